This design comes from an exercise in tuning for small area, a short achievable clock period and few clock cycles per item on the open sky130 flow, not from production work. The RTL was checked by simulation tests, not by an equivalence proof against the original design. Order is by start time. A run may have started before the one above it ended, and the first run may already hold edits. The series may have gaps, and a smaller design here may also do less where the tests do not look.

File: run.sh
#!/bin/bash
# synth_recipe.tcl (not shown) runs the flow's synth.tcl, then flattens the netlist and writes it again
# the make line also repeats each setting of config.mk as NAME=value (left out here)
make -C /OpenROAD-flow-scripts/flow DESIGN_CONFIG=/design/flow/config.mk WORK_HOME=/design/flow/orfs CLKGATE_MAP_FILE= SYNTH_SCRIPT=/design/flow/synth_recipe.tcl finish
File: config.mk
export PLATFORM = sky130hd
export DESIGN_NAME = mult_top
export DESIGN_NICKNAME = mult_top
export VERILOG_FILES = /design/flow/design.v
export SDC_FILE = /design/flow/constraint.sdc
export NUM_CORES = 4
export LEC_CHECK = 0
export CAP_MARGIN = 20
export CORE_MARGIN = 2
export CORE_UTILIZATION = 30
export PLACE_DENSITY = 0.45
export SLEW_MARGIN = 20
File: constraint.sdc
create_clock -name core_clock -period 55.0 [get_ports {clk}]
set_input_delay 11.0000 -clock core_clock [delete_from_list [all_inputs] [get_ports {clk}]]
set_output_delay 11.0000 -clock core_clock [all_outputs]
set_load 0.01 [all_outputs]
File: design.v
module booth_1bit #(parameter WIDTH=32) (
  input   [WIDTH-1:0] x,
  input   [      2:0] s,
  output  [  WIDTH:0] psum,  
  output              clow   
);
  wire y_add,y,y_sub;  
  wire sel_negative,sel_double_negative,sel_positive,sel_double_positive;
  assign {y_add,y,y_sub} = s;
  assign sel_negative =  y_add & (y & ~y_sub | ~y & y_sub);
  assign sel_positive = ~y_add & (y & ~y_sub | ~y & y_sub);
  assign sel_double_negative =  y_add & ~y & ~y_sub;
  assign sel_double_positive = ~y_add &  y &  y_sub;
  assign psum = sel_double_negative ? ~{x, 1'b0} : 
            (sel_double_positive ?  {x, 1'b0} :
            (sel_negative ? ~{x[WIDTH-1],x} :
            (sel_positive ?  {x[WIDTH-1],x} : {(WIDTH+1){1'b0}})));
  assign clow = sel_double_negative | sel_negative;
endmodule
module booth #(
  parameter INXY_W = 66 ,
  parameter PSUM_W = INXY_W*2,
  parameter PSUM_N = INXY_W/2
)(
  input  [INXY_W-1:0] x,
  input  [INXY_W-1:0] y,
  output [PSUM_N-1:0][PSUM_W-1:0] psum  
);
  logic [PSUM_N-1:0][INXY_W:0] psum_raw;
  logic [PSUM_N-1:0]          clow_raw;
  booth_1bit #(.WIDTH (INXY_W)) B_0(.x (x),.s ({y[1:0], 1'b0}),.psum (psum_raw[0]), .clow(clow_raw[0]));
  assign psum[0] = {{(INXY_W-1){psum_raw[0][INXY_W]}}, psum_raw[0]};   
  for(genvar i=1; i<PSUM_N; i=i+1) begin: gen_shift_partial_sum
    booth_1bit #(.WIDTH (INXY_W)) B_(.x (x),.s (y[2*i+1 : 2*i-1]),.psum (psum_raw[i]), .clow(clow_raw[i]));
    assign psum[i] = {{(INXY_W-1-2*i){psum_raw[i][INXY_W]}}, psum_raw[i], 1'b0, clow_raw[i-1], {(2*i-2){1'b0}}};
  end
endmodule
module csa_nbit#(
  parameter N = 64
)(
  input  [N-1:0] i_a, 
  input  [N-1:0] i_b, 
  input  [N-1:0] i_c, 
  output [N-1:0] o_s, 
  output [N-1:0] o_c
);
  wire [N-1:0] p;
  wire [N-1:0] g;
  genvar i;
  generate
    for(i=0; i<N; i=i+1)begin:csa
      assign g[i] = i_a[i] & i_b[i];
      assign p[i] = i_a[i] ^ i_b[i];
      assign o_s[i] = p[i] ^ i_c[i];
      assign o_c[i] = i_c[i] & p[i] | g[i] ;
    end
  endgenerate
endmodule
module rca_nbit#(
  parameter N = 64
)(
  input  [N-1:0] i_a, 
  input  [N-1:0] i_b, 
  input          i_c, 
  output [N-1:0] o_s, 
  output         o_c
);
  wire [N-1:0] p;
  wire [N-1:0] g;
  /*verilator lint_off UNOPTFLAT*/
  wire [N:0] c;
  /*verilator lint_on UNOPTFLAT*/
  for(genvar i=0; i<N; i=i+1)begin:csa
    assign g[i]   = i_a[i] & i_b[i];
    assign p[i]   = i_a[i] ^ i_b[i];
    assign c[i+1] = c[i] & p[i] | g[i];
    assign o_s[i] = p[i] ^ c[i];
  end
  assign c[0] = i_c;
  assign o_c = c[N];
endmodule
module wallace_tree_33 #(
  parameter WIDTH=132
) (
  input  [32:0][WIDTH-1:0] in,
  output [1:0][WIDTH-1:0] out
);
  wire  [WIDTH-1:0] s_row1[11:0];
  wire  [WIDTH-1:0] c_row1[11:0];
  wire  [WIDTH-1:0] c_row1_shift[11:0];
  wire  [WIDTH-1:0] s_row2[6:0];
  wire  [WIDTH-1:0] c_row2[6:0];
  wire  [WIDTH-1:0] c_row2_shift[6:0];
  wire  [WIDTH-1:0] s_row3[4:0];
  wire  [WIDTH-1:0] c_row3[4:0];
  wire  [WIDTH-1:0] c_row3_shift[4:0];
  wire  [WIDTH-1:0] s_row4[2:0];
  wire  [WIDTH-1:0] c_row4[2:0];
  wire  [WIDTH-1:0] c_row4_shift[2:0];
  wire  [WIDTH-1:0] s_row5[1:0];
  wire  [WIDTH-1:0] c_row5[1:0];
  wire  [WIDTH-1:0] c_row5_shift[1:0];
  wire  [WIDTH-1:0] s_row6, c_row6, c_row6_shift;
  wire  [WIDTH-1:0] s_row7, c_row7, c_row7_shift;
  wire  [WIDTH-1:0] s_row8, c_row8, c_row8_shift;
  for(genvar i=0; i<11; i=i+1)begin: csa_row1
    csa_nbit #(.N(WIDTH)) csa_row1  (in[3*i] , in[3*i+1] , in[3*i+2] , s_row1[i], c_row1[i]);
    assign c_row1_shift[i] = {c_row1[i][WIDTH-2:0], 1'b0};
  end
  csa_nbit #(.N(WIDTH)) csa_row2_0  (s_row1[0]      , c_row1_shift[0],  s_row1[1]      ,  s_row2[0], c_row2[0]);
  csa_nbit #(.N(WIDTH)) csa_row2_1  (c_row1_shift[1], s_row1[2]      ,  c_row1_shift[2],  s_row2[1], c_row2[1]);
  csa_nbit #(.N(WIDTH)) csa_row2_2  (s_row1[3]      , c_row1_shift[3],  s_row1[4]      ,  s_row2[2], c_row2[2]);
  csa_nbit #(.N(WIDTH)) csa_row2_3  (c_row1_shift[4], s_row1[5]      ,  c_row1_shift[5],  s_row2[3], c_row2[3]);
  csa_nbit #(.N(WIDTH)) csa_row2_4  (s_row1[6]      , c_row1_shift[6],  s_row1[7]      ,  s_row2[4], c_row2[4]);
  csa_nbit #(.N(WIDTH)) csa_row2_5  (c_row1_shift[7], s_row1[8]      ,  c_row1_shift[8],  s_row2[5], c_row2[5]);
  csa_nbit #(.N(WIDTH)) csa_row2_6  (s_row1[9]      , c_row1_shift[9],  s_row1[10]     ,  s_row2[6], c_row2[6]);
  for(genvar i=0; i<7; i=i+1)begin: csa_row2_shift
    assign c_row2_shift[i] = {c_row2[i][WIDTH-2:0], 1'b0};
  end
  csa_nbit #(.N(WIDTH)) csa_row3_0  (c_row1_shift[10], s_row2[0]      , c_row2_shift[0], s_row3[0], c_row3[0]);
  csa_nbit #(.N(WIDTH)) csa_row3_1  (s_row2[1]       , c_row2_shift[1], s_row2[2]      , s_row3[1], c_row3[1]);
  csa_nbit #(.N(WIDTH)) csa_row3_2  (c_row2_shift[2] , s_row2[3]      , c_row2_shift[3], s_row3[2], c_row3[2]);
  csa_nbit #(.N(WIDTH)) csa_row3_3  (s_row2[4]       , c_row2_shift[4], s_row2[5]      , s_row3[3], c_row3[3]);
  csa_nbit #(.N(WIDTH)) csa_row3_4  (c_row2_shift[5] , s_row2[6]      , c_row2_shift[6], s_row3[4], c_row3[4]);
  for(genvar i=0; i<5; i=i+1)begin: csa_row3_shift
    assign c_row3_shift[i] = {c_row3[i][WIDTH-2:0], 1'b0};
  end
  csa_nbit #(.N(WIDTH)) csa_row4_0  (s_row3[0]       , c_row3_shift[0], s_row3[1]      , s_row4[0], c_row4[0]);
  csa_nbit #(.N(WIDTH)) csa_row4_1  (c_row3_shift[1] , s_row3[2]      , c_row3_shift[2], s_row4[1], c_row4[1]);
  csa_nbit #(.N(WIDTH)) csa_row4_2  (s_row3[3]       , c_row3_shift[3], s_row3[4]      , s_row4[2], c_row4[2]);
  for(genvar i=0; i<3; i=i+1)begin: csa_row4_shift
    assign c_row4_shift[i] = {c_row4[i][WIDTH-2:0], 1'b0};
  end
  csa_nbit #(.N(WIDTH)) csa_row5_0  (c_row3_shift[4], s_row4[0]      , c_row4_shift[0], s_row5[0], c_row5[0]);
  csa_nbit #(.N(WIDTH)) csa_row5_1  (s_row4[1]      , c_row4_shift[1], s_row4[2]      , s_row5[1], c_row5[1]);
  for(genvar i=0; i<2; i=i+1)begin: csa_row5_shift
    assign c_row5_shift[i] = {c_row5[i][WIDTH-2:0], 1'b0};
  end
  csa_nbit #(.N(WIDTH)) csa_row6    (c_row4_shift[2], s_row5[0], c_row5_shift[0], s_row6, c_row6);
  assign c_row6_shift = {c_row6[WIDTH-2:0], 1'b0};
  csa_nbit #(.N(WIDTH)) csa_row7    (s_row5[1], c_row5_shift[1], s_row6, s_row7, c_row7);
  assign c_row7_shift = {c_row7[WIDTH-2:0], 1'b0};
  csa_nbit #(.N(WIDTH)) csa_row8    (c_row6_shift, s_row7, c_row7_shift, s_row8, c_row8);
  assign c_row8_shift = {c_row8[WIDTH-2:0], 1'b0};
  assign out[1] = c_row8_shift;
  assign out[0] = s_row8;
endmodule
module mult #(
  parameter W = 64           
)(
  input             i_mulw  ,
  input             i_x_sign,
  input             i_y_sign,
  input 	[W-1:0]   i_x     ,
  input 	[W-1:0]   i_y     ,
  output 	[W-1:0]   o_hi_res,
  output 	[W-1:0]   o_lw_res
);
  localparam EXTEN_W = W + 2 ;  
  localparam PSUM_W = EXTEN_W*2;
  localparam PSUM_N = EXTEN_W/2;
  logic	[EXTEN_W-1:0] x, y;
  assign x = i_mulw ? {{(2+W/2){i_x[W/2-1]}}, i_x[W/2-1:0]} : {i_x_sign ? {2{i_x[W-1]}} : 2'b0, i_x[W-1:0]};
  assign y = i_mulw ? {{(2+W/2){i_y[W/2-1]}}, i_y[W/2-1:0]} : {i_y_sign ? {2{i_y[W-1]}} : 2'b0, i_y[W-1:0]};
  logic  [PSUM_N-1:0][PSUM_W-1:0] psum;
  booth #(
    .INXY_W(EXTEN_W),
    .PSUM_W(PSUM_W),
    .PSUM_N(PSUM_N)
  ) u_booth (
    .x   (x   ),
    .y   (y   ),
    .psum(psum)
  );
  wire [1:0][PSUM_W-1:0] tree_out;
  wallace_tree_33 #(PSUM_W) wallace_tree (.in(psum),.out(tree_out));
  logic [PSUM_W-1:0] res;
  logic carry;
  rca_nbit #(
    .N (PSUM_W)
  ) u_rca_nbit(
    .i_a (tree_out[1]),
    .i_b (tree_out[0]),
    .i_c (1'b0       ),
    .o_s (res        ),
    .o_c (carry      ));
  assign {o_hi_res, o_lw_res} = res[2*W-1:0];
endmodule
module mult_top (
  input               clk     ,
  input               rst_n   ,
  input               i_valid ,
  input               i_mulw  ,
  input               i_x_sign,
  input               i_y_sign,
  input      [63:0]   i_x     ,
  input      [63:0]   i_y     ,
  output reg          o_valid ,
  output reg [63:0]   o_hi_res,
  output reg [63:0]   o_lw_res
);
  reg        s1_valid;
  reg        s1_mulw, s1_x_sign, s1_y_sign;
  reg [63:0] s1_x, s1_y;
  always @(posedge clk or negedge rst_n) begin
    if (!rst_n) begin
      s1_valid <= 1'b0;
      o_valid  <= 1'b0;
    end else begin
      s1_valid <= i_valid;
      o_valid  <= s1_valid;
    end
  end
  always @(posedge clk) begin
    if (i_valid) begin
      s1_mulw   <= i_mulw;
      s1_x_sign <= i_x_sign;
      s1_y_sign <= i_y_sign;
      s1_x      <= i_x;
      s1_y      <= i_y;
    end
  end
  wire [63:0] hi, lw;
  mult #(.W(64)) u_mult (
    .i_mulw  (s1_mulw  ),
    .i_x_sign(s1_x_sign),
    .i_y_sign(s1_y_sign),
    .i_x     (s1_x     ),
    .i_y     (s1_y     ),
    .o_hi_res(hi       ),
    .o_lw_res(lw       )
  );
  always @(posedge clk) begin
    if (s1_valid) begin
      o_hi_res <= hi;
      o_lw_res <= lw;
    end
  end
endmodule
==> run summary, run 1 <==
status=no timing/DRC/antenna violations; vias in the first global route=108300; top-count cell post-synth=fa_1; Num CTS Buffers=45; worst reg2reg setup slack=1.65 ns; minimum clock period after layout=53.35 ns; die outline width=654.7 um; overall routing resource usage=0.2939; die footprint=~0.43 mm^2; Fillers=44350; Rows=238; Slew Viols, Final=0; fin area=0.1368 mm^2; die height=654.7 um; setup violators final=0; Syn Area/Cell=8.572 um^2; initial antenna violation count=47; sequential area share after synthesis=0.06163; distinct cell type count after synthesis=60; Hold EP=o_valid; Post-synth ARST share=0.007663; Root Buffer=clkbuf_16; placed cell areas=0.1349 mm^2; Pre-antenna DRT Iters=7; Min-Delay Path Class=reg -> reg; RSZ-0062 raised after global routing=false; worst hold stages=0; First DRT Iteration DRCs=between 10000 and 15000; top cells by instance count after synthesis=fa_1 (2441), inv_1 (2411), nor2_1 (2171), xnor2_1 (1187), clkbuf_1 (1132); Synth-to-Final Area Change=7.674%; GPL Wtd Cong=between 0.9 and 1; cell area after synthesis=about 0.13 mm^2; Skew-Pair Late Insertion Delay=0.79 ns; FF+latch count, synth=about 260; Critical R2R Launch=s1_y[1]; fmax=18.74 MHz; nets@finish=16830; Worst path max stage delay=0.56 ns; worst reg2reg endpoint=o_hi_res[63]; Ports=263; Setup CP Type=reg -> reg; maxcap violations=0; hold_buf cts=0; Initial Util=0.3018; Max clock buf depth=3; share of the synthesized area in the top cell type=0.3848; crit path capture type=register; post-route setup TNS=0 ns; DRT Wirelength=634400 um; post-layout util=0.3250; core area=roughly 0.42 mm^2; Post-synth top flop=edfxtp_1; vias=roughly 110k; fraction of layout cells with a size suffix above 1=0.06042; crit path DAT=53.82 ns; area leader, netlist=fa_1; CTS clk-pin slew, worst paths=0.07 ns; gr ovfl total=0; CTS tree=built; FF-to-FF path depth=approximately 140; worst-margin pin slew=1.181 ns; post-route ant nets=0; CP startpoint kind=register; Residual DRC=0; clk_skew=0.06793 ns; H-tree depth=2; Area contributors post-synth=fa_1 (38%), xnor2_1 (8.2%), a221oi_1 (7.4%), inv_1 (7.1%), nor2_1 (6.4%); Mapped Cells=around 15000; largest net degree at the start of global routing=113; cell mode on critical path=fa_1; PortBufs=262; Worst slew margin=0.2106; CP Data Required Time=55.47 ns; Tcrit/Tclk final=0.9700; CP max stage cell=fa_1; clock sink total=261; Hold WS=0.7123 ns; synth warn=2; Hold Startpoint=s1_valid; crit path max fanout=16; vias per inst=5.609; Post-DP HPWL=485100 um; first-pass GRT wire length=894500 um; Routed wire per std cell=32.23 um; EDFF count, synth=259; hold violation count in the final report=0
## layer usage
metal | share of wire | wire length, um | global-route usage | up-vias
li1 | - | - | - | 45830
met1 | 0.41 | 258400 | 0.3988 | 57140
met2 | 0.42 | 268100 | 0.4321 | 6293
met3 | 0.11 | 70030 | 0.07813 | 1098
met4 | 0.059 | 37520 | 0.1403 | 48
met5 | 0.00052 | 331 | 0 | -
## worst max-delay path by stage
stage | from | endpoint | slack [ns] | cells after the start
CTS | s1_y[3] | o_hi_res[63] | 0.76 | 136
finish | s1_y[1] | o_hi_res[63] | 1.65 | 138
detailed placement | s1_y[3] | o_hi_res[63] | 0.79 | 136
floorplan | s1_y[3] | o_hi_res[63] | 4.53 | 139
global placement | s1_y[3] | o_hi_res[63] | 0.91 | 136
global route | s1_y[1] | o_hi_res[63] | 0.04 | 138
## repair_timing
item / CTS / global route
resized for setup: 0 / 25
setup endpoints to repair: 0 / 1
buffers inserted: 0 / 25
## worst max-delay path, delay by kind of cell (launching register included)
| kind | cells | cell delay [ns] |
|---|---|---|
| fa+ha+maj | 125 | 50.44 |
| xor+xnor | 5 | 1.07 |
| simple gates | 1 | 0.26 |
| buf+inv | 6 | 0.61 |
| compound gates | 1 | 0.13 |
| flops | 1 | 0.48 |
## flip-flops by register name, indices dropped and copies added (netlist names)
name	count
o_hi_res	64
o_lw_res	64
o_valid	1
s1_mulw	1
s1_valid	1
s1_x	64
s1_x_sign	1
s1_y	64
s1_y_sign	1
## layout make-up
class | count | area [um^2] | area share
multi-input cells | 10430 | 104100 | 0.7610
inverters | 2414 | 9070 | 0.06633
flip-flops and latches | 261 | 7831 | 0.05727
repair buffers | 841 | 7166 | 0.05240
well taps | 5640 | 7057 | 0.05160
clock buffers | 53 | 1156 | 0.008454
clock inverters | 31 | 372.9 | 0.002727
diodes | 12 | 30.03 | 0.0002196
## cell usage in the layout (no fill, tap or decap), types with 12 or more instances in the layout
master / synthesis / final
a21o_1: 32 / 30
a21oi_1: 170 / 159
a21oi_4: 9 / 32
a221o_1: 171 / 171
a221oi_1: 1072 / 1070
a221oi_2: 11 / 13
a22o_1: 26 / 26
a22oi_1: 120 / 120
a31oi_1: 20 / 20
and2_1: 55 / 51
and3_1: 14 / 13
buf_12: 0 / 12
buf_4: 83 / 559
clkbuf_16: 0 / 45
clkdlybuf4s50_1: 0 / 261
diode_2: 0 / 12
edfxtp_1: 259 / 259
fa_1: 2441 / 2435
ha_1: 257 / 257
inv_1: 2411 / 2409
mux2i_1: 39 / 39
nand2_1: 846 / 835
nor2_1: 2171 / 2145
nor2_2: 0 / 12
nor2_4: 1 / 15
nor2b_1: 24 / 23
nor3_1: 24 / 21
o21ai_0: 129 / 129
o221ai_1: 537 / 537
o22ai_1: 117 / 117
or2_2: 31 / 31
xnor2_1: 1187 / 1175
xor2_1: 841 / 817
xor2_4: 0 / 20
## cells by family (layout without fill, tap and decap cells)
family / Yosys count / after routing / synth area share
compound gates: 2451 / 2451 / 0.1586
xor+xnor: 2029 / 2029 / 0.1400
fa+ha+maj: 2698 / 2698 / 0.4101
buf+inv: 4121 / 3339 / 0.1274
flops: 261 / 261 / 0.06163
mux: 40 / 40 / 0.003162
other cells: 0 / 12 / 0
simple gates: 3216 / 3216 / 0.09914
## stage by stage
step                      std cells  setup WS [ns]
after floorplan               14820          4.528
after global placement        19560         0.9101
after detailed placement      19560         0.7945
after CTS                     19650         0.7593
after global routing          19680        0.03997
final                         19690          1.652
Testbench counts, summed over its fixed seeds: cycles 15,012, items 15,000.
Power of run 1 is left out: the tool's default activity adds up to more than one toggle a clock period on the data nets, which glitch-free logic cannot reach.
## Run 2: large edit since run 1, in outline
design.v: 239 -> 11095 lines; modules unchanged: 0
  mult_top: edited, 51 -> 11086 lines, shown in part
  mul_fa: new, 5 lines
  mul_ha: new, 4 lines
  removed: booth_1bit, booth, csa_nbit, rca_nbit, wallace_tree_33, mult
==> module mult_top, changes in run 2, first 94 of 11098 lines <==
@@ -11,9 +11,11 @@
   output reg [63:0]   o_hi_res,
   output reg [63:0]   o_lw_res
 );
-  reg        s1_valid;
-  reg        s1_mulw, s1_x_sign, s1_y_sign;
-  reg [63:0] s1_x, s1_y;
+  reg         s1_valid;
+  reg  [64:0] xr, yr;    
+  wire [64:0] xe, ye;
+  assign xe = i_mulw ? {{33{i_x[31]}}, i_x[31:0]} : {i_x_sign & i_x[63], i_x};
+  assign ye = i_mulw ? {{33{i_y[31]}}, i_y[31:0]} : {i_y_sign & i_y[63], i_y};
   always @(posedge clk or negedge rst_n) begin
     if (!rst_n) begin
       s1_valid <= 1'b0;
@@ -24,28 +26,11061 @@
     end
   end
   always @(posedge clk) begin
-    if (i_valid) begin
-      s1_mulw   <= i_mulw;
-      s1_x_sign <= i_x_sign;
-      s1_y_sign <= i_y_sign;
-      s1_x      <= i_x;
-      s1_y      <= i_y;
-    end
+    xr <= xe;
+    yr <= ye;
   end
-  wire [63:0] hi, lw;
-  mult #(.W(64)) u_mult (
-    .i_mulw  (s1_mulw  ),
-    .i_x_sign(s1_x_sign),
-    .i_y_sign(s1_y_sign),
-    .i_x     (s1_x     ),
-    .i_y     (s1_y     ),
-    .o_hi_res(hi       ),
-    .o_lw_res(lw       )
-  );
+  wire tg1;
+  wire tg2;
+  wire tg3;
+  wire tg4;
+  wire tg5;
+  wire tg6;
+  wire tg7;
+  wire tg8;
+  wire tg9;
+  wire tg10;
+  wire tg11;
+  wire tg12;
+  wire tg13;
+  wire tg14;
+  wire tg15;
+  wire tg16;
+  wire tg17;
+  wire tg18;
+  wire tg19;
+  wire tg20;
+  wire tg21;
+  wire tg22;
+  wire tg23;
+  wire tg24;
+  wire tg25;
+  wire tg26;
+  wire tg27;
+  wire tg28;
+  wire tg29;
+  wire tg30;
+  wire tg31;
+  wire tg32;
+  wire tg33;
+  wire tg34;
+  wire tg35;
+  wire tg36;
+  wire tg37;
+  wire tg38;
+  wire tg39;
+  wire tg40;
+  wire tg41;
+  wire tg42;
+  wire tg43;
+  wire tg44;
+  wire tg45;
+  wire tg46;
+  wire tg47;
+  wire tg48;
+  wire tg49;
+  wire tg50;
+  wire tg51;
+  wire tg52;
+  wire tg53;
+  wire tg54;
+  wire tg55;
==> module mul_fa as of run 2 <==
module mul_fa (input a, input b, input c, output s, output co);
  wire p = a ^ b;
  assign s  = p ^ c;
  assign co = (a & b) | (p & c);
endmodule
==> module mul_ha as of run 2 <==
module mul_ha (input a, input b, output s, output co);
  assign s  = a ^ b;
  assign co = a & b;
endmodule
removed: run.sh
==> flow/run.sh (new file) <==
#!/bin/bash
# Layout flow: the standard ORFS layout (standard.sh, standard synthesis and
# every standard step), except that the port buffers that global placement
# inserts on every input and output are sky130_fd_sc_hd__buf_2 cells instead of
# the default delay-buffer choice. The whole make output goes to run_standard.log.
set -euo pipefail
bash standard.sh BUFFER_PORTS_ARGS="-buffer_cell sky130_fd_sc_hd__buf_2" finish > run_standard.log 2>&1
==> standard.sh (new file) <==
#!/bin/bash
# synth_recipe.tcl (not shown) runs the flow's synth.tcl, then flattens the netlist and writes it again
# the make line also repeats each setting of config.mk as NAME=value (left out here)
make -C /OpenROAD-flow-scripts/flow DESIGN_CONFIG=/design/flow/config.mk WORK_HOME=/design/flow/orfs CLKGATE_MAP_FILE= SYNTH_SCRIPT=/design/flow/synth_recipe.tcl "${@:-finish}"
==> config.mk (replaced) <==
export PLATFORM = sky130hd
export DESIGN_NAME = mult_top
export DESIGN_NICKNAME = mult_top
export VERILOG_FILES = /design/flow/design.v
export SDC_FILE = /design/flow/constraint.sdc
export NUM_CORES = 4
export LEC_CHECK = 0
export ABC_AREA = 1
export CAP_MARGIN = 40
export CELL_PAD_IN_SITES_DETAIL_PLACEMENT = 1
export CELL_PAD_IN_SITES_GLOBAL_PLACEMENT = 2
export CORE_MARGIN = 2
export CORE_UTILIZATION = 35
export PLACE_DENSITY = 0.5
export SLEW_MARGIN = 50
export SYNTH_HIERARCHICAL = 1
==> run 2 against run 1 <==
Against the previous run: via count down 9.7%; first-iteration DRC count up 3.8%; count of clock-buffer cells in the layout down 10.
==> run summary, run 2 <==
CP Data Required Time=44.00 ns; Worst slew margin=0.4157; top cells by instance count after synthesis=xor2_1 (1522), a21oi_1 (1385), fa_1 (1344), o22ai_1 (1333), clkbuf_1 (1017); commonest cells after routing, fill and taps aside=xor2_1 (1476), a21oi_1 (1383), fa_1 (1343); Levels on crit path=1; critical path capture point=o_hi_res[58]; share of the synthesized area in the top cell type=0.3139; setup violators final=0; Root Buffer=clkbuf_16; crit path DAT=1.24 ns; Max clock buf depth=3; Residual DRC=0; Tcrit/Tclk final=0.2226; number of setup buffers added after CTS=0; clock sink total=260; Rows=around 180; synth warn=7; post-route ant nets=0; critical-path cell list=buf_2; sequential area share after synthesis=0.06085; hold violation count in the final report=0; DRT Wirelength=~670000 um; die outline width=between 400 and 500 um; CP startpoint kind=register; top-count cell post-synth=xor2_1; Slew Viols, Final=0; Buf/Inv on CP=1; Synth-to-Final Area Change=9.279%; vias in the first global route=99810; vias per inst=7.340; dpl cells=13440; First DRT Iteration DRCs=15350; die footprint=0.2488 mm^2; crit path launch=o_hi_res[58]; Min-Delay Path Class=reg -> reg; crit path max fanout=1; Initial Util=0.3520; fmax=81.67 MHz; Num CTS Buffers=37; Pre-antenna DRT Iters=9; Post-synth ARST share=0.007692; CTS clk-pin slew, worst paths=about 0.06 ns; CP max stage cell=dfxtp_1; Routed wire per std cell=just under 50 um; CTS resizes=0; cell area after synthesis=about 0.086 mm^2; PortBufs=262; worst reg2reg endpoint=o_hi_res[62]; Ports=263; RSZ-0062 raised after global routing=false; Post-DP HPWL=467300 um; Finished Layout Cells=around 14000; fraction of layout cells with a size suffix above 1=0.1207; overall routing resource usage=0.5198; Worst path max stage delay=0.38 ns; GPL Wtd Cong=between 1 and 1.5; Largest regs=xr (65), yr (65); status=no timing/DRC/antenna violations; CTS tree=built; core area=about 0.24 mm^2; Post-synth top flop=dfxtp_1; worst reg2reg setup slack=approximately 43 ns; Setup CP Type=reg -> out; Mapped Cells=10650; H-tree depth=2; most common cell after layout, fill and taps aside=xor2_1; maxcap violations=0; Area contributors post-synth=fa_1 (31%), xor2_1 (16%), o22ai_1 (9.7%), a21oi_1 (8.1%), dfxtp_1 (6.0%); die height=about 500 um; nets@finish=12050; Critical R2R Launch=xr[4]; gr ovfl total=0; Syn Area/Cell=8.046 um^2; minimum clock period after layout=12.24 ns; EDFF count, synth=0; FF+latch count, synth=260; first-pass GRT wire length=890300 um; hold_buf cts=0; vias=approximately 100000; post-route setup TNS=0 ns; area leader, netlist=fa_1; Worst path top cell family by delay=flip-flops; Skew-Pair Late Insertion Delay=0.72 ns; distinct cell type count after synthesis=65; Fillers=28700; FF-to-FF path depth=42; largest net degree at the start of global routing=69; worst-margin pin slew=0.8764 ns; crit path capture type=output port; initial antenna violation count=63; clk_skew=0.04479 ns
run 2: routing by layer:
| metal | up-vias | track usage | wire length [um] |
|---|---|---|---|
| met2 | 9566 | 0.7177 | 263800 |
| met1 | 50670 | 0.5954 | 231100 |
| li1 | 36270 | - | - |
| met5 | - | 0.01563 | 867 |
| met4 | 34 | 0.4505 | 71860 |
| met3 | 3128 | 0.2491 | 97860 |
run 2: kinds of logic (layout without fill, tap and decap cells):
group / Yosys count / after routing / synth area share
adders and majority gates: 1638 / 1638 / 0.3569
buffers and inverters: 1706 / 1321 / 0.07767
DFF: 260 / 260 / 0.06085
AOI/OAI and AO/OA: 4209 / 4209 / 0.2756
and+or+nand+nor: 1194 / 1194 / 0.06082
xor gates and xnor gates: 1644 / 1644 / 0.1682
other: 1 / 109 / 0.00004375
run 2: layout make-up:
class                      instances  area, um^2  share of cell area
sequential                       260        5313             0.05672
clock buffer                      43       978.4             0.01045
timing repair buffer             819        5977             0.06382
multi-input combinational       8727       75170              0.8026
inverter                         434        1679             0.01793
clock inverter                    25       364.1            0.003888
tap                             3202        4006             0.04278
antenna                           67       167.7            0.001790
run 2: how the worst min path moves through the flow:
stage,cells past startpoint,to,from,slack (ns)
CTS,0,o_valid,s1_valid,0.35
detailed placement,0,o_valid,s1_valid,0.34
floorplan,0,o_valid,s1_valid,0.33
global placement,0,o_valid,s1_valid,0.34
finish,0,o_valid,s1_valid,0.35
global route,0,o_valid,s1_valid,0.37
run 2: metrics by stage:
step	worst slack, ns	hold slack, ns	instance area (um^2)	util
floorplan	43.26	0.3312	85860	-
global placement	42.12	0.3373	91140	0.3744
detailed placement	42.51	0.3410	91960	0.3777
CTS	42.73	0.3537	93310	0.3833
global route	42.52	0.3682	93500	0.3841
finish	42.76	0.3511	93660	0.3847
run 2: modules after synthesis, one instance, submodules excluded:
module    copies in the design  cells  area (um^2)  flip-flops and latches
mul_fa                    1281      1        20.02                       0
mul_ha                     104      1        12.51                       0
mult_top                     1   9267        58760                     260
Testbench counts for the RTL of run 2, summed over its fixed seeds: cycles 15,012, items 15,000.
Power of run 2 is left out for the same reason.
## Run 3: large edit since run 2, in outline
design.v: 11095 -> 12777 lines; modules unchanged: 2
  mult_top: edited, 11086 -> 12768 lines, shown in part
==> module mult_top as of run 3, first 102 of 12768 lines <==
module mult_top (
  input               clk     ,
  input               rst_n   ,
  input               i_valid ,
  input               i_mulw  ,
  input               i_x_sign,
  input               i_y_sign,
  input      [63:0]   i_x     ,
  input      [63:0]   i_y     ,
  output reg          o_valid ,
  output reg [63:0]   o_hi_res,
  output reg [63:0]   o_lw_res
);
  reg         s1_valid;
  reg  [64:0] xr, yr;    
  wire [64:0] xe, ye;
  assign xe = i_mulw ? {{33{i_x[31]}}, i_x[31:0]} : {i_x_sign & i_x[63], i_x};
  assign ye = i_mulw ? {{33{i_y[31]}}, i_y[31:0]} : {i_y_sign & i_y[63], i_y};
  always @(posedge clk or negedge rst_n) begin
    if (!rst_n) begin
      s1_valid <= 1'b0;
      o_valid  <= 1'b0;
    end else begin
      s1_valid <= i_valid;
      o_valid  <= s1_valid;
    end
  end
  always @(posedge clk) begin
    xr <= xe;
    yr <= ye;
  end
  wire eb1;
  wire ec2;
  wire one3;
  wire two4;
  wire pp5;
  wire pp6;
  wire pp7;
  wire pp8;
  wire pp9;
  wire pp10;
  wire pp11;
  wire pp12;
  wire pp13;
  wire pp14;
  wire pp15;
  wire pp16;
  wire pp17;
  wire pp18;
  wire pp19;
  wire pp20;
  wire pp21;
  wire pp22;
  wire pp23;
  wire pp24;
  wire pp25;
  wire pp26;
  wire pp27;
  wire pp28;
  wire pp29;
  wire pp30;
  wire pp31;
  wire pp32;
  wire pp33;
  wire pp34;
  wire pp35;
  wire pp36;
  wire pp37;
  wire pp38;
  wire pp39;
  wire pp40;
  wire pp41;
  wire pp42;
  wire pp43;
  wire pp44;
  wire pp45;
  wire pp46;
  wire pp47;
  wire pp48;
  wire pp49;
  wire pp50;
  wire pp51;
  wire pp52;
  wire pp53;
  wire pp54;
  wire pp55;
  wire pp56;
  wire pp57;
  wire pp58;
  wire pp59;
  wire pp60;
  wire pp61;
  wire pp62;
  wire pp63;
  wire pp64;
  wire pp65;
  wire pp66;
  wire pp67;
  wire pp68;
  wire pp69;
  wire pp70;
  wire eb71;
==> run 3 against run 2 <==
Against the previous run: global-route usage fell by 13 points; worst setup slack improved by 0.11 ns; non-clock buffer count fell by 216; register-to-register slack improved by 1.1 ns; flip-flop and latch count did not move; cell count fell by 13%; first-iteration DRC count fell by 44%; largest cell class unchanged; highest routed layer unchanged.
==> run summary, run 3 <==
crit path capture type=output port; top-count cell post-synth=xor2_1; H-tree depth=2; Area contributors post-synth=fa_1 (46%), xor2_1 (21%), o22ai_1 (14%), dfxtp_1 (5.8%), ha_1 (3.1%); Post-synth top flop=dfxtp_1; Finished Layout Cells=~12000; largest net degree at the start of global routing=66; crit path DAT=roughly 1.1 ns; setup violators final=0; CTS clk-pin slew, worst paths=0.06 ns; Residual DRC=0; First DRT Iteration DRCs=8589; cell area after synthesis=0.08971 mm^2; number of setup buffers added after CTS=0; post-route ant nets=0; Num CTS Buffers=35; most common cell after layout, fill and taps aside=xor2_1; DRT Wirelength=516900 um; CTS resizes=0; clk_skew=~0.035 ns; CP Data Required Time=44.00 ns; PortBufs=around 260; nets@finish=between 10000 and 15000; Routed wire per std cell=43.70 um; hold violation count in the final report=0; Post-DP HPWL=343600 um; die footprint=0.2604 mm^2; commonest cells after routing, fill and taps aside=xor2_1 (2131), o22ai_1 (2048), fa_1 (2048); Worst path max stage delay=0.36 ns; initial antenna violation count=12; Pre-antenna DRT Iters=5; GPL Wtd Cong=0.9564; Worst slew margin=0.3811; die outline width=510.3 um; worst reg2reg setup slack=43.91 ns; Setup CP Type=reg -> out; post-route setup TNS=0 ns; worst-margin pin slew=0.9283 ns; share of the synthesized area in the top cell type=0.4570; sequential area share after synthesis=0.05813; CP startpoint kind=register; Ports=approximately 260; vias=78870; synth warn=7; Worst path top cell family by delay=flip-flops; FF-to-FF path depth=29; Max clock buf depth=3; core area=roughly 0.25 mm^2; Mapped Cells=approximately 9000; maxcap violations=0; fraction of layout cells with a size suffix above 1=0.1044; Slew Viols, Final=0; Buf/Inv on CP=1; RSZ-0062 raised after global routing=false; Min-Delay Path Class=reg -> reg; minimum clock period after layout=between 10 and 15 ns; overall routing resource usage=0.3943; gr ovfl total=0; Skew-Pair Late Insertion Delay=0.68 ns; area leader, netlist=fa_1; first-pass GRT wire length=about 720000 um; status=no timing/DRC/antenna violations; crit path max fanout=1; Syn Area/Cell=just over 10 um^2; Largest regs=xr (65), yr (65); critical-path cell list=buf_2; clock sink total=between 200 and 300; Fillers=27730; Post-synth ARST share=0.007692; Initial Util=0.3526; CP max stage cell=dfrtp_1; Synth-to-Final Area Change=7.331%; top cells by instance count after synthesis=xor2_1 (2132), fa_1 (2048), o22ai_1 (2048), clkbuf_1 (672), nand2_1 (267); die height=between 500 and 600 um; dpl cells=11760; vias per inst=6.668; Root Buffer=clkbuf_16; vias in the first global route=86460; fmax=between 80 and 90 MHz; CTS tree=built; Rows=between 150 and 200; hold_buf cts=0; worst hold stages=0; Levels on crit path=1; EDFF count, synth=0; distinct cell type count after synthesis=43; FF+latch count, synth=260; Tcrit/Tclk final=0.2207
[run 3: changes by cell type after synthesis, moves of 136 or more]
cell	delta
clkbuf_1	-345
o21ai_1	-208
buf_1	+136
inv_1	-166
o21ai_0	-875
xor2_1	+610
nand2_1	-385
o22ai_1	+715
nand3_1	-195
fa_1	+704
a21oi_1	-1282
[run 3: cell families after synthesis]
group | after synthesis | share of synthesized area
AO/OA/AOI/OAI | 2374 | 0.1643
XOR/XNOR | 2145 | 0.2094
adder cells (fa/ha/maj) | 2269 | 0.4879
buffers and inverters | 1350 | 0.05901
flip-flops | 260 | 0.05813
other | 1 | 0.00004180
AND/OR/NAND/NOR | 458 | 0.02120
[run 3: layout make-up]
class	instances	area (um^2)	area share
Multi-Input combinational cell	7278	79850	0.8293
Sequential cell	260	5335	0.05541
Timing Repair Buffer	603	4606	0.04783
Tap cell	3366	4212	0.04374
Inverter	256	1006	0.01045
Clock buffer	40	947.2	0.009837
Clock inverter	24	327.8	0.003405
Antenna cell	2	5.005	0.00005198
[run 3: path summary, 6_finish.rpt]
check,startpoint,end
max,o_valid,o_valid
max in group asynchronous,rst_n,o_valid
max reg2reg,yr[19],o_hi_res[58]
min in group asynchronous,rst_n,o_valid
min,s1_valid,o_valid
min reg2reg,s1_valid,o_valid
[run 3: modules after synthesis (local to each module, per instance)]
| module | area [um^2] | flops+latches |
|---|---|---|
| mul_fa | 20.02 | 0 |
| mul_ha | 12.51 | 0 |
| mult_top | 48790 | 260 |
[run 3: routing by layer]
layer,wire (um),vias up,share of wire,global-route usage
li1,-,29340,-,-
met1,203500,42830,0.39,0.5037
met2,233500,5181,0.45,0.6207
met3,47600,1520,0.092,0.09000
met4,32280,8,0.062,0.2093
met5,58,-,0.00011,0
[run 3: stage by stage]
step / hold WS, ns / area, um^2 / util / setup slack (ns)
after floorplan: 0.3312 / 89820 / - / 43.26
after global placement: 0.3408 / 94110 / 0.3699 / 41.79
after detailed placement: 0.3498 / 94850 / 0.3729 / 42.20
after CTS: 0.3635 / 96130 / 0.3779 / 42.81
after global routing: 0.3729 / 96280 / 0.3785 / 42.81
final: 0.3575 / 96280 / 0.3785 / 42.86
[run 3: worst reg2reg max path, delay by kind of cell, from the launching register on]
kind / cells / cell delay, ns
buffers and inverters: 4 / 1.89
xor gates and xnor gates: 1 / 0.21
AOI/OAI and AO/OA: 3 / 0.90
adders and majority gates: 10 / 5.00
DFF: 1 / 0.74
and+or+nand+nor: 11 / 2.21
Testbench counts for the RTL of run 3, summed over its fixed seeds: cycles 15,012, items 15,000.
Power of run 3 is left out for the same reason.
==> run 4, diff against run 3 <==
--- a/design.v
+++ b/design.v
@@ -12,10 +12,11 @@
   output reg [63:0]   o_lw_res
 );
   reg         s1_valid;
-  reg  [64:0] xr, yr;    
-  wire [64:0] xe, ye;
-  assign xe = i_mulw ? {{33{i_x[31]}}, i_x[31:0]} : {i_x_sign & i_x[63], i_x};
-  assign ye = i_mulw ? {{33{i_y[31]}}, i_y[31:0]} : {i_y_sign & i_y[63], i_y};
+  reg         s1_mulw, s1_x_sign, s1_y_sign;
+  reg  [63:0] s1_x, s1_y;
+  wire [64:0] xr, yr;    
+  assign xr = s1_mulw ? {{33{s1_x[31]}}, s1_x[31:0]} : {s1_x_sign & s1_x[63], s1_x};
+  assign yr = s1_mulw ? {{33{s1_y[31]}}, s1_y[31:0]} : {s1_y_sign & s1_y[63], s1_y};
   always @(posedge clk or negedge rst_n) begin
     if (!rst_n) begin
       s1_valid <= 1'b0;
@@ -26,8 +27,11 @@
     end
   end
   always @(posedge clk) begin
-    xr <= xe;
-    yr <= ye;
+    s1_mulw   <= i_mulw;
+    s1_x_sign <= i_x_sign;
+    s1_y_sign <= i_y_sign;
+    s1_x      <= i_x;
+    s1_y      <= i_y;
   end
   wire eb1;
   wire ec2;
--- a/config.mk
+++ b/config.mk
@@ -6,11 +6,11 @@
 export NUM_CORES = 4
 export LEC_CHECK = 0
 export ABC_AREA = 1
-export CAP_MARGIN = 40
+export CAP_MARGIN = 20
 export CELL_PAD_IN_SITES_DETAIL_PLACEMENT = 1
 export CELL_PAD_IN_SITES_GLOBAL_PLACEMENT = 2
 export CORE_MARGIN = 2
-export CORE_UTILIZATION = 35
-export PLACE_DENSITY = 0.5
-export SLEW_MARGIN = 50
+export CORE_UTILIZATION = 40
+export PLACE_DENSITY = 0.55
+export SLEW_MARGIN = 20
 export SYNTH_HIERARCHICAL = 1
==> run 4 against run 3 <==
Against the previous run: critical path depth is the same; sequential share of layout area grew 0.055 points; synthesized area grew 0.15%; clock skew shrank 0.0089 ns; utilization grew 4.6 points; via count grew 1.0%; die area shrank 12%; first-iteration DRC count grew 11%; maximum frequency shrank 0.16%; synthesized cell count shrank 1.1%; register-to-register slack lost 0.57 ns.
==> run summary, run 4 <==
cell area after synthesis=0.08984 mm^2; Area contributors post-synth=fa_1 (46%), xor2_1 (21%), o22ai_1 (14%), dfxtp_1 (5.8%), ha_1 (3.3%); worst reg2reg setup slack=between 40 and 50 ns; Ports=263; Hold EP=o_valid; worst reg2reg endpoint=o_hi_res[30]; DRT Wirelength=503500 um; sequential area share after synthesis=0.05827; distinct cell type count after synthesis=45; CTS clk-pin slew, worst paths=0.06 ns; area of the multi-input gates=0.07998 mm^2; share of the synthesized area in the top cell type=0.4563; core area=0.2227 mm^2; Rows=approximately 170; Hold WS=0.3481 ns; CP max stage cell=dfrtp_1; top-count cell post-synth=xor2_1; CP Data Required Time=~44 ns; clk_skew=0.02599 ns; Syn Area/Cell=10.26 um^2; Initial Util=0.4034; dpl cells=11190; EDFF count, synth=0; Post-synth ARST share=0.007663; GPL Wtd Cong=0.9899; post-layout util=0.4249; Setup CP Type=reg -> out; H-tree depth=2; hold violation count in the final report=0; hold_buf cts=0; Post-synth top flop=dfxtp_1; fmax=between 80 and 90 MHz; Fillers=24180; nets@finish=10670; vias=79680; CTS resizes=0; post-route setup TNS=0 ns; Critical R2R Launch=s1_mulw; Seq. cell area=0.005295 mm^2; top cells by instance count after synthesis=xor2_1 (2122), o22ai_1 (2063), fa_1 (2048), clkbuf_1 (670), buf_2 (344); setup violators final=0; Levels on crit path=1; Post-DP HPWL=320500 um; Max clock buf depth=3; worst hold stages=0; crit path DAT=1.16 ns; Hold Startpoint=s1_valid; die height=477.9 um; Num CTS Buffers=35; post-route ant nets=0; minimum clock period after layout=12.16 ns; worst-margin pin slew=1.277 ns; Worst path max stage delay=0.35 ns; Residual DRC=0; CTS tree=built; gr ovfl total=0; Tcrit/Tclk final=0.2210; status=no timing/DRC/antenna violations; vias per inst=7.078; largest net degree at the start of global routing=68; Worst slew margin=0.1400; RSZ-0062 raised after global routing=false; Worst path top cell family by delay=flip-flops; Synth-to-Final Area Change=5.325%; area leader, netlist=fa_1; first-pass GRT wire length=699000 um; die footprint=between 0.2 and 0.25 mm^2; initial antenna violation count=15; number of setup buffers added after CTS=0; maxcap violations=0; critical-path cell list=buf_2; FF-to-FF path depth=33; overall routing resource usage=0.4343; commonest cells after routing, fill and taps aside=xor2_1 (2121), o22ai_1 (2063), fa_1 (2048); Routed wire per std cell=44.72 um; CP startpoint kind=register; die outline width=477.9 um; Skew-Pair Late Insertion Delay=approximately 0.68 ns; PortBufs=between 200 and 300; crit path max fanout=1; Min-Delay Path Class=reg -> reg; most common cell after layout, fill and taps aside=xor2_1; Root Buffer=clkbuf_16; Buf/Inv on CP=1; synth warn=7; FF+latch count, synth=261; Slew Viols, Final=0; Mapped Cells=8760; Pre-antenna DRT Iters=6; Finished Layout Cells=11260; fraction of layout cells with a size suffix above 1=0.1025; crit path capture type=output port; clock sink total=261; vias in the first global route=86630; First DRT Iteration DRCs=9574
run 4: cell types whose count changed after synthesis, sizes merged, moves of 31 or more:
| cell | before | now |
|---|---|---|
| nand2 | 285 | 235 |
| xnor2 | 13 | 44 |
| buf | 422 | 476 |
| o21ai | 138 | 18 |
| inv | 255 | 188 |
| a21oi | 109 | 191 |
| nor2 | 123 | 76 |
run 4: modules after synthesis, one instance, submodules excluded:
module	flops+latches	times used
mul_ha	0	94
mult_top	261	1
mul_fa	0	1985
run 4: logic make-up (layout without fill, tap and decap cells):
| kind of cell | after synthesis | in the layout | synth area share |
|---|---|---|---|
| xor gates and xnor gates | 2166 | 2166 | 0.2111 |
| and+or+nand+nor | 361 | 361 | 0.01727 |
| adders and majority gates | 2286 | 2286 | 0.4895 |
| other | 1 | 38 | 0.00004174 |
| buffers and inverters | 1334 | 820 | 0.06073 |
| AOI/OAI and AO/OA | 2351 | 2351 | 0.1631 |
| DFF | 261 | 261 | 0.05827 |
run 4: area by class of cell:
| cell class | instances | area share |
|---|---|---|
| clock buffer | 40 | 0.009771 |
| antenna | 6 | 0.0001587 |
| inverter | 188 | 0.007523 |
| clock inverter | 22 | 0.002063 |
| multi-input combinational | 7196 | 0.8452 |
| tap | 2975 | 0.03934 |
| sequential | 261 | 0.05596 |
| timing repair buffer | 570 | 0.03996 |
run 4: how the worst max path moves through the flow:
stage / end / start
floorplan: o_valid / o_valid
global route: o_valid / o_valid
CTS: o_valid / o_valid
finish: o_valid / o_valid
global placement: o_valid / o_valid
detailed placement: o_hi_res[30] / s1_mulw
run 4: metal layers:
| metal | global-route usage | share of wire |
|---|---|---|
| met4 | 0.2513 | 0.071 |
| met2 | 0.6590 | 0.44 |
| met5 | 0 | 0.00019 |
| met1 | 0.5446 | 0.37 |
| met3 | 0.1365 | 0.12 |
run 4: per-stage QoR:
step | cell area (um^2) | setup slack (ns)
floorplan | 89960 | 43.62
global placement | 93450 | 43.54
detailed placement | 93460 | 43.50
CTS | 94580 | 42.82
global route | 94620 | 42.81
finish | 94630 | 42.84
Testbench counts for the RTL of run 4, summed over its fixed seeds: cycles 15,012, items 15,000.
Power of run 4 is left out for the same reason.
==> run 5, diff against run 4 <==
--- a/design.v
+++ b/design.v
@@ -10706,7 +10706,8 @@
   mul_fa u_s4351 (.a(s4345), .b(s4347), .c(c4286), .s(s4351), .co(c4352));
   mul_fa u_s4353 (.a(s4349), .b(c4288), .c(s4351), .s(s4353), .co(c4354));
   mul_ha u_hs4355 (.a(c4290), .b(s4353), .s(hs4355), .co(hc4356));
-  mul_fa u_s4357 (.a(1'b1), .b(pp70), .c(pp138), .s(s4357), .co(c4358));
+  assign s4357 = ~(pp70 ^ pp138);
+  assign c4358 = pp70 | pp138;
   mul_fa u_s4359 (.a(pp206), .b(pp274), .c(pp342), .s(s4359), .co(c4360));
   mul_fa u_s4361 (.a(pp410), .b(pp478), .c(pp546), .s(s4361), .co(c4362));
   mul_fa u_s4363 (.a(pp614), .b(pp682), .c(pp750), .s(s4363), .co(c4364));
@@ -10738,7 +10739,8 @@
   mul_fa u_s4415 (.a(s4409), .b(c4348), .c(s4411), .s(s4415), .co(c4416));
   mul_fa u_s4417 (.a(c4350), .b(s4413), .c(s4415), .s(s4417), .co(c4418));
   mul_fa u_s4419 (.a(c4352), .b(s4417), .c(c4354), .s(s4419), .co(c4420));
-  mul_fa u_s4421 (.a(1'b1), .b(pp139), .c(pp207), .s(s4421), .co(c4422));
+  assign s4421 = ~(pp139 ^ pp207);
+  assign c4422 = pp139 | pp207;
   mul_fa u_s4423 (.a(pp275), .b(pp343), .c(pp411), .s(s4423), .co(c4424));
   mul_fa u_s4425 (.a(pp479), .b(pp547), .c(pp615), .s(s4425), .co(c4426));
   mul_fa u_s4427 (.a(pp683), .b(pp751), .c(pp819), .s(s4427), .co(c4428));
@@ -10801,7 +10803,8 @@
   mul_fa u_s4541 (.a(s4535), .b(c4476), .c(s4537), .s(s4541), .co(c4542));
   mul_fa u_s4543 (.a(c4478), .b(s4539), .c(s4541), .s(s4543), .co(c4544));
   mul_fa u_s4545 (.a(c4480), .b(s4543), .c(c4482), .s(s4545), .co(c4546));
-  mul_fa u_s4547 (.a(1'b1), .b(pp209), .c(pp277), .s(s4547), .co(c4548));
+  assign s4547 = ~(pp209 ^ pp277);
+  assign c4548 = pp209 | pp277;
   mul_fa u_s4549 (.a(pp345), .b(pp413), .c(pp481), .s(s4549), .co(c4550));
   mul_fa u_s4551 (.a(pp549), .b(pp617), .c(pp685), .s(s4551), .co(c4552));
   mul_fa u_s4553 (.a(pp753), .b(pp821), .c(pp889), .s(s4553), .co(c4554));
@@ -10862,7 +10865,8 @@
   mul_fa u_s4663 (.a(s4657), .b(c4600), .c(s4659), .s(s4663), .co(c4664));
   mul_fa u_s4665 (.a(c4602), .b(s4661), .c(s4663), .s(s4665), .co(c4666));
   mul_fa u_s4667 (.a(c4604), .b(s4665), .c(c4606), .s(s4667), .co(c4668));
-  mul_fa u_s4669 (.a(1'b1), .b(pp279), .c(pp347), .s(s4669), .co(c4670));
+  assign s4669 = ~(pp279 ^ pp347);
+  assign c4670 = pp279 | pp347;
   mul_fa u_s4671 (.a(pp415), .b(pp483), .c(pp551), .s(s4671), .co(c4672));
   mul_fa u_s4673 (.a(pp619), .b(pp687), .c(pp755), .s(s4673), .co(c4674));
   mul_fa u_s4675 (.a(pp823), .b(pp891), .c(pp959), .s(s4675), .co(c4676));
@@ -10921,7 +10925,8 @@
   mul_fa u_s4781 (.a(c4718), .b(c4720), .c(s4777), .s(s4781), .co(c4782));
   mul_fa u_s4783 (.a(s4779), .b(c4722), .c(s4781), .s(s4783), .co(c4784));
   mul_fa u_s4785 (.a(c4724), .b(s4783), .c(c4726), .s(s4785), .co(c4786));
-  mul_fa u_s4787 (.a(1'b1), .b(pp349), .c(pp417), .s(s4787), .co(c4788));
+  assign s4787 = ~(pp349 ^ pp417);
+  assign c4788 = pp349 | pp417;
   mul_fa u_s4789 (.a(pp485), .b(pp553), .c(pp621), .s(s4789), .co(c4790));
   mul_fa u_s4791 (.a(pp689), .b(pp757), .c(pp825), .s(s4791), .co(c4792));
   mul_fa u_s4793 (.a(pp893), .b(pp961), .c(pp1029), .s(s4793), .co(c4794));
@@ -10978,7 +10983,8 @@
   mul_fa u_s4895 (.a(c4834), .b(c4836), .c(s4891), .s(s4895), .co(c4896));
   mul_fa u_s4897 (.a(s4893), .b(c4838), .c(c4840), .s(s4897), .co(c4898));
   mul_fa u_s4899 (.a(s4895), .b(s4897), .c(c4842), .s(s4899), .co(c4900));
-  mul_fa u_s4901 (.a(1'b1), .b(pp419), .c(pp487), .s(s4901), .co(c4902));
+  assign s4901 = ~(pp419 ^ pp487);
+  assign c4902 = pp419 | pp487;
   mul_fa u_s4903 (.a(pp555), .b(pp623), .c(pp691), .s(s4903), .co(c4904));
   mul_fa u_s4905 (.a(pp759), .b(pp827), .c(pp895), .s(s4905), .co(c4906));
   mul_fa u_s4907 (.a(pp963), .b(pp1031), .c(pp1099), .s(s4907), .co(c4908));
@@ -11033,7 +11039,8 @@
   mul_fa u_s5005 (.a(s4999), .b(c4948), .c(s5001), .s(s5005), .co(c5006));
   mul_fa u_s5007 (.a(c4950), .b(s5003), .c(s5005), .s(s5007), .co(c5008));
   mul_fa u_s5009 (.a(c4952), .b(s5007), .c(c4954), .s(s5009), .co(c5010));
-  mul_fa u_s5011 (.a(1'b1), .b(pp489), .c(pp557), .s(s5011), .co(c5012));
+  assign s5011 = ~(pp489 ^ pp557);
+  assign c5012 = pp489 | pp557;
   mul_fa u_s5013 (.a(pp625), .b(pp693), .c(pp761), .s(s5013), .co(c5014));
   mul_fa u_s5015 (.a(pp829), .b(pp897), .c(pp965), .s(s5015), .co(c5016));
   mul_fa u_s5017 (.a(pp1033), .b(pp1101), .c(pp1169), .s(s5017), .co(c5018));
@@ -11086,7 +11093,8 @@
   mul_fa u_s5111 (.a(s5105), .b(c5056), .c(s5107), .s(s5111), .co(c5112));
   mul_fa u_s5113 (.a(c5058), .b(s5109), .c(c5060), .s(s5113), .co(c5114));
   mul_fa u_s5115 (.a(s5111), .b(s5113), .c(c5062), .s(s5115), .co(c5116));
-  mul_fa u_s5117 (.a(1'b1), .b(pp559), .c(pp627), .s(s5117), .co(c5118));
+  assign s5117 = ~(pp559 ^ pp627);
+  assign c5118 = pp559 | pp627;
   mul_fa u_s5119 (.a(pp695), .b(pp763), .c(pp831), .s(s5119), .co(c5120));
   mul_fa u_s5121 (.a(pp899), .b(pp967), .c(pp1035), .s(s5121), .co(c5122));
   mul_fa u_s5123 (.a(pp1103), .b(pp1171), .c(pp1239), .s(s5123), .co(c5124));
@@ -11137,7 +11145,8 @@
   mul_fa u_s5213 (.a(s5207), .b(s5209), .c(c5160), .s(s5213), .co(c5214));
   mul_fa u_s5215 (.a(c5162), .b(s5211), .c(s5213), .s(s5215), .co(c5216));
   mul_fa u_s5217 (.a(c5164), .b(s5215), .c(c5166), .s(s5217), .co(c5218));
-  mul_fa u_s5219 (.a(1'b1), .b(pp629), .c(pp697), .s(s5219), .co(c5220));
+  assign s5219 = ~(pp629 ^ pp697);
+  assign c5220 = pp629 | pp697;
   mul_fa u_s5221 (.a(pp765), .b(pp833), .c(pp901), .s(s5221), .co(c5222));
   mul_fa u_s5223 (.a(pp969), .b(pp1037), .c(pp1105), .s(s5223), .co(c5224));
   mul_fa u_s5225 (.a(pp1173), .b(pp1241), .c(pp1309), .s(s5225), .co(c5226));
@@ -11186,7 +11195,8 @@
   mul_fa u_s5311 (.a(s5305), .b(s5307), .c(c5260), .s(s5311), .co(c5312));
   mul_fa u_s5313 (.a(c5262), .b(s5309), .c(c5264), .s(s5313), .co(c5314));
   mul_fa u_s5315 (.a(s5311), .b(c5266), .c(s5313), .s(s5315), .co(c5316));
-  mul_fa u_s5317 (.a(1'b1), .b(pp699), .c(pp767), .s(s5317), .co(c5318));
+  assign s5317 = ~(pp699 ^ pp767);
+  assign c5318 = pp699 | pp767;
   mul_fa u_s5319 (.a(pp835), .b(pp903), .c(pp971), .s(s5319), .co(c5320));
   mul_fa u_s5321 (.a(pp1039), .b(pp1107), .c(pp1175), .s(s5321), .co(c5322));
   mul_fa u_s5323 (.a(pp1243), .b(pp1311), .c(pp1379), .s(s5323), .co(c5324));
@@ -11233,7 +11243,8 @@
   mul_fa u_s5405 (.a(s5399), .b(s5401), .c(c5356), .s(s5405), .co(c5406));
   mul_fa u_s5407 (.a(c5358), .b(s5403), .c(c5360), .s(s5407), .co(c5408));
   mul_fa u_s5409 (.a(s5405), .b(c5362), .c(s5407), .s(s5409), .co(c5410));
-  mul_fa u_s5411 (.a(1'b1), .b(pp769), .c(pp837), .s(s5411), .co(c5412));
+  assign s5411 = ~(pp769 ^ pp837);
+  assign c5412 = pp769 | pp837;
   mul_fa u_s5413 (.a(pp905), .b(pp973), .c(pp1041), .s(s5413), .co(c5414));
   mul_fa u_s5415 (.a(pp1109), .b(pp1177), .c(pp1245), .s(s5415), .co(c5416));
   mul_fa u_s5417 (.a(pp1313), .b(pp1381), .c(pp1449), .s(s5417), .co(c5418));
@@ -11278,7 +11289,8 @@
   mul_fa u_s5495 (.a(s5489), .b(s5491), .c(c5448), .s(s5495), .co(c5496));
   mul_fa u_s5497 (.a(c5450), .b(s5493), .c(s5495), .s(s5497), .co(c5498));
   mul_fa u_s5499 (.a(c5452), .b(s5497), .c(c5454), .s(s5499), .co(c5500));
-  mul_fa u_s5501 (.a(1'b1), .b(pp839), .c(pp907), .s(s5501), .co(c5502));
+  assign s5501 = ~(pp839 ^ pp907);
+  assign c5502 = pp839 | pp907;
   mul_fa u_s5503 (.a(pp975), .b(pp1043), .c(pp1111), .s(s5503), .co(c5504));
   mul_fa u_s5505 (.a(pp1179), .b(pp1247), .c(pp1315), .s(s5505), .co(c5506));
   mul_fa u_s5507 (.a(pp1383), .b(pp1451), .c(pp1519), .s(s5507), .co(c5508));
@@ -11321,7 +11333,8 @@
   mul_fa u_s5581 (.a(c5536), .b(s5575), .c(s5577), .s(s5581), .co(c5582));
   mul_fa u_s5583 (.a(c5538), .b(s5579), .c(s5581), .s(s5583), .co(c5584));
   mul_fa u_s5585 (.a(c5540), .b(s5583), .c(c5542), .s(s5585), .co(c5586));
-  mul_fa u_s5587 (.a(1'b1), .b(pp909), .c(pp977), .s(s5587), .co(c5588));
+  assign s5587 = ~(pp909 ^ pp977);
+  assign c5588 = pp909 | pp977;
   mul_fa u_s5589 (.a(pp1045), .b(pp1113), .c(pp1181), .s(s5589), .co(c5590));
   mul_fa u_s5591 (.a(pp1249), .b(pp1317), .c(pp1385), .s(s5591), .co(c5592));
   mul_fa u_s5593 (.a(pp1453), .b(pp1521), .c(pp1589), .s(s5593), .co(c5594));
@@ -11362,7 +11375,8 @@
   mul_fa u_s5663 (.a(c5620), .b(s5657), .c(s5659), .s(s5663), .co(c5664));
   mul_fa u_s5665 (.a(c5622), .b(s5661), .c(s5663), .s(s5665), .co(c5666));
   mul_fa u_s5667 (.a(c5624), .b(s5665), .c(c5626), .s(s5667), .co(c5668));
-  mul_fa u_s5669 (.a(1'b1), .b(pp979), .c(pp1047), .s(s5669), .co(c5670));
+  assign s5669 = ~(pp979 ^ pp1047);
+  assign c5670 = pp979 | pp1047;
   mul_fa u_s5671 (.a(pp1115), .b(pp1183), .c(pp1251), .s(s5671), .co(c5672));
   mul_fa u_s5673 (.a(pp1319), .b(pp1387), .c(pp1455), .s(s5673), .co(c5674));
   mul_fa u_s5675 (.a(pp1523), .b(pp1591), .c(pp1659), .s(s5675), .co(c5676));
@@ -11401,7 +11415,8 @@
   mul_fa u_s5741 (.a(c5698), .b(c5700), .c(s5737), .s(s5741), .co(c5742));
   mul_fa u_s5743 (.a(s5739), .b(c5702), .c(s5741), .s(s5743), .co(c5744));
   mul_fa u_s5745 (.a(c5704), .b(s5743), .c(c5706), .s(s5745), .co(c5746));
-  mul_fa u_s5747 (.a(1'b1), .b(pp1049), .c(pp1117), .s(s5747), .co(c5748));
+  assign s5747 = ~(pp1049 ^ pp1117);
+  assign c5748 = pp1049 | pp1117;
   mul_fa u_s5749 (.a(pp1185), .b(pp1253), .c(pp1321), .s(s5749), .co(c5750));
   mul_fa u_s5751 (.a(pp1389), .b(pp1457), .c(pp1525), .s(s5751), .co(c5752));
   mul_fa u_s5753 (.a(pp1593), .b(pp1661), .c(pp1729), .s(s5753), .co(c5754));
@@ -11438,7 +11453,8 @@
   mul_fa u_s5815 (.a(c5774), .b(c5776), .c(s5811), .s(s5815), .co(c5816));
   mul_fa u_s5817 (.a(s5813), .b(c5778), .c(c5780), .s(s5817), .co(c5818));
   mul_fa u_s5819 (.a(s5815), .b(c5782), .c(s5817), .s(s5819), .co(c5820));
-  mul_fa u_s5821 (.a(1'b1), .b(pp1119), .c(pp1187), .s(s5821), .co(c5822));
+  assign s5821 = ~(pp1119 ^ pp1187);
+  assign c5822 = pp1119 | pp1187;
   mul_fa u_s5823 (.a(pp1255), .b(pp1323), .c(pp1391), .s(s5823), .co(c5824));
   mul_fa u_s5825 (.a(pp1459), .b(pp1527), .c(pp1595), .s(s5825), .co(c5826));
   mul_fa u_s5827 (.a(pp1663), .b(pp1731), .c(pp1799), .s(s5827), .co(c5828));
@@ -11473,7 +11489,8 @@
   mul_fa u_s5885 (.a(s5879), .b(c5848), .c(s5881), .s(s5885), .co(c5886));
   mul_fa u_s5887 (.a(c5850), .b(s5883), .c(s5885), .s(s5887), .co(c5888));
   mul_fa u_s5889 (.a(c5852), .b(s5887), .c(c5854), .s(s5889), .co(c5890));
-  mul_fa u_s5891 (.a(1'b1), .b(pp1189), .c(pp1257), .s(s5891), .co(c5892));
+  assign s5891 = ~(pp1189 ^ pp1257);
+  assign c5892 = pp1189 | pp1257;
   mul_fa u_s5893 (.a(pp1325), .b(pp1393), .c(pp1461), .s(s5893), .co(c5894));
   mul_fa u_s5895 (.a(pp1529), .b(pp1597), .c(pp1665), .s(s5895), .co(c5896));
   mul_fa u_s5897 (.a(pp1733), .b(pp1801), .c(pp1869), .s(s5897), .co(c5898));
@@ -11506,7 +11523,8 @@
   mul_fa u_s5951 (.a(s5945), .b(s5947), .c(c5916), .s(s5951), .co(c5952));
   mul_fa u_s5953 (.a(c5918), .b(s5949), .c(c5920), .s(s5953), .co(c5954));
   mul_fa u_s5955 (.a(s5951), .b(c5922), .c(s5953), .s(s5955), .co(c5956));
-  mul_fa u_s5957 (.a(1'b1), .b(pp1259), .c(pp1327), .s(s5957), .co(c5958));
+  assign s5957 = ~(pp1259 ^ pp1327);
+  assign c5958 = pp1259 | pp1327;
   mul_fa u_s5959 (.a(pp1395), .b(pp1463), .c(pp1531), .s(s5959), .co(c5960));
   mul_fa u_s5961 (.a(pp1599), .b(pp1667), .c(pp1735), .s(s5961), .co(c5962));
   mul_fa u_s5963 (.a(pp1803), .b(pp1871), .c(pp1939), .s(s5963), .co(c5964));
@@ -11537,7 +11555,8 @@
   mul_fa u_s6013 (.a(s6007), .b(s6009), .c(c5980), .s(s6013), .co(c6014));
   mul_fa u_s6015 (.a(c5982), .b(s6011), .c(c5984), .s(s6015), .co(c6016));
   mul_fa u_s6017 (.a(s6013), .b(c5986), .c(s6015), .s(s6017), .co(c6018));
-  mul_fa u_s6019 (.a(1'b1), .b(pp1329), .c(pp1397), .s(s6019), .co(c6020));
+  assign s6019 = ~(pp1329 ^ pp1397);
+  assign c6020 = pp1329 | pp1397;
   mul_fa u_s6021 (.a(pp1465), .b(pp1533), .c(pp1601), .s(s6021), .co(c6022));
   mul_fa u_s6023 (.a(pp1669), .b(pp1737), .c(pp1805), .s(s6023), .co(c6024));
   mul_fa u_s6025 (.a(pp1873), .b(pp1941), .c(pp2009), .s(s6025), .co(c6026));
@@ -11566,7 +11585,8 @@
   mul_fa u_s6071 (.a(s6065), .b(s6067), .c(c6040), .s(s6071), .co(c6072));
   mul_fa u_s6073 (.a(c6042), .b(s6069), .c(c6044), .s(s6073), .co(c6074));
   mul_fa u_s6075 (.a(s6071), .b(c6046), .c(s6073), .s(s6075), .co(c6076));
-  mul_fa u_s6077 (.a(1'b1), .b(pp1399), .c(pp1467), .s(s6077), .co(c6078));
+  assign s6077 = ~(pp1399 ^ pp1467);
+  assign c6078 = pp1399 | pp1467;
   mul_fa u_s6079 (.a(pp1535), .b(pp1603), .c(pp1671), .s(s6079), .co(c6080));
   mul_fa u_s6081 (.a(pp1739), .b(pp1807), .c(pp1875), .s(s6081), .co(c6082));
   mul_fa u_s6083 (.a(pp1943), .b(pp2011), .c(pp2079), .s(s6083), .co(c6084));
@@ -11593,7 +11613,8 @@
   mul_fa u_s6125 (.a(s6119), .b(c6096), .c(s6121), .s(s6125), .co(c6126));
   mul_fa u_s6127 (.a(c6098), .b(s6123), .c(s6125), .s(s6127), .co(c6128));
   mul_fa u_s6129 (.a(c6100), .b(s6127), .c(c6102), .s(s6129), .co(c6130));
-  mul_fa u_s6131 (.a(1'b1), .b(pp1469), .c(pp1537), .s(s6131), .co(c6132));
+  assign s6131 = ~(pp1469 ^ pp1537);
+  assign c6132 = pp1469 | pp1537;
   mul_fa u_s6133 (.a(pp1605), .b(pp1673), .c(pp1741), .s(s6133), .co(c6134));
   mul_fa u_s6135 (.a(pp1809), .b(pp1877), .c(pp1945), .s(s6135), .co(c6136));
   mul_fa u_s6137 (.a(pp2013), .b(pp2081), .c(pp2149), .s(s6137), .co(c6138));
@@ -11618,7 +11639,8 @@
   mul_fa u_s6175 (.a(c6146), .b(c6148), .c(s6171), .s(s6175), .co(c6176));
   mul_fa u_s6177 (.a(s6173), .b(c6150), .c(s6175), .s(s6177), .co(c6178));
   mul_fa u_s6179 (.a(c6152), .b(s6177), .c(c6154), .s(s6179), .co(c6180));
-  mul_fa u_s6181 (.a(1'b1), .b(pp1539), .c(pp1607), .s(s6181), .co(c6182));
+  assign s6181 = ~(pp1539 ^ pp1607);
+  assign c6182 = pp1539 | pp1607;
   mul_fa u_s6183 (.a(pp1675), .b(pp1743), .c(pp1811), .s(s6183), .co(c6184));
   mul_fa u_s6185 (.a(pp1879), .b(pp1947), .c(pp2015), .s(s6185), .co(c6186));
   mul_fa u_s6187 (.a(pp2083), .b(pp2151), .c(pp2219), .s(s6187), .co(c6188));
@@ -11641,7 +11663,8 @@
   mul_fa u_s6221 (.a(s6215), .b(c6196), .c(s6217), .s(s6221), .co(c6222));
   mul_fa u_s6223 (.a(c6198), .b(s6219), .c(c6200), .s(s6223), .co(c6224));
   mul_fa u_s6225 (.a(s6221), .b(c6202), .c(s6223), .s(s6225), .co(c6226));
-  mul_fa u_s6227 (.a(1'b1), .b(pp1609), .c(pp1677), .s(s6227), .co(c6228));
+  assign s6227 = ~(pp1609 ^ pp1677);
+  assign c6228 = pp1609 | pp1677;
   mul_fa u_s6229 (.a(pp1745), .b(pp1813), .c(pp1881), .s(s6229), .co(c6230));
   mul_fa u_s6231 (.a(pp1949), .b(pp2017), .c(pp2085), .s(s6231), .co(c6232));
   mul_fa u_s6233 (.a(pp2153), .b(pp2221), .c(pp2289), .s(s6233), .co(c6234));
@@ -11662,7 +11685,8 @@
   mul_fa u_s6263 (.a(c6238), .b(s6259), .c(c6240), .s(s6263), .co(c6264));
   mul_fa u_s6265 (.a(c6242), .b(s6261), .c(c6244), .s(s6265), .co(c6266));
   mul_fa u_s6267 (.a(s6263), .b(c6246), .c(s6265), .s(s6267), .co(c6268));
-  mul_fa u_s6269 (.a(1'b1), .b(pp1679), .c(pp1747), .s(s6269), .co(c6270));
+  assign s6269 = ~(pp1679 ^ pp1747);
+  assign c6270 = pp1679 | pp1747;
   mul_fa u_s6271 (.a(pp1815), .b(pp1883), .c(pp1951), .s(s6271), .co(c6272));
   mul_fa u_s6273 (.a(pp2019), .b(pp2087), .c(pp2155), .s(s6273), .co(c6274));
   mul_fa u_s6275 (.a(pp2223), .b(pp2291), .c(c6250), .s(s6275), .co(c6276));
@@ -11681,7 +11705,8 @@
   mul_fa u_s6301 (.a(c6278), .b(s6297), .c(c6280), .s(s6301), .co(c6302));
   mul_fa u_s6303 (.a(c6282), .b(s6299), .c(c6284), .s(s6303), .co(c6304));
   mul_fa u_s6305 (.a(s6301), .b(c6286), .c(s6303), .s(s6305), .co(c6306));
-  mul_fa u_s6307 (.a(1'b1), .b(pp1749), .c(pp1817), .s(s6307), .co(c6308));
+  assign s6307 = ~(pp1749 ^ pp1817);
+  assign c6308 = pp1749 | pp1817;
   mul_fa u_s6309 (.a(pp1885), .b(pp1953), .c(pp2021), .s(s6309), .co(c6310));
   mul_fa u_s6311 (.a(pp2089), .b(pp2157), .c(pp2225), .s(s6311), .co(c6312));
   mul_fa u_s6313 (.a(pp2293), .b(c6290), .c(c6292), .s(s6313), .co(c6314));
@@ -11698,7 +11723,8 @@
   mul_fa u_s6335 (.a(c6314), .b(s6331), .c(c6316), .s(s6335), .co(c6336));
   mul_fa u_s6337 (.a(s6333), .b(c6318), .c(s6335), .s(s6337), .co(c6338));
   mul_fa u_s6339 (.a(c6320), .b(s6337), .c(c6322), .s(s6339), .co(c6340));
-  mul_fa u_s6341 (.a(1'b1), .b(pp1819), .c(pp1887), .s(s6341), .co(c6342));
+  assign s6341 = ~(pp1819 ^ pp1887);
+  assign c6342 = pp1819 | pp1887;
   mul_fa u_s6343 (.a(pp1955), .b(pp2023), .c(pp2091), .s(s6343), .co(c6344));
   mul_fa u_s6345 (.a(pp2159), .b(pp2227), .c(pp2295), .s(s6345), .co(c6346));
   mul_fa u_s6347 (.a(c6326), .b(c6328), .c(c6330), .s(s6347), .co(c6348));
@@ -11713,7 +11739,8 @@
   mul_fa u_s6365 (.a(s6359), .b(c6348), .c(s6361), .s(s6365), .co(c6366));
   mul_fa u_s6367 (.a(c6350), .b(s6363), .c(c6352), .s(s6367), .co(c6368));
   mul_fa u_s6369 (.a(s6365), .b(c6354), .c(s6367), .s(s6369), .co(c6370));
-  mul_fa u_s6371 (.a(1'b1), .b(pp1889), .c(pp1957), .s(s6371), .co(c6372));
+  assign s6371 = ~(pp1889 ^ pp1957);
+  assign c6372 = pp1889 | pp1957;
   mul_fa u_s6373 (.a(pp2025), .b(pp2093), .c(pp2161), .s(s6373), .co(c6374));
   mul_fa u_s6375 (.a(pp2229), .b(pp2297), .c(c6358), .s(s6375), .co(c6376));
   mul_fa u_s6377 (.a(c6360), .b(s6371), .c(s6373), .s(s6377), .co(c6378));
@@ -11726,7 +11753,8 @@
   mul_fa u_s6391 (.a(s6385), .b(s6387), .c(c6376), .s(s6391), .co(c6392));
   mul_fa u_s6393 (.a(s6389), .b(c6378), .c(c6380), .s(s6393), .co(c6394));
   mul_fa u_s6395 (.a(s6391), .b(c6382), .c(s6393), .s(s6395), .co(c6396));
-  mul_fa u_s6397 (.a(1'b1), .b(pp1959), .c(pp2027), .s(s6397), .co(c6398));
+  assign s6397 = ~(pp1959 ^ pp2027);
+  assign c6398 = pp1959 | pp2027;
   mul_fa u_s6399 (.a(pp2095), .b(pp2163), .c(pp2231), .s(s6399), .co(c6400));
   mul_fa u_s6401 (.a(pp2299), .b(c6386), .c(c6388), .s(s6401), .co(c6402));
   mul_fa u_s6403 (.a(s6397), .b(s6399), .c(c6390), .s(s6403), .co(c6404));
@@ -11737,7 +11765,8 @@
   mul_fa u_s6413 (.a(c6398), .b(c6400), .c(s6409), .s(s6413), .co(c6414));
   mul_fa u_s6415 (.a(s6411), .b(c6402), .c(s6413), .s(s6415), .co(c6416));
   mul_fa u_s6417 (.a(c6404), .b(s6415), .c(c6406), .s(s6417), .co(c6418));
-  mul_fa u_s6419 (.a(1'b1), .b(pp2029), .c(pp2097), .s(s6419), .co(c6420));
+  assign s6419 = ~(pp2029 ^ pp2097);
+  assign c6420 = pp2029 | pp2097;
   mul_fa u_s6421 (.a(pp2165), .b(pp2233), .c(pp2301), .s(s6421), .co(c6422));
   mul_fa u_s6423 (.a(c6410), .b(c6412), .c(s6419), .s(s6423), .co(c6424));
   mul_fa u_s6425 (.a(s6421), .b(c6414), .c(s6423), .s(s6425), .co(c6426));
@@ -11746,19 +11775,22 @@
   mul_fa u_s6431 (.a(pp2234), .b(pp2302), .c(c6420), .s(s6431), .co(c6432));
   mul_fa u_s6433 (.a(c6422), .b(s6429), .c(s6431), .s(s6433), .co(c6434));
   mul_fa u_s6435 (.a(c6424), .b(c6426), .c(s6433), .s(s6435), .co(c6436));
-  mul_fa u_s6437 (.a(1'b1), .b(pp2099), .c(pp2167), .s(s6437), .co(c6438));
+  assign s6437 = ~(pp2099 ^ pp2167);
+  assign c6438 = pp2099 | pp2167;
   mul_fa u_s6439 (.a(pp2235), .b(pp2303), .c(c6430), .s(s6439), .co(c6440));
   mul_fa u_s6441 (.a(s6437), .b(c6432), .c(s6439), .s(s6441), .co(c6442));
   mul_ha u_hs6443 (.a(c6434), .b(s6441), .s(hs6443), .co(hc6444));
   mul_fa u_s6445 (.a(pp2100), .b(pp2168), .c(pp2236), .s(s6445), .co(c6446));
   mul_fa u_s6447 (.a(pp2304), .b(c6438), .c(s6445), .s(s6447), .co(c6448));
   mul_fa u_s6449 (.a(c6440), .b(s6447), .c(c6442), .s(s6449), .co(c6450));
-  mul_fa u_s6451 (.a(1'b1), .b(pp2169), .c(pp2237), .s(s6451), .co(c6452));
+  assign s6451 = ~(pp2169 ^ pp2237);
+  assign c6452 = pp2169 | pp2237;
   mul_fa u_s6453 (.a(pp2305), .b(c6446), .c(s6451), .s(s6453), .co(c6454));
   mul_ha u_hs6455 (.a(c6448), .b(s6453), .s(hs6455), .co(hc6456));
   mul_fa u_s6457 (.a(pp2170), .b(pp2238), .c(pp2306), .s(s6457), .co(c6458));
   mul_fa u_s6459 (.a(c6452), .b(s6457), .c(c6454), .s(s6459), .co(c6460));
-  mul_fa u_s6461 (.a(1'b1), .b(pp2239), .c(pp2307), .s(s6461), .co(c6462));
+  assign s6461 = ~(pp2239 ^ pp2307);
+  assign c6462 = pp2239 | pp2307;
   mul_ha u_hs6463 (.a(c6458), .b(s6461), .s(hs6463), .co(hc6464));
   mul_fa u_s6465 (.a(pp2240), .b(pp2308), .c(c6462), .s(s6465), .co(c6466));
   assign fg6467 = pp5 & yr[1];
--- a/config.mk
+++ b/config.mk
@@ -10,7 +10,7 @@
 export CELL_PAD_IN_SITES_DETAIL_PLACEMENT = 1
 export CELL_PAD_IN_SITES_GLOBAL_PLACEMENT = 2
 export CORE_MARGIN = 2
-export CORE_UTILIZATION = 40
-export PLACE_DENSITY = 0.55
+export CORE_UTILIZATION = 45
+export PLACE_DENSITY = 0.6
 export SLEW_MARGIN = 20
 export SYNTH_HIERARCHICAL = 1
==> run 5 against run 4 <==
Against the previous run: still clean on timing, DRC and antenna; via count increased by 2.0%; first-iteration DRC count increased by 14%; critical path depth increased by 29; critical path type is now reg -> reg.
==> run summary, run 5 <==
post-route setup TNS=0 ns; H-tree depth=2; crit path DAT=13.38 ns; Worst path max stage delay=0.88 ns; vias in the first global route=87720; distinct cell type count after synthesis=44; first-pass GRT wire length=about 690000 um; vias=81280; minimum clock period after layout=~13 ns; CTS tree=built; gr ovfl total=0; maxcap violations=0; Synth-to-Final Area Change=4.927%; CP max stage cell=buf_4; worst reg2reg endpoint=o_hi_res[15]; Rows=163; CP startpoint kind=register; area leader, netlist=fa_1; placed cell areas=~0.093 mm^2; most common cell after layout, fill and taps aside=xor2_1; crit path max fanout=50; initial antenna violation count=22; die height=450.8 um; synth warn=7; Setup CP Type=reg -> reg; hold_buf cts=0; CTS clk-pin slew, worst paths=approximately 0.060 ns; Post-synth ARST share=0.007663; DRT Wirelength=489200 um; worst-margin pin slew=1.196 ns; worst hold stages=0; clk_skew=0.03694 ns; Critical R2R Launch=s1_mulw; PortBufs=262; crit path capture type=register; Root Buffer=clkbuf_16; share of the synthesized area in the top cell type=0.4493; Post-DP HPWL=approximately 300000 um; Routed wire per std cell=~45 um; Mapped Cells=8837; Post-synth top flop=dfxtp_1; Min-Delay Path Class=reg -> reg; top-count cell post-synth=xor2_1; clock sink total=261; vias per inst=7.397; fin area=about 0.094 mm^2; Slew Viols, Final=0; Residual DRC=0; cell mode on critical path=fa_1; Max clock buf depth=3; fmax=78.02 MHz; FF+latch count, synth=261; Syn Area/Cell=10.16 um^2; sequential area share after synthesis=0.05828; overall routing resource usage=0.4753; dpl cells=10910; top cells by instance count after synthesis=xor2_1 (2091), o22ai_1 (2063), fa_1 (2016), clkbuf_1 (682), buf_2 (300); die outline width=450.8 um; core area=0.1978 mm^2; RSZ-0062 raised after global routing=false; Worst slew margin=0.1996; Finished Layout Cells=between 10000 and 15000; setup violators final=0; status=no timing/DRC/antenna violations; largest net degree at the start of global routing=66; Initial Util=0.4540; cell area after synthesis=0.08982 mm^2; CP Data Required Time=around 56 ns; fraction of layout cells with a size suffix above 1=0.1001; Num CTS Buffers=37; commonest cells after routing, fill and taps aside=xor2_1 (2090), o22ai_1 (2063), fa_1 (2016); Hold EP=o_valid; FF-to-FF path depth=30; Ports=263; Skew-Pair Late Insertion Delay=approximately 0.68 ns; nets@finish=10730; worst reg2reg setup slack=42.18 ns; CTS resizes=0; number of setup buffers added after CTS=0; First DRT Iteration DRCs=roughly 11000; Tcrit/Tclk final=0.2330; hold violation count in the final report=0; Hold Startpoint=s1_valid; Area contributors post-synth=fa_1 (45%), xor2_1 (20%), o22ai_1 (14%), dfxtp_1 (5.8%), ha_1 (3.8%); GPL Wtd Cong=between 1 and 1.5; Pre-antenna DRT Iters=7; post-route ant nets=0; die footprint=0.2032 mm^2; EDFF count, synth=0
run 5: cell types whose count changed after synthesis, moves of 10 or more:
cell	before	now
buf_1	127	137
ha_1	238	270
nor2_1	73	59
xnor2_1	44	75
clkbuf_1	670	682
a21oi_1	184	171
xor2_1	2122	2091
inv_1	177	254
fa_1	2048	2016
buf_2	344	300
o21ai_1	2	21
nand2_1	217	233
inv_2	11	35
run 5: layout make-up:
type | count | area [um^2]
fillers | 21370 | 103600
multi-input cells | 7165 | 79630
flip-flops and latches | 261 | 5295
repair buffers | 551 | 3681
well taps | 2640 | 3303
inverters | 289 | 1089
clock buffers | 47 | 1023
clock inverters | 19 | 186.4
diodes | 16 | 40.04
run 5: how the worst max path moves through the flow:
stage / start / end / slack (ns) / cells past startpoint
after global routing: s1_mulw / o_hi_res[15] / 41.87 / 30
final: s1_mulw / o_hi_res[15] / 42.18 / 30
after detailed placement: s1_mulw / o_hi_res[15] / 42.56 / 30
after floorplan: o_valid / o_valid / 43.62 / 0
after global placement: s1_mulw / o_hi_res[15] / 42.71 / 30
after CTS: s1_mulw / o_hi_res[15] / 42.58 / 30
run 5: cells by family after synthesis:
family / count (synthesis) / share of synthesized area
compound gates: 2350 / 0.1630
fa+ha+maj: 2286 / 0.4869
xor+xnor: 2166 / 0.2112
buf+inv: 1411 / 0.06327
simple gates: 363 / 0.01736
flops: 261 / 0.05828
run 5: metal layers:
metal | track usage | vias to the layer above | part of all wire
met5 | 0.0004735 | - | 0.00037
met4 | 0.3209 | 26 | 0.083
met3 | 0.1647 | 2341 | 0.13
met2 | 0.7084 | 7257 | 0.43
met1 | 0.5800 | 42580 | 0.36
li1 | - | 29070 | -
run 5: modules after synthesis, one instance, submodules excluded:
module,cells,flops+latches
mult_top,6790,261
mul_fa,1,0
mul_ha,1,0
run 5: per-stage QoR:
step	utilization	setup slack (ns)	hold slack, ns
finish	0.4764	42.18	0.3506
global route	0.4763	41.87	0.3685
CTS	0.4762	42.58	0.3527
detailed placement	0.4701	42.56	0.3395
global placement	0.4701	42.71	0.3398
floorplan	-	43.62	0.3312
run 5: worst max-delay path, delay by kind of cell (launching register included):
| family | cells | cell delay [ns] |
|---|---|---|
| simple gates | 4 | 0.80 |
| flops | 1 | 0.76 |
| fa+ha+maj | 12 | 5.46 |
| xor+xnor | 2 | 0.39 |
| compound gates | 8 | 2.70 |
| buf+inv | 4 | 2.54 |
Testbench counts for the RTL of run 5, summed over its fixed seeds: cycles 15,012, items 15,000.
Power of run 5 is left out for the same reason.
==> run 6, diff against run 5 <==
--- a/design.v
+++ b/design.v
@@ -12,11 +12,10 @@
   output reg [63:0]   o_lw_res
 );
   reg         s1_valid;
-  reg         s1_mulw, s1_x_sign, s1_y_sign;
-  reg  [63:0] s1_x, s1_y;
-  wire [64:0] xr, yr;    
-  assign xr = s1_mulw ? {{33{s1_x[31]}}, s1_x[31:0]} : {s1_x_sign & s1_x[63], s1_x};
-  assign yr = s1_mulw ? {{33{s1_y[31]}}, s1_y[31:0]} : {s1_y_sign & s1_y[63], s1_y};
+  reg  [64:0] xr, yr;    
+  wire [64:0] xe, ye;
+  assign xe = i_mulw ? {{33{i_x[31]}}, i_x[31:0]} : {i_x_sign & i_x[63], i_x};
+  assign ye = i_mulw ? {{33{i_y[31]}}, i_y[31:0]} : {i_y_sign & i_y[63], i_y};
   always @(posedge clk or negedge rst_n) begin
     if (!rst_n) begin
       s1_valid <= 1'b0;
@@ -27,11 +26,8 @@
     end
   end
   always @(posedge clk) begin
-    s1_mulw   <= i_mulw;
-    s1_x_sign <= i_x_sign;
-    s1_y_sign <= i_y_sign;
-    s1_x      <= i_x;
-    s1_y      <= i_y;
+    xr <= xe;
+    yr <= ye;
   end
   wire eb1;
   wire ec2;
--- a/config.mk
+++ b/config.mk
@@ -10,7 +10,7 @@
 export CELL_PAD_IN_SITES_DETAIL_PLACEMENT = 1
 export CELL_PAD_IN_SITES_GLOBAL_PLACEMENT = 2
 export CORE_MARGIN = 2
-export CORE_UTILIZATION = 45
-export PLACE_DENSITY = 0.6
+export CORE_UTILIZATION = 40
+export PLACE_DENSITY = 0.55
 export SLEW_MARGIN = 20
 export SYNTH_HIERARCHICAL = 1
==> run 6 against run 5 <==
Against the previous run: sequential share of layout area about the same; critical endpoint is now o_valid; design area up 0.60%; worst setup slack improved by 0.66 ns; via count is 2.1% lower.
==> run summary, run 6 <==
Area contributors post-synth=fa_1 (45%), xor2_1 (21%), o22ai_1 (14%), dfxtp_1 (5.8%), ha_1 (3.5%); clk_skew=0.03621 ns; most common cell after layout, fill and taps aside=xor2_1; CP Data Required Time=44.00 ns; number of setup buffers added after CTS=0; PortBufs=between 200 and 300; CP max stage cell=dfrtp_1; Syn Area/Cell=10.02 um^2; Initial Util=0.4029; Post-synth ARST share=0.007692; GPL Wtd Cong=0.9981; share of the synthesized area in the top cell type=0.4502; adder-cell area share of the yosys netlist=0.4855; critical-path cell list=buf_2; Post-DP HPWL=328100 um; Slew Viols, Final=0; Buf/Inv on CP=1; CTS tree=built; crit path max fanout=1; status=no timing/DRC/antenna violations; Routed wire per std cell=between 40 and 50 um; hold violation count in the final report=0; minimum clock period after layout=12.16 ns; commonest cells after routing, fill and taps aside=xor2_1 (2132), o22ai_1 (2048), fa_1 (2016); fraction of layout cells with a size suffix above 1=0.1003; Largest regs=xr (65), yr (65); Post-synth top flop=dfxtp_1; fmax=approximately 82 MHz; fin area=0.09481 mm^2; worst-margin pin slew=between 1 and 1.5 ns; EDFF count, synth=0; Setup CP Type=reg -> out; Max clock buf depth=3; CTS clk-pin slew, worst paths=0.06 ns; sequential area share after synthesis=0.05817; crit path capture type=output port; initial antenna violation count=21; Synth-to-Final Area Change=5.758%; clock sink total=260; crit path DAT=1.16 ns; synth warn=7; placed cell areas=0.09361 mm^2; maxcap violations=0; Seq. cell area=0.005335 mm^2; top-count cell post-synth=xor2_1; vias in the first global route=87000; Rows=approximately 170; CTS resizes=0; Skew-Pair Late Insertion Delay=a little under 0.7 ns; overall routing resource usage=0.4243; Ports=about 260; Residual DRC=0; Worst path top cell family by delay=flip-flops; die footprint=0.2279 mm^2; First DRT Iteration DRCs=9387; dpl cells=11410; setup violators final=0; CP startpoint kind=register; Finished Layout Cells=about 11000; area of the multi-input gates=0.07943 mm^2; Worst slew margin=0.2451; vias=between 70000 and 80000; H-tree depth=2; post-route setup TNS=0 ns; vias per inst=roughly 7; post-route ant nets=0; FF+latch count, synth=260; Min-Delay Path Class=reg -> reg; largest net degree at the start of global routing=66; first-pass GRT wire length=just under 700000 um; core area=0.2225 mm^2; top cells by instance count after synthesis=xor2_1 (2133), o22ai_1 (2048), fa_1 (2016), clkbuf_1 (816), nand2_1 (296); Fillers=around 24000; Mapped Cells=about 9000; largest family of logic cells by synthesized area=adder cells; RSZ-0062 raised after global routing=false; Worst path max stage delay=about 0.36 ns; compound-cell area share of the yosys netlist=0.1645; cell area after synthesis=approximately 0.090 mm^2; die height=477.4 um; Pre-antenna DRT Iters=6; nets@finish=10870; Tcrit/Tclk final=0.2210; multiplexer area fraction after synthesis=0; Num CTS Buffers=35; die outline width=477.4 um; Hold WS=0.3645 ns; Root Buffer=clkbuf_16; area leader, netlist=fa_1; distinct cell type count after synthesis=42; XOR/XNOR share of the synthesized area=0.2096; DRT Wirelength=~500000 um; simple-gate area share of the yosys netlist=0.02141; hold_buf cts=0; gr ovfl total=0
==> run 6: cell types whose count changed after synthesis, sizes merged, moves of 32 or more <==
cell	change
o21ai	+135
xnor2	-63
clkbuf	+134
buf	-163
xor2	+42
inv	+63
nand2	+63
a21oi	-100
nor2	+32
==> run 6: metal layers <==
metal / share of wire / GRT usage / routed length [um] / vias up
li1: - / - / - / 29490
met2: 0.44 / 0.6437 / 216200 / 5825
met4: 0.070 / 0.2505 / 34320 / 20
met1: 0.38 / 0.5362 / 186000 / 42410
met3: 0.11 / 0.1234 / 53660 / 1829
met5: 0.00082 / 0.005672 / 402 / -
==> run 6: Yosys stat by module (local to each module, per instance) <==
module    flip-flops and latches  area (um^2)  cells inside  times used
mul_fa                         0        20.02             1        1953
mul_ha                         0        12.51             1          94
mult_top                     260        49380          6903           1
==> run 6: stage by stage <==
step / util / setup slack (ns)
after CTS: 0.4260 / 42.51
after detailed placement: 0.4207 / 41.83
after global placement: 0.4206 / 41.81
after floorplan: - / 43.26
final: 0.4261 / 42.84
after global routing: 0.4260 / 42.70
==> run 6: worst paths after layout <==
| path | startpoint | endpoint | slack (ns) | cells past startpoint |
|---|---|---|---|---|
| worst max-delay path | o_valid | o_valid | 42.84 | 1 |
| worst min-delay path | s1_valid | o_valid | 0.36 | 0 |
| worst max register to register | yr[27] | o_hi_res[7] | 43.38 | 29 |
| worst min register to register | s1_valid | o_valid | 0.36 | 0 |
| max in group asynchronous | rst_n | s1_valid | 44.78 | 1 |
| min in group asynchronous | rst_n | o_valid | 10.12 | 1 |
==> run 6: kinds of logic after synthesis <==
family | count (synthesis)
compound gates | 2373
simple gates | 458
fa+ha+maj | 2269
buf+inv | 1445
xor+xnor | 2145
flops | 260
==> run 6: worst register-to-register path: cells and delay by family, from the launching register on <==
family,cells,cell delay (ns)
flip-flops,1,0.73
AND/OR/NAND/NOR,7,1.09
AO/OA/AOI/OAI,6,2.15
adder cells (fa/ha/maj),11,4.94
XOR/XNOR,2,0.67
buffers and inverters,3,1.84
==> run 6: final cells by class <==
cell class,count,area share
Antenna cell,9,0.0002375
Clock buffer,44,0.01024
Clock inverter,20,0.002191
Inverter,352,0.01395
Multi-Input combinational cell,7245,0.8378
Sequential cell,260,0.05627
Tap cell,2975,0.03926
Timing Repair Buffer,573,0.04004
Testbench counts for the RTL of run 6, summed over its fixed seeds: cycles 15,012, items 15,000.
Power of run 6 is left out for the same reason.

[re-timing with driven ports]
Ports are ideal in the flow. The routed layouts listed here were re-timed in OpenROAD. Step 1 sets driving cells, clkbuf_16 on the clock port and buf_2 on the other inputs (assumed; they add their load-dependent delay and slew). Step 2 also shifts input and output timing later by t, the mid clock arrival at the registers, as if the neighbouring blocks saw the same clock. Three values: ideal, step 1, step 2; two values: the first two.
run | t, ns | slack for setup (ns) | worst hold slack (ns) | slew at the worst register clock pin (ns)
run 1 | 0.871 | 1.652 / 1.652 / 1.652 | 0.712 / 0.712 / 0.712 | 0.09 / 0.09
run 2 | 0.812 | 42.755 / 42.645 / 42.495 | 0.351 / 0.351 / 0.351 | 0.07 / 0.07
run 3 | 0.756 | 42.862 / 42.764 / 42.471 | 0.357 / 0.357 / 0.357 | 0.06 / 0.06
run 4 | 0.765 | 42.843 / 42.749 / 43.340 | 0.348 / 0.348 / 0.348 | 0.06 / 0.06
run 5 | 0.762 | 42.183 / 42.183 / 42.183 | 0.351 / 0.351 / 0.351 | 0.06 / 0.06
run 6 | 0.774 | 42.844 / 42.740 / 42.177 | 0.365 / 0.365 / 0.365 | 0.07 / 0.07
After both steps setup and hold are still met in every run listed. For run 6, which loses most, drivers alone change the setup slack by -0.104 ns; drivers and shift together by -0.667 ns.
